Context: an optimization exercise on an open-source flow, tuned for small area. The choices shown serve that exercise and are no tape-out recipe.
The RTL was checked by simulation tests, not by an equivalence proof against the original design.
Runs are listed by start time; runs that overlapped did not see each other's results, and the first one shown may already differ from the original design.
Some runs may be left out. An edit can pass the tests and still lose a function that they never use.
Power and IR drop assume default switching activity.

$ cat flow/design.v
module parking (clk, rst, car_entered, car_exited, is_uni_car_entered, is_uni_car_exited,
 uni_parked_car, parked_car, uni_vacated_space, vacated_space, uni_is_vacated_space, is_vacated_space, t
);
    input clk, rst, car_entered, car_exited, is_uni_car_entered, is_uni_car_exited;
    output [9:0] uni_parked_car, parked_car, uni_vacated_space, vacated_space;
    output uni_is_vacated_space, is_vacated_space;
    output [4:0] t;
    reg [4:0] hr;
    reg [8:0] p, up;
    assign t = hr;
    assign parked_car = {1'b0, p};
    assign uni_parked_car = {1'b0, up};
    reg [9:0] cap, ucap;
    always @* begin
        case (hr)
            5'd9, 5'd10, 5'd11, 5'd12, 5'd13: cap = 10'd200;
            5'd14: cap = 10'd250;
            5'd15: cap = 10'd300;
            5'd16: cap = 10'd350;
            default: cap = 10'd500;
        endcase
        ucap = 10'd700 - cap;
    end
    wire [9:0] pz = {1'b0, p}, upz = {1'b0, up};
    wire [10:0] b, ub;
    assign b[0] = 1'b0;
    assign ub[0] = 1'b0;
    genvar i;
    generate
        for (i = 0; i < 10; i = i + 1) begin : sub
            assign vacated_space[i] = cap[i] ^ pz[i] ^ b[i];
            assign b[i+1] = (~cap[i] & pz[i]) | (~(cap[i] ^ pz[i]) & b[i]);
            assign uni_vacated_space[i] = ucap[i] ^ upz[i] ^ ub[i];
            assign ub[i+1] = (~ucap[i] & upz[i]) | (~(ucap[i] ^ upz[i]) & ub[i]);
        end
    endgenerate
    wire [9:0] s = pz + upz;
    wire full = (s == 10'd700);
    wire u500 = (up == 9'd500);
    assign uni_is_vacated_space = ~u500 & ~full;
    wire lt_now = ~vacated_space[9] & (|vacated_space[8:0]);
    assign is_vacated_space = lt_now & ~full;
    reg lt_next;
    always @* begin
        case (hr)
            5'd8: lt_next = p < 9'd200;
            5'd13: lt_next = p < 9'd250;
            5'd14: lt_next = p < 9'd300;
            5'd15: lt_next = p < 9'd350;
            5'd16: lt_next = p != 9'd500;
            default: lt_next = lt_now;
        endcase
    end
    wire p_zero = (p == 9'd0);
    wire u_zero = (up == 9'd0);
    wire p_dec = car_exited & ~is_uni_car_exited & ~p_zero;
    wire u_dec = car_exited & is_uni_car_exited & ~u_zero;
    wire idle = ~p_dec & ~u_dec;
    wire p_inc = idle & car_entered & ~is_uni_car_entered & ~full & lt_next;
    wire u_inc = idle & car_entered & is_uni_car_entered & ~full & ~u500;
    wire [9:0] pa, pd, ua, ud;
    assign pa[0] = p_inc;
    assign pd[0] = p_dec;
    assign ua[0] = u_inc;
    assign ud[0] = u_dec;
    generate
        for (i = 0; i < 9; i = i + 1) begin : cnt
            assign pa[i+1] = pa[i] & p[i];
            assign pd[i+1] = pd[i] & ~p[i];
            assign ua[i+1] = ua[i] & up[i];
            assign ud[i+1] = ud[i] & ~up[i];
        end
    endgenerate
    wire [8:0] p_nx = p ^ (pa[8:0] | pd[8:0]);
    wire [8:0] u_nx = up ^ (ua[8:0] | ud[8:0]);
    wire c8 = &hr[2:0];
    wire [4:0] hr_nx = {c8 ? hr[3] : hr[4], c8 ? ~(hr[3] | hr[4]) : hr[3],
                        hr[2] ^ (hr[1] & hr[0]), hr[1] ^ hr[0], ~hr[0]};
    always @(posedge clk or posedge rst) begin
        if (rst) begin
            hr <= 5'd9;
            p <= 9'd0;
            up <= 9'd0;
        end else begin
            hr <= hr_nx;
            p <= p_nx;
            up <= u_nx;
        end
    end
endmodule
$ cat flow/constraint.sdc
create_clock -name core_clock -period 7.0 [get_ports {clk}]
set_input_delay 1.4000 -clock core_clock [delete_from_list [all_inputs] [get_ports {clk}]]
set_output_delay 1.4000 -clock core_clock [all_outputs]
set_load 0.01 [all_outputs]
$ cat flow/config.mk
export PLATFORM = sky130hd
export DESIGN_NAME = parking
export DESIGN_NICKNAME = parking
export VERILOG_FILES = /design/flow/design.v
export SDC_FILE = /design/flow/constraint.sdc
export NUM_CORES = 4
export LEC_CHECK = 0
export CAP_MARGIN = 20
export CORE_MARGIN = 2
export CORE_UTILIZATION = 40
export SLEW_MARGIN = 20
$ cat flow/run.sh
#!/bin/bash
# synth_recipe.tcl (not shown) runs the flow's synth.tcl, then flattens the netlist and writes it again
# the make line also repeats each setting of config.mk as NAME=value (left out here)
make -C /OpenROAD-flow-scripts/flow DESIGN_CONFIG=/design/flow/config.mk WORK_HOME=/design/flow/orfs CLKGATE_MAP_FILE= SYNTH_SCRIPT=/design/flow/synth_recipe.tcl finish
==> results of run 1 <==
cell families after synthesis:
family,Yosys count
muxes,2
DFF,23
buffers and inverters,46
and+or+nand+nor,90
AOI/OAI and AO/OA,57
adders and majority gates,34
other,1
xor gates and xnor gates,26
report_power, final:
group,switching (mW),internal (mW)
clock,0.0449,0.0398
sequential,0.134,0.184
combinational,0.475,0.523
cell type report:
class,instances,share of cell area [%]
inverter,34,3.989
timing repair buffer,56,17.36
clock buffer,3,1.291
multi-input combinational,211,56.08
clock inverter,1,0.1564
sequential,23,18.11
tap,77,3.011
worst max-delay path, cell delays in order (launching register included):
cell             delay, ps
dfstp_2                570
inv_1                   90
ha_2                   210
a21oi_1                190
and2_4                 190
inv_2                   70
ha_1                   290
inv_1                   50
fa_1                   400
fa_1                   390
fa_1                   380
fa_1                   390
fa_1                   380
fa_1                   380
fa_1                   390
xnor2_1                150
clkdlybuf4s50_1        550
Yosys cell counts, drive strengths merged, types with 3 or more instances:
| library cell | instances |
|---|---|
| nand3 | 7 |
| a21oi | 14 |
| o311ai | 3 |
| a31oi | 12 |
| xnor2 | 24 |
| a211oi | 3 |
| buf | 9 |
| o21ai | 6 |
| nor2b | 6 |
| nand4 | 3 |
| nor3 | 11 |
| ha | 17 |
| inv | 34 |
| fa | 17 |
| clkbuf | 3 |
| dfrtp | 21 |
| and3 | 4 |
| and2 | 3 |
| or4 | 4 |
| nand2 | 20 |
| nor2 | 12 |
| nor4 | 8 |
final timing paths:
check,end,slack (ps),cells past startpoint
setup / recovery,uni_vacated_space[9],260,16
hold / removal,hr[0],570,1
setup reg to reg,p[7],1380,24
hold reg to reg,hr[0],570,1
max in group asynchronous,hr[3],5140,3
min in group asynchronous,up[4],1360,2
state kept, by name, indices dropped and copies added (netlist names):
signal,flops
hr,5
p,9
up,9
routing by layer:
metal  global-route usage [%]  share of wire [%]  up-vias
met5                        0                  0        -
met4                    4.106                1.1        0
met2                    33.45                 49       58
met1                    25.61                 46     1052
li1                         -                  -     1078
met3                    3.264                4.1        6
what timing repair did:
item                       in CTS  in global routing
pin swaps                       1                  2
buffers inserted                0                  3
setup endpoints to repair       1                  3
hold buffers                    0                  0
resized for setup               2                  7
==> impl_metrics.env, run 1 <==
export IMPL_async_reset_ff_share_pct=100.0
export IMPL_synth_edff_count=0
export IMPL_routed_via_count=2194
export IMPL_grt_overflow_total=0
export IMPL_tightestPinTransition_ps=798.9
export IMPL_clockBufferDepth=2
export IMPL_design_area_um2=3199
export IMPL_power_density_nw_per_um2=437.6
export IMPL_slew_headroom_pct=46.25
export IMPL_chipHeight_um=83.71
export IMPL_ys_warnings_count=1
export IMPL_power_ir_vdd_worst_mv=0.2489
export IMPL_ys_top_cells_by_area="dfrtp_1 (21%), fa_1 (13%), ha_1 (8.4%)"
export IMPL_final_hold_viol_count=0
export IMPL_cts_buffers=3
export IMPL_post_synth_inst_count=279
export IMPL_dieWidth_um=83.71
export IMPL_initial_utilization_pct=40.72
export IMPL_hold_ws_ps=569.7
export IMPL_syn_to_final_growth_pct=25.90
export IMPL_htree_num_levels=1
export IMPL_layout_core_utilization_pct=51.26
export IMPL_multi_input_area_um2=1794
export IMPL_worst_ep_required_time_ps=5600
export IMPL_finClkSkew_ps=6.348
export IMPL_grt_start_max_net_pins=24
export IMPL_iter_0_drt_violations=74
export IMPL_worstSetupEndpointType="output port"
export IMPL_worstSetupStartpoint="hr[0]"
export IMPL_yosys_area_share_adder_pct=21.76
export IMPL_place_inst=397
export IMPL_worstSetupPathType="reg2out"
export IMPL_finalSetupViolations=0
export IMPL_power_total_mw=1.400
export IMPL_place_ws_ps=147.6
export IMPL_antenna_found_initial=0
export IMPL_hold_start="hr[0]"
export IMPL_placed_cell_area_um2=3082
export IMPL_combinational_family_with_the_most_area_after_synthesis="adder cells"
export IMPL_drt_pre_antenna_iters=4
export IMPL_drive_above_1_share_pct=10.67
export IMPL_timing_setup_tns_ps=0
export IMPL_routed_wl_um=6536
export IMPL_synthMuxAreaShare_pct=0.8863
export IMPL_timing_rr_start="hr[1]"
export IMPL_drc=0
export IMPL_synthXorXnorAreaFrac_pct=8.961
export IMPL_grt_setup_unrepaired="false"
export IMPL_wire_per_inst_um=16.14
export IMPL_syn_mean_instance_area_um2=9.108
export IMPL_clock_sinks=23
export IMPL_final_report_max_slew_violation_count=0
export IMPL_run_status="finished clean"
export IMPL_ys_seq_area_share_pct=22.75
export IMPL_gp_routability_congestion=0.9087
export IMPL_most_used_dff_post_synth="dfrtp_1"
export IMPL_timing_final_crit_period_ps=6740
export IMPL_cts_tree="yes"
export IMPL_drtAntennaViolNets=0
export IMPL_nature_of_the_critical_path_startpoint="register"
export IMPL_core_region_area_um2=6241
export IMPL_drv_max_cap_violation_count=0
export IMPL_grtUsageTotal_pct=19.39
export IMPL_critPathMaxFanout=6
export IMPL_ctsRootBufferMaster="clkbuf_8"
export IMPL_layoutNonFillerInstCount=405
export IMPL_place_port_buffers=50
export IMPL_insertion_delay_ps=270
export IMPL_hold_path_class="reg2reg"
export IMPL_finalCritPeriodShare_pct=96.28
export IMPL_fill_cells=593
export IMPL_synth_ff_latch_count=23
export IMPL_grt_pass1_wl_um=10880
export IMPL_mappedNetlistArea_um2=2541
export IMPL_netlist_top_cell_by_area="dfrtp_1"
export IMPL_most_common_layout_cells="clkdlybuf4s50_1 (49), inv_1 (33), xnor2_1 (24), dfrtp_1 (20), nand2_1 (19)"
export IMPL_first_global_vias=2195
export IMPL_finish_net_count=369
export IMPL_avgViaCountPerCell=5.417
export IMPL_floorplan_io_pins=53
export IMPL_max_freq_mhz=148.4
export IMPL_clkTransAtPathRegs_ps=90
export IMPL_hpwl_um=5101
export IMPL_floorplan_die_area_um2=7007
export IMPL_synth_cell_type_count=61
export IMPL_placement_rows=29
export IMPL_register_area_um2=579.3
export IMPL_most_frequent_standard_cell_in_the_layout_excluding_fill_and_tap_cells="clkdlybuf4s50_1"
export IMPL_synth_compound_area_share_pct=16.94
export IMPL_power_leakage_nw=1.345
export IMPL_worst_ep_arrival_time_ps=5340
export IMPL_final_critical_path_setup_slack_ps=260.2
export IMPL_synth_simple_gate_area_share_pct=20.58
export IMPL_antennaDiodeCount=0
export IMPL_synthDominantCellAreaShare_pct=20.68
==> run 2: changes to the inputs <==
--- a/flow/design.v
+++ b/flow/design.v
@@ -5,6 +5,7 @@
     output [9:0] uni_parked_car, parked_car, uni_vacated_space, vacated_space;
     output uni_is_vacated_space, is_vacated_space;
     output [4:0] t;
+    genvar i;
     reg [4:0] hr;
     reg [8:0] p, up;
     assign t = hr;
@@ -25,7 +26,6 @@
     wire [10:0] b, ub;
     assign b[0] = 1'b0;
     assign ub[0] = 1'b0;
-    genvar i;
     generate
         for (i = 0; i < 10; i = i + 1) begin : sub
             assign vacated_space[i] = cap[i] ^ pz[i] ^ b[i];
@@ -34,20 +34,35 @@
             assign ub[i+1] = (~ucap[i] & upz[i]) | (~(ucap[i] ^ upz[i]) & ub[i]);
         end
     endgenerate
-    wire [9:0] s = pz + upz;
-    wire full = (s == 10'd700);
+    localparam [9:0] K = 10'd324;
+    wire [9:0] cs_s = pz ^ upz ^ K;
+    wire [9:0] cs_c = (pz & upz) | ((pz | upz) & K);
+    wire [10:0] fc;
+    assign fc[0] = 1'b0;
+    generate
+        for (i = 0; i < 10; i = i + 1) begin : fcmp
+            if (i == 0) begin : b0
+                assign fc[1] = 1'b0;
+            end else begin : bi
+                assign fc[i+1] = (cs_s[i] & cs_c[i-1]) | ((cs_s[i] | cs_c[i-1]) & fc[i]);
+            end
+        end
+    endgenerate
+    wire full = fc[10] | cs_c[9];
     wire u500 = (up == 9'd500);
     assign uni_is_vacated_space = ~u500 & ~full;
     wire lt_now = ~vacated_space[9] & (|vacated_space[8:0]);
     assign is_vacated_space = lt_now & ~full;
+    wire [9:0] v = vacated_space;
+    wire v_gt_m50 = ~v[9] | (v >= 10'd975);      
+    wire v_gt_m150 = ~v[9] | (v >= 10'd875);     
+    wire v_gt_300 = ~v[9] & (v > 10'd300);
     reg lt_next;
     always @* begin
         case (hr)
-            5'd8: lt_next = p < 9'd200;
-            5'd13: lt_next = p < 9'd250;
-            5'd14: lt_next = p < 9'd300;
-            5'd15: lt_next = p < 9'd350;
-            5'd16: lt_next = p != 9'd500;
+            5'd8: lt_next = v_gt_300;
+            5'd13, 5'd14, 5'd15: lt_next = v_gt_m50;
+            5'd16: lt_next = v_gt_m150;
             default: lt_next = lt_now;
         endcase
     end
==> flow/flow/run.sh (new file) <==
#!/bin/bash
# Own layout flow: the standard synthesis, then its combinational logic
# re-mapped for area by ABC (flip-flops untouched), then the standard ORFS
# layout with minimum-size port buffers.
set -euo pipefail
W=$PWD
F=$W/flow
RES=$W/orfs/results/$FLOW_PLATFORM/parking/base
LIB=$FLOW_HOME/platforms/$FLOW_PLATFORM/lib/sky130_fd_sc_hd__tt_025C_1v80.lib
YOSYS=$FLOW_HOME/../tools/install/yosys/bin/yosys
[[ -x $YOSYS ]] || YOSYS=yosys

bash standard.sh synth > $W/1_synth_standard.log 2>&1
cp $RES/1_2_yosys.v $W/standard_synth.v

sed -e "s#@LIB@#$LIB#g" -e "s#@IN@#$W/standard_synth.v#g" -e "s#@TOP@#$FLOW_TOP#g" \
    -e "s#@ABC@#$F/reopt.abc#g" -e "s#@OUT@#$W/reopt.v#g" $F/reopt.ys > $W/reopt.ys
$YOSYS -s $W/reopt.ys > $W/1_reopt_yosys.log 2>&1

cp $W/reopt.v $RES/1_2_yosys.v
rm -f $RES/1_synth.odb $RES/1_synth.sdc
bash standard.sh "BUFFER_PORTS_ARGS=-buffer_cell sky130_fd_sc_hd__buf_1" finish > $W/2_layout.log 2>&1
==> flow/flow/reopt.abc (new file) <==
&get -n
&st
&deepsyn -J 100 -T 900
&dch -f
&nf -a
&put
topo
==> flow/flow/reopt.ys (new file) <==
# Re-maps the combinational logic of the standard synthesis netlist for area.
# The flip-flop cells (and their instance names) are kept as they are.
read_liberty -ignore_miss_func @LIB@
blackbox sky130_fd_sc_hd__df* sky130_fd_sc_hd__sdf* sky130_fd_sc_hd__edf* sky130_fd_sc_hd__dl* sky130_fd_sc_hd__sedf* sky130_fd_sc_hd__conb*
read_verilog @IN@
hierarchy -top @TOP@
flatten
opt_clean -purge
stat -liberty @LIB@
abc -liberty @LIB@ -dont_use *probe* -dont_use *lpflow* -script @ABC@
opt_clean -purge
setundef -zero
hilomap -singleton -hicell sky130_fd_sc_hd__conb_1 HI -locell sky130_fd_sc_hd__conb_1 LO
splitnets
opt_clean -purge
stat -liberty @LIB@
read_liberty -lib -ignore_miss_func @LIB@
check -assert
write_verilog -noattr -noexpr -nohex -nodec @OUT@
==> flow/standard.sh (new file) <==
#!/bin/bash
# synth_recipe.tcl (not shown) runs the flow's synth.tcl, then flattens the netlist and writes it again
# the make line also repeats each setting of config.mk as NAME=value (left out here)
make -C /OpenROAD-flow-scripts/flow DESIGN_CONFIG=/design/flow/config.mk WORK_HOME=/design/flow/orfs CLKGATE_MAP_FILE= SYNTH_SCRIPT=/design/flow/synth_recipe.tcl "${@:-finish}"
removed: flow/run.sh
==> run 2 against run 1 <==
Effect of this change:
- critical path depth fell by 1
- via count is 9.1% lower
- utilization down 3.1 points
- sequential power decreased by 6%
- register-to-register slack better by 720 ps
- worst setup slack better by 950 ps
- combinational power decreased by 45%
- cell count fell by 7.9%
- clock skew down 1.4 ps
- power fell by 33%
- global-route usage up 1.7 points
- synthesized cell count down 10%
- largest cell class unchanged
==> impl_metrics.env, run 2 <==
export IMPL_fill_cells=504
export IMPL_routed_via_count=1994
export IMPL_crit_path_frequent_cell="a21oi_1"
export IMPL_floorplan_die_area_um2=5464
export IMPL_register_area_um2=578.1
export IMPL_worst_ep_arrival_time_ps=4390
export IMPL_floorplan_io_pins=53
export IMPL_hpwl_um=4110
export IMPL_gp_routability_congestion=0.8892
export IMPL_crit_chain="nor3_1, mux2i_1, or3_1, a21oi_1, nor2b_1, nor3_1, o21ai_0, nand2_1, o211ai_1, nand3_1, a21oi_1, a21oi_1, maj3_1, o21ai_0, buf_1"
export IMPL_initial_utilization_pct=41.40
export IMPL_finalSetupViolations=0
export IMPL_mappedNetlistArea_um2=1956
export IMPL_htree_num_levels=1
export IMPL_clkTransAtPathRegs_ps=90
export IMPL_drive_above_1_share_pct=1.961
export IMPL_chipHeight_um=73.92
export IMPL_worst_ep_required_time_ps=5600
export IMPL_worstSetupEndpointType="output port"
export IMPL_power_density_nw_per_um2=410.2
export IMPL_nature_of_the_critical_path_startpoint="register"
export IMPL_insertion_delay_ps=270
export IMPL_iter_0_drt_violations=156
export IMPL_antenna_found_initial=0
export IMPL_multi_input_area_um2=1344
export IMPL_ctsRootBufferMaster="clkbuf_8"
export IMPL_final_report_max_slew_violation_count=0
export IMPL_design_area_um2=2277
export IMPL_most_common_layout_cells="buf_1 (50), nand2_1 (34), nor2_1 (27), dfrtp_1 (21), xnor2_1 (18)"
export IMPL_grt_pass1_wl_um=8873
export IMPL_tightestPinTransition_ps=838.4
export IMPL_finClkSkew_ps=4.900
export IMPL_grt_start_max_net_pins=24
export IMPL_critical_path_max_stage_delay_ps=530
export IMPL_drc=0
export IMPL_first_global_vias=1741
export IMPL_worstSetupPathType="reg2out"
export IMPL_cts_buffers=3
export IMPL_wire_per_inst_um=14.48
export IMPL_avgViaCountPerCell=5.346
export IMPL_placed_cell_area_um2=2231
export IMPL_final_hold_viol_count=0
export IMPL_cts_hold_repair_buffers=0
export IMPL_crit_slowest_cell="nor3_1"
export IMPL_slew_headroom_pct=43.76
export IMPL_timing_setup_tns_ps=0
export IMPL_grt_overflow_total=0
export IMPL_ys_warnings_count=1
export IMPL_run_status="finished clean"
export IMPL_timing_final_crit_period_ps=5789
export IMPL_cts_tree="yes"
export IMPL_hold_path_class="reg2reg"
export IMPL_drv_max_cap_violation_count=0
export IMPL_antennaDiodeCount=0
export IMPL_drt_pre_antenna_iters=4
export IMPL_finalCritPeriodShare_pct=82.70
export IMPL_placement_rows=25
export IMPL_grtUsageTotal_pct=21.08
export IMPL_most_frequent_standard_cell_in_the_layout_excluding_fill_and_tap_cells="buf_1"
export IMPL_power_ir_vdd_worst_mv=0.2277
export IMPL_syn_mean_instance_area_um2=7.791
export IMPL_routed_wl_um=5401
export IMPL_dieWidth_um=73.92
export IMPL_max_freq_mhz=172.7
export IMPL_core_region_area_um2=4723
export IMPL_critPathMaxFanout=8
export IMPL_place_port_buffers=50
export IMPL_finish_net_count=313
export IMPL_grt_setup_unrepaired="false"
export IMPL_syn_to_final_growth_pct=16.44
export IMPL_reg_largest_list="p (9), up (9), hr (5)"
export IMPL_drtAntennaViolNets=0
export IMPL_post_synth_inst_count=251
export IMPL_post_cts_resized_instances=0
export IMPL_clock_sinks=23
export IMPL_cts_post_setup_buffers_inserted=0
export IMPL_power_leakage_nw=0.8878
export IMPL_clockBufferDepth=2
==> run 2: stage by stage <==
stage / hold WS (ps) / worst slack [ps] / util [%] / instances / power (mW)
after floorplan: 476.2 / 1991 / - / 252 / 0.6584
after global placement: 470.9 / 1796 / 47.23 / 369 / 0.8456
after detailed placement: 477.5 / 1608 / 47.23 / 369 / 0.8449
after CTS: 499.9 / 1288 / 48.21 / 373 / 0.9357
after global routing: 521.6 / 760.8 / 48.21 / 373 / 1.021
final: 497.1 / 1211 / 48.21 / 373 / 0.9341
==> run 2: path summary, 6_finish.rpt <==
kind	start	endpoint	cells after the start	slack, ps
worst max register to register	hr[2]	p[7]	14	2100
worst min-delay path	hr[0]	hr[0]	1	500
worst max-delay path	hr[2]	uni_vacated_space[9]	15	1210
worst min register to register	hr[0]	hr[0]	1	500
min in group asynchronous	rst	p[1]	2	1150
max in group asynchronous	rst	up[3]	2	5450
==> run 2: layout make-up <==
type	instances	area share (%)
well taps	67	3.681
clock buffers	3	1.813
clock inverters	1	0.2198
inverters	10	1.648
flip-flops and latches	23	25.38
repair buffers	50	8.242
multi-input cells	219	59.01
==> run 2: layer usage <==
metal	GRT usage (%)	vias to the layer above	wire length, um
met5	0	-	0
met4	5.051	0	50
met3	2.743	4	300
met2	32.44	60	2416
met1	31.31	913	2634
li1	-	1017	-
==> run 2: report_power, final <==
part           switching [mW]  internal (mW)
logic                   0.326          0.221
clock network          0.0473         0.0399
registers               0.125          0.175
total                   0.498          0.436
==> run 2: critical path: cells and delay by family (launching register included) <==
family                   cells  cell delay (ps)
AND/OR/NAND/NOR              6             1560
AO/OA/AOI/OAI                6             1240
buffers and inverters        1              170
multiplexers                 1              290
flip-flops                   1              460
adder cells (fa/ha/maj)      1              400
==> run 3: changes to the inputs <==
--- a/flow/flow/run.sh
+++ b/flow/flow/run.sh
@@ -19,4 +19,5 @@
 
 cp $W/reopt.v $RES/1_2_yosys.v
 rm -f $RES/1_synth.odb $RES/1_synth.sdc
-bash standard.sh "BUFFER_PORTS_ARGS=-buffer_cell sky130_fd_sc_hd__buf_1" finish > $W/2_layout.log 2>&1
+bash standard.sh "BUFFER_PORTS_ARGS=-buffer_cell sky130_fd_sc_hd__buf_1" \
+    "CTS_ARGS=-sink_clustering_enable -sink_clustering_size 30 -sink_clustering_max_diameter 500 -buf_list sky130_fd_sc_hd__clkbuf_8 -root_buf sky130_fd_sc_hd__clkbuf_8 -dont_use_dummy_load -repair_clock_nets" finish > $W/2_layout.log 2>&1
==> run 3 against run 2 <==
Effect of this change:
- worst setup slack gained 0.84 ps
- via count is 0.55% higher
- worst hold slack about the same
- critical endpoint unchanged
- largest power group unchanged
==> impl_metrics.env, run 3 <==
export IMPL_grtUsageTotal_pct=21.02
export IMPL_cts_hold_repair_buffers=0
export IMPL_timing_setup_tns_ps=0
export IMPL_timing_rr_start="hr[2]"
export IMPL_cpLargestDelayFamily="simple AND/OR/NAND/NOR gates"
export IMPL_crit_end="uni_vacated_space[9]"
export IMPL_dieWidth_um=73.92
export IMPL_critical_path_max_stage_delay_ps=530
export IMPL_critPathMaxFanout=8
export IMPL_finalSetupViolations=0
export IMPL_drtAntennaViolNets=0
export IMPL_power_report_internal_total_mw=0.4348
export IMPL_clkTransAtPathRegs_ps=90
export IMPL_routed_wl_um=5356
export IMPL_wire_per_inst_um=14.40
export IMPL_mappedNetlistArea_um2=1956
export IMPL_most_common_layout_cells="buf_1 (50), nand2_1 (34), nor2_1 (27), dfrtp_1 (21), xnor2_1 (18)"
export IMPL_final_report_max_slew_violation_count=0
export IMPL_final_critical_path_setup_slack_ps=1212
export IMPL_critical_r2r_capture="p[7]"
export IMPL_power_total_mw=0.9267
export IMPL_placement_rows=25
export IMPL_worst_ep_required_time_ps=5600
export IMPL_most_frequent_standard_cell_in_the_layout_excluding_fill_and_tap_cells="buf_1"
export IMPL_worstSetupStartpoint="hr[2]"
export IMPL_finish_net_count=313
export IMPL_slew_headroom_pct=44.10
export IMPL_reg_largest_list="p (9), up (9), hr (5)"
export IMPL_clock_sinks=23
export IMPL_share_seq_of_total_power_pct=32.4
export IMPL_worst_ep_arrival_time_ps=4390
export IMPL_floorplan_die_area_um2=5464
export IMPL_floorplan_io_pins=53
export IMPL_worstSetupPathType="reg2out"
export IMPL_finClkSkew_ps=13.12
export IMPL_power_leakage_nw=0.8839
export IMPL_grt_overflow_total=0
export IMPL_crit_path_frequent_cell="a21oi_1"
export IMPL_timing_final_crit_period_ps=5788
export IMPL_grt_pass1_wl_um=8845
export IMPL_chipHeight_um=73.92
export IMPL_cts_buffers=3
export IMPL_power_density_nw_per_um2=407.9
export IMPL_ctsRootBufferMaster="clkbuf_8"
export IMPL_drc=0
export IMPL_tightestPinTransition_ps=833.4
export IMPL_cts_post_setup_buffers_inserted=0
export IMPL_max_freq_mhz=172.8
export IMPL_cts_tree="yes"
export IMPL_syn_mean_instance_area_um2=7.791
export IMPL_hpwl_um=4110
export IMPL_sw_frac_of_total_pct=53.08
export IMPL_drive_above_1_share_pct=1.639
export IMPL_avgViaCountPerCell=5.390
export IMPL_fill_cells=503
export IMPL_syn_to_final_growth_pct=16.19
export IMPL_crit_chain="nor3_1, mux2i_1, or3_1, a21oi_1, nor2b_1, nor3_1, o21ai_0, nand2_1, o211ai_1, nand3_1, a21oi_1, a21oi_1, maj3_1, o21ai_0, buf_1"
export IMPL_grt_start_max_net_pins=24
export IMPL_gp_routability_congestion=0.8892
export IMPL_hold_ws_ps=497.4
export IMPL_grt_setup_unrepaired="false"
export IMPL_drt_pre_antenna_iters=4
export IMPL_comb_power_share_pct=58.9
export IMPL_first_global_vias=1739
export IMPL_register_area_um2=578.1
export IMPL_insertion_delay_ps=270
export IMPL_crit_path_depth=15
export IMPL_clockBufferDepth=2
export IMPL_post_synth_inst_count=251
export IMPL_antennaDiodeCount=0
export IMPL_power_ir_vdd_worst_mv=0.2270
export IMPL_worstSetupEndpointType="output port"
export IMPL_run_status="finished clean"
export IMPL_routed_via_count=2005
export IMPL_iter_0_drt_violations=139
export IMPL_layoutNonFillerInstCount=372
export IMPL_reg2reg_depth=14
export IMPL_multi_input_area_um2=1344
export IMPL_post_cts_resized_instances=0
export IMPL_finalCritPeriodShare_pct=82.69
export IMPL_core_region_area_um2=4723
export IMPL_final_hold_viol_count=0
export IMPL_htree_num_levels=1
export IMPL_ys_warnings_count=1
export IMPL_place_inst=369
export IMPL_antenna_found_initial=0
export IMPL_setup_reg_to_reg_worst_slack_ps=2090
export IMPL_place_port_buffers=50
export IMPL_hold_path_class="reg2reg"
export IMPL_crit_slowest_cell="nor3_1"
export IMPL_power_frac_clock_pct=8.7
export IMPL_critical_path_n_buffers_inverters=1
export IMPL_drv_max_cap_violation_count=0
export IMPL_netSwitchingPower_mw=0.4919
export IMPL_nature_of_the_critical_path_startpoint="register"
export IMPL_place_ws_ps=1608
export IMPL_initial_utilization_pct=41.40
run 3: final cells by class:
cell class,instances,area share (%)
tap,67,3.689
clock buffer,3,1.817
inverter,10,1.652
sequential,23,25.44
timing repair buffer,50,8.260
multi-input combinational,219,59.14
run 3: how the worst min path moves through the flow:
stage	startpoint	end	cells after the start
2_1_floorplan	hr[0]	hr[0]	1
3_3_place_gp	hr[0]	hr[0]	1
3_5_place_dp	hr[0]	hr[0]	1
4_1_cts	hr[0]	hr[0]	1
5_1_grt	hr[0]	hr[0]	1
6_report	hr[0]	hr[0]	1
run 3: layer usage:
metal	wire, um	track usage, %	up-vias	part of all wire (%)
met2	2413	32.34	53	45
met4	51	5.051	0	0.95
met5	0	0	-	0
li1	-	-	1012	-
met1	2662	31.22	936	50
met3	229	2.743	4	4.3
run 3: through the flow:
step | util (%) | area (um2)
2_1_floorplan | - | 1959
4_1_cts | 48.11 | 2272
6_report | 48.11 | 2272
3_5_place_dp | 47.23 | 2231
5_1_grt | 48.11 | 2272
3_3_place_gp | 47.23 | 2231
run 3: worst reg2reg max path, delay by kind of cell (launching register included):
family                     cells  cell delay, ps
adders and majority gates      1             430
AOI/OAI and AO/OA              9            2660
and+or+nand+nor                2             830
xor gates and xnor gates       1             170
muxes                          1             290
DFF                            1             450
run 3: power groups by stage:
stage / Sequential (mW) / Clock, mW / Combinational (mW)
2_1_floorplan: 0.291 / 0 / 0.367
3_3_place_gp: 0.304 / 0 / 0.541
3_5_place_dp: 0.304 / 0 / 0.541
4_1_cts: 0.301 / 0.0848 / 0.545
5_1_grt: 0.316 / 0.0906 / 0.609
6_report: 0.300 / 0.0807 / 0.546
==> run 4: changes to the inputs <==
--- a/flow/design.v
+++ b/flow/design.v
@@ -49,7 +49,7 @@
         end
     endgenerate
     wire full = fc[10] | cs_c[9];
-    wire u500 = (up == 9'd500);
+    wire u500 = up[8] & up[7] & up[6] & up[5] & up[4] & up[2];
     assign uni_is_vacated_space = ~u500 & ~full;
     wire lt_now = ~vacated_space[9] & (|vacated_space[8:0]);
     assign is_vacated_space = lt_now & ~full;
==> flow/flow/run.sh (replaced) <==
#!/bin/bash
# Own layout flow: the standard synthesis, then its combinational logic
# re-mapped for area by ABC (flip-flops untouched), then the standard ORFS
# layout with minimum-size port buffers.
set -euo pipefail
W=$PWD
F=$W/flow
RES=$W/orfs/results/$FLOW_PLATFORM/parking/base
LIB=$FLOW_HOME/platforms/$FLOW_PLATFORM/lib/sky130_fd_sc_hd__tt_025C_1v80.lib
YOSYS=$FLOW_HOME/../tools/install/yosys/bin/yosys
[[ -x $YOSYS ]] || YOSYS=yosys

bash standard.sh synth > $W/1_synth_standard.log 2>&1
cp $RES/1_2_yosys.v $W/standard_synth.v

# ABC's deepsyn is run from a few random seeds in parallel; the smallest
# result is kept.
for S in 1 2 3 4 5 6 7 8; do
  sed "s/@SEED@/$S/" $F/reopt.abc > $W/reopt_$S.abc
  sed -e "s#@LIB@#$LIB#g" -e "s#@IN@#$W/standard_synth.v#g" -e "s#@TOP@#$FLOW_TOP#g" \
      -e "s#@ABC@#$W/reopt_$S.abc#g" -e "s#@OUT@#$W/reopt_$S.v#g" $F/reopt.ys > $W/reopt_$S.ys
  $YOSYS -s $W/reopt_$S.ys > $W/1_reopt_yosys_$S.log 2>&1 &
  (( S % 4 )) || wait
done
wait
best=; best_area=
for S in 1 2 3 4 5 6 7 8; do
  a=$(grep "Chip area" $W/1_reopt_yosys_$S.log | tail -1 | awk '{print $NF}')
  [[ -n $a && -s $W/reopt_$S.v ]] || continue
  if [[ -z $best ]] || awk -v a=$a -v b=$best_area 'BEGIN{exit !(a<b)}'; then best=$S; best_area=$a; fi
done
[[ -n $best ]]
echo "seed $best area $best_area" > $W/reopt_choice.txt
cp $W/reopt_$best.v $W/reopt.v

cp $W/reopt.v $RES/1_2_yosys.v
rm -f $RES/1_synth.odb $RES/1_synth.sdc
bash standard.sh "BUFFER_PORTS_ARGS=-buffer_cell sky130_fd_sc_hd__buf_1" finish > $W/2_layout.log 2>&1
==> flow/flow/reopt.abc (replaced) <==
&get -n
&st
&deepsyn -J 100 -T 300 -S @SEED@
&put
dch -f
amap -m -F 50 -A 100 -C 1000
topo
==> run 4 against run 3 <==
Effect of this change:
- synthesized cell count is 6.8% higher
- power grew 14%
- largest power group unchanged
- first-iteration DRC count is 9.4% higher
- highest routed layer unchanged
- worst hold slack gained 0.70 ps
- synthesized area fell by 7.4%
- clock skew decreased by 7.6 ps
- maximum frequency shrank 5.7%
==> impl_metrics.env, run 4 <==
export IMPL_slew_headroom_pct=39.88
export IMPL_final_report_max_slew_violation_count=0
export IMPL_post_synth_inst_count=268
export IMPL_gp_routability_congestion=0.9592
export IMPL_syn_to_final_growth_pct=17.07
export IMPL_critical_path_n_buffers_inverters=5
export IMPL_finClkSkew_ps=5.487
export IMPL_antennaDiodeCount=0
export IMPL_power_density_nw_per_um2=497.5
export IMPL_multi_input_area_um2=1079
export IMPL_cts_buffers=3
export IMPL_most_common_layout_cells="nor2_1 (52), buf_1 (50), clkinv_1 (42), a21oi_1 (38), o22ai_1 (22)"
export IMPL_crit_slowest_cell="dfstp_2"
export IMPL_chipHeight_um=71.28
export IMPL_syn_mean_instance_area_um2=6.756
export IMPL_drv_max_cap_violation_count=0
export IMPL_grt_pass1_wl_um=9149
export IMPL_crit_path_depth=25
export IMPL_timing_setup_tns_ps=0
export IMPL_fill_cells=437
export IMPL_drtAntennaViolNets=0
export IMPL_worst_ep_required_time_ps=5600
export IMPL_crit_end="is_vacated_space"
export IMPL_htree_num_levels=1
export IMPL_clockBufferDepth=2
export IMPL_wire_per_inst_um=14.63
export IMPL_grt_setup_unrepaired="false"
export IMPL_placement_rows=24
export IMPL_worst_ep_arrival_time_ps=4740
export IMPL_timing_final_crit_period_ps=6139
export IMPL_clkTransAtPathRegs_ps=80
export IMPL_drt_pre_antenna_iters=4
export IMPL_cts_hold_repair_buffers=0
export IMPL_critical_path_max_stage_delay_ps=560
export IMPL_setup_reg_to_reg_worst_slack_ps=1010
export IMPL_worstSetupPathType="reg2out"
export IMPL_dieWidth_um=71.28
export IMPL_worstSetupStartpoint="hr[3]"
export IMPL_final_hold_viol_count=0
export IMPL_nature_of_the_critical_path_startpoint="register"
export IMPL_reg2reg_depth=34
export IMPL_cpLargestDelayFamily="compound AO/OA/AOI/OAI gates"
export IMPL_drc=0
export IMPL_routed_via_count=2148
export IMPL_clock_sinks=23
export IMPL_cts_post_setup_buffers_inserted=0
export IMPL_hold_path_class="reg2reg"
export IMPL_post_cts_resized_instances=0
export IMPL_finalSetupViolations=0
export IMPL_first_global_vias=1959
export IMPL_hpwl_um=4300
export IMPL_crit_path_frequent_cell="nor2_1"
export IMPL_timing_rr_start="hr[3]"
export IMPL_final_critical_path_setup_slack_ps=861.1
export IMPL_grtUsageTotal_pct=22.45
export IMPL_core_region_area_um2=4354
export IMPL_floorplan_io_pins=53
export IMPL_avgViaCountPerCell=5.713
export IMPL_finalCritPeriodShare_pct=87.70
export IMPL_antenna_found_initial=0
export IMPL_grt_start_max_net_pins=24
export IMPL_grt_overflow_total=0
export IMPL_drive_above_1_share_pct=1.852
export IMPL_finish_net_count=331
export IMPL_most_frequent_standard_cell_in_the_layout_excluding_fill_and_tap_cells="nor2_1"
export IMPL_cts_tree="yes"
export IMPL_critPathMaxFanout=6
export IMPL_tightestPinTransition_ps=890.1
export IMPL_power_ir_vdd_worst_mv=0.1753
export IMPL_register_area_um2=578.1
export IMPL_max_freq_mhz=162.9
export IMPL_floorplan_die_area_um2=5080
export IMPL_insertion_delay_ps=270
export IMPL_worstSetupEndpointType="output port"
export IMPL_initial_utilization_pct=41.58
export IMPL_critical_r2r_capture="p[7]"
export IMPL_ys_warnings_count=1
export IMPL_place_port_buffers=50
export IMPL_power_leakage_nw=0.7529
export IMPL_mappedNetlistArea_um2=1810
export IMPL_routed_wl_um=5502
export IMPL_iter_0_drt_violations=152
export IMPL_reg_largest_list="p (9), up (9), hr (5)"
export IMPL_place_ws_ps=1240
export IMPL_ctsRootBufferMaster="clkbuf_8"
export IMPL_run_status="finished clean"
## run 4: how the worst min path moves through the flow
stage / start / to / cells after the start
4_1_cts: hr[4] / hr[3] / 1
2_1_floorplan: hr[0] / hr[0] / 1
6_report: hr[4] / hr[3] / 1
5_1_grt: hr[4] / hr[3] / 1
3_3_place_gp: hr[4] / hr[3] / 1
3_5_place_dp: hr[4] / hr[3] / 1
## run 4: through the flow
stage	cell area (um2)	utilization, %	power, mW	hold slack [ps]	cells
final	2120	48.68	1.054	498.1	376
after global routing	2120	48.68	1.162	537.4	376
after CTS	2120	48.68	1.054	499.0	376
after detailed placement	2074	47.64	0.9607	475.2	372
after global placement	2074	47.64	0.9573	482.2	372
after floorplan	1814	-	0.7454	482.8	269
## run 4: metal layers
layer | global-route usage [%] | up-vias | share of wire, %
met4 | 7.338 | 0 | 1.6
li1 | - | 1090 | -
met1 | 31.79 | 972 | 46
met5 | 0 | - | 0
met3 | 3.376 | 7 | 6.6
met2 | 35.29 | 79 | 46
## run 4: where the power goes
part	internal [mW]	switching, mW	total, mW
registers	0.181	0.0939	0.275
clock network	0.0408	0.0455	0.0863
logic	0.241	0.452	0.693
total	0.463	0.592	1.05
## run 4: worst register-to-register path, delay by kind of cell, from the launching register on
kind | cells | cell delay, ps
buf+inv | 5 | 610
simple gates | 15 | 2370
flops | 1 | 560
compound gates | 14 | 2370
## run 4: final cells by class
cell class | instances | share of cell area (%)
repair buffers | 51 | 9.209
clock buffers | 4 | 2.125
inverters | 42 | 7.438
well taps | 52 | 3.070
multi-input cells | 204 | 50.89
flip-flops and latches | 23 | 27.27
==> run 5: changes to the inputs <==
--- a/flow/design.v
+++ b/flow/design.v
@@ -51,19 +51,27 @@
     wire full = fc[10] | cs_c[9];
     wire u500 = up[8] & up[7] & up[6] & up[5] & up[4] & up[2];
     assign uni_is_vacated_space = ~u500 & ~full;
-    wire lt_now = ~vacated_space[9] & (|vacated_space[8:0]);
     assign is_vacated_space = lt_now & ~full;
-    wire [9:0] v = vacated_space;
-    wire v_gt_m50 = ~v[9] | (v >= 10'd975);      
-    wire v_gt_m150 = ~v[9] | (v >= 10'd875);     
-    wire v_gt_300 = ~v[9] & (v > 10'd300);
-    reg lt_next;
+    wire lt200 = ~p[8] & ~(p[7] & p[6] & (p[5] | p[4] | p[3]));
+    wire lt250 = ~p[8] & ~(p[7] & p[6] & p[5] & p[4] & p[3] & (p[2] | p[1]));
+    wire lt300 = ~p[8] | (~p[7] & ~p[6] & ~(p[5] & (p[4] | (p[3] & p[2]))));
+    wire lt350 = ~p[8] | (~p[7] & ~(p[6] & (p[5] | (p[4] & p[3] & p[2] & p[1]))));
+    wire lt500 = ~(p[8] & p[7] & p[6] & p[5] & p[4] & p[2]);
+    reg lt_now, lt_next;
     always @* begin
         case (hr)
-            5'd8: lt_next = v_gt_300;
-            5'd13, 5'd14, 5'd15: lt_next = v_gt_m50;
-            5'd16: lt_next = v_gt_m150;
-            default: lt_next = lt_now;
+            5'd9, 5'd10, 5'd11, 5'd12, 5'd13: lt_now = lt200;
+            5'd14: lt_now = lt250;
+            5'd15: lt_now = lt300;
+            5'd16: lt_now = lt350;
+            default: lt_now = lt500;
+        endcase
+        case (hr)
+            5'd8, 5'd9, 5'd10, 5'd11, 5'd12: lt_next = lt200;
+            5'd13: lt_next = lt250;
+            5'd14: lt_next = lt300;
+            5'd15: lt_next = lt350;
+            default: lt_next = lt500;
         endcase
     end
     wire p_zero = (p == 9'd0);
==> run 5 against run 4 <==
Effect of this change:
- non-clock buffer count shrank 1
- worst setup slack better by 120 ps
- clock-buffer cell count unchanged
- critical endpoint is now vacated_space[8]
- worst hold slack worse by 7.2 ps
- sequential power down 7%
- sequential share of layout area rose by 0.31 points
- synthesized area decreased by 0.90%
- still clean
- combinational power fell by 32%
- maximum frequency up 1.9%
- synthesized cell count grew 0.37%
==> impl_metrics.env, run 5 <==
export IMPL_ctsRootBufferMaster="clkbuf_8"
export IMPL_post_cts_resized_instances=0
export IMPL_grt_setup_unrepaired="false"
export IMPL_antennaDiodeCount=0
export IMPL_final_hold_viol_count=0
export IMPL_cts_post_setup_buffers_inserted=0
export IMPL_chipHeight_um=70.98
export IMPL_worst_ep_arrival_time_ps=4620
export IMPL_timing_setup_tns_ps=0
export IMPL_critPathMaxFanout=7
export IMPL_iter_0_drt_violations=168
export IMPL_nature_of_the_critical_path_startpoint="register"
export IMPL_place_port_buffers=50
export IMPL_cts_hold_repair_buffers=0
export IMPL_drc=0
export IMPL_worst_ep_required_time_ps=5600
export IMPL_clock_sinks=23
export IMPL_timing_final_crit_period_ps=6022
export IMPL_floorplan_io_pins=53
export IMPL_clockBufferDepth=2
export IMPL_insertion_delay_ps=270
export IMPL_fill_cells=508
export IMPL_post_synth_inst_count=269
export IMPL_cts_buffers=3
export IMPL_first_global_vias=1900
export IMPL_avgViaCountPerCell=5.691
export IMPL_routed_wl_um=5576
export IMPL_run_status="finished clean"
export IMPL_drv_max_cap_violation_count=0
export IMPL_syn_to_final_growth_pct=16.81
export IMPL_finClkSkew_ps=6.216
export IMPL_drt_pre_antenna_iters=4
export IMPL_grt_overflow_total=0
export IMPL_power_ir_vdd_worst_mv=0.1694
export IMPL_clkTransAtPathRegs_ps=90
export IMPL_drive_above_1_share_pct=1.543
export IMPL_gp_routability_congestion=0.9062
export IMPL_wire_per_inst_um=14.83
export IMPL_finalCritPeriodShare_pct=86.02
export IMPL_slew_headroom_pct=42.25
export IMPL_routed_via_count=2140
export IMPL_final_report_max_slew_violation_count=0
export IMPL_htree_num_levels=1
export IMPL_max_freq_mhz=166.1
export IMPL_dieWidth_um=70.98
export IMPL_drtAntennaViolNets=0
export IMPL_ys_warnings_count=1
export IMPL_reg_largest_list="p (9), up (9), hr (5)"
export IMPL_mappedNetlistArea_um2=1794
export IMPL_most_common_layout_cells="buf_1 (50), nor2_1 (47), clkinv_1 (36), a21oi_1 (29), o21ai_0 (28)"
export IMPL_cts_tree="yes"
export IMPL_most_frequent_standard_cell_in_the_layout_excluding_fill_and_tap_cells="buf_1"
export IMPL_grtUsageTotal_pct=22.54
export IMPL_initial_utilization_pct=41.49
export IMPL_finalSetupViolations=0
export IMPL_power_leakage_nw=0.7693
export IMPL_grt_start_max_net_pins=24
export IMPL_grt_pass1_wl_um=9101
export IMPL_placement_rows=24
export IMPL_core_region_area_um2=4324
export IMPL_multi_input_area_um2=1085
export IMPL_power_total_mw=0.8190
export IMPL_worstSetupPathType="reg2out"
export IMPL_worstSetupEndpointType="output port"
export IMPL_tightestPinTransition_ps=860.9
export IMPL_antenna_found_initial=0
export IMPL_hpwl_um=4395
export IMPL_register_area_um2=578.1
export IMPL_placed_cell_area_um2=2051
export IMPL_power_density_nw_per_um2=390.8
export IMPL_layout_core_utilization_pct=48.47
export IMPL_hold_path_class="reg2reg"
export IMPL_design_area_um2=2096
export IMPL_floorplan_die_area_um2=5037
export IMPL_finish_net_count=331
export IMPL_syn_mean_instance_area_um2=6.670
-- run 5: path summary, 6_finish.rpt --
kind | slack [ps] | depth (start not counted) | from | end
min in group asynchronous | 1160 | 2 | rst | up[4]
max in group asynchronous | 5430 | 2 | rst | p[2]
worst min register to register | 490 | 1 | hr[0] | hr[0]
worst min-delay path | 490 | 1 | hr[0] | hr[0]
worst max-delay path | 980 | 20 | hr[0] | vacated_space[8]
worst max register to register | 3400 | 18 | p[5] | p[6]
-- run 5: final cells by class --
cell class,instances,share of cell area [%]
clock buffer,4,2.149
inverter,36,6.448
timing repair buffer,50,8.955
tap,52,3.104
sequential,23,27.58
multi-input combinational,211,51.76
-- run 5: critical path: stages (launching register included) --
cell	delay (ps)
dfstp_2	570
clkinv_1	100
nor2_1	180
nand2_1	140
nor3_1	580
nor2_1	170
clkinv_1	140
nor2_1	130
o21ai_0	360
o22ai_1	190
o22ai_1	270
o22ai_1	170
nor2_1	170
a21oi_1	90
nor2_1	160
a21oi_1	90
o21ai_0	320
o22a_1	210
nand2_1	60
o21ai_0	90
buf_1	170
-- run 5: report_power, final --
part           leakage, nW  total [mW]  internal, mW  switching, mW
logic                0.467       0.473         0.167          0.307
registers            0.279       0.257         0.171         0.0860
clock network       0.0228      0.0884        0.0408         0.0477
-- run 5: per-stage QoR --
stage / hold WS [ps] / std cells / setup WS, ps
final: 491.0 / 376 / 978.4
after CTS: 493.5 / 376 / 984.5
after floorplan: 477.0 / 270 / 2081
after global placement: 472.3 / 372 / 1282
after global routing: 513.9 / 376 / 443.0
after detailed placement: 471.6 / 372 / 1304
-- run 5: layer usage --
layer	vias up	share of wire, %	wire [um]	track usage [%]
li1	1097	-	-	-
met1	970	46	2560	30.61
met2	61	47	2644	37.49
met3	12	4.7	262	2.849
met4	0	1.9	108	6.918
met5	-	0	0	0
==> run 6: changes to the inputs <==
--- a/flow/design.v
+++ b/flow/design.v
@@ -11,17 +11,20 @@
     assign t = hr;
     assign parked_car = {1'b0, p};
     assign uni_parked_car = {1'b0, up};
-    reg [9:0] cap, ucap;
-    always @* begin
-        case (hr)
-            5'd9, 5'd10, 5'd11, 5'd12, 5'd13: cap = 10'd200;
-            5'd14: cap = 10'd250;
-            5'd15: cap = 10'd300;
-            5'd16: cap = 10'd350;
-            default: cap = 10'd500;
-        endcase
-        ucap = 10'd700 - cap;
-    end
+    wire r200 = hr[3] & ((~hr[2] & (hr[1] | hr[0])) | (hr[2] & ~hr[1]));
+    wire r250 = hr[3] & hr[2] & hr[1] & ~hr[0];
+    wire r300 = hr[3] & hr[2] & hr[1] & hr[0];
+    wire r350 = hr[4] & ~hr[2] & ~hr[1] & ~hr[0];
+    wire r500 = ~(r200 | r250 | r300 | r350);
+    wire n200 = hr[3] & ~(hr[2] & (hr[1] | hr[0]));
+    wire n250 = hr[3] & hr[2] & ~hr[1] & hr[0];
+    wire n300 = r250;
+    wire n350 = r300;
+    wire n500 = ~(n200 | n250 | n300 | n350);
+    wire [9:0] cap = {1'b0, ~(r200 | r250), ~(r300 | r350), ~r300, ~(r200 | r350),
+                      ~(r200 | r300), ~r500, ~(r200 | r250), r250 | r350, 1'b0};
+    wire [9:0] ucap = {1'b0, ~r500, ~r350, ~r300, r200, ~(r250 | r500),
+                       r350 | r500, r200 | r350, r250 | r350, 1'b0};
     wire [9:0] pz = {1'b0, p}, upz = {1'b0, up};
     wire [10:0] b, ub;
     assign b[0] = 1'b0;
@@ -57,23 +60,8 @@
     wire lt300 = ~p[8] | (~p[7] & ~p[6] & ~(p[5] & (p[4] | (p[3] & p[2]))));
     wire lt350 = ~p[8] | (~p[7] & ~(p[6] & (p[5] | (p[4] & p[3] & p[2] & p[1]))));
     wire lt500 = ~(p[8] & p[7] & p[6] & p[5] & p[4] & p[2]);
-    reg lt_now, lt_next;
-    always @* begin
-        case (hr)
-            5'd9, 5'd10, 5'd11, 5'd12, 5'd13: lt_now = lt200;
-            5'd14: lt_now = lt250;
-            5'd15: lt_now = lt300;
-            5'd16: lt_now = lt350;
-            default: lt_now = lt500;
-        endcase
-        case (hr)
-            5'd8, 5'd9, 5'd10, 5'd11, 5'd12: lt_next = lt200;
-            5'd13: lt_next = lt250;
-            5'd14: lt_next = lt300;
-            5'd15: lt_next = lt350;
-            default: lt_next = lt500;
-        endcase
-    end
+    wire lt_now = (r200 & lt200) | (r250 & lt250) | (r300 & lt300) | (r350 & lt350) | (r500 & lt500);
+    wire lt_next = (n200 & lt200) | (n250 & lt250) | (n300 & lt300) | (n350 & lt350) | (n500 & lt500);
     wire p_zero = (p == 9'd0);
     wire u_zero = (up == 9'd0);
     wire p_dec = car_exited & ~is_uni_car_exited & ~p_zero;
--- a/flow/flow/run.sh
+++ b/flow/flow/run.sh
@@ -15,7 +15,7 @@
 
 # ABC's deepsyn is run from a few random seeds in parallel; the smallest
 # result is kept.
-for S in 1 2 3 4 5 6 7 8; do
+for S in 1 2 3 4 5 6 7 8 9 10 11 12; do
   sed "s/@SEED@/$S/" $F/reopt.abc > $W/reopt_$S.abc
   sed -e "s#@LIB@#$LIB#g" -e "s#@IN@#$W/standard_synth.v#g" -e "s#@TOP@#$FLOW_TOP#g" \
       -e "s#@ABC@#$W/reopt_$S.abc#g" -e "s#@OUT@#$W/reopt_$S.v#g" $F/reopt.ys > $W/reopt_$S.ys
@@ -24,7 +24,7 @@
 done
 wait
 best=; best_area=
-for S in 1 2 3 4 5 6 7 8; do
+for S in 1 2 3 4 5 6 7 8 9 10 11 12; do
   a=$(grep "Chip area" $W/1_reopt_yosys_$S.log | tail -1 | awk '{print $NF}')
   [[ -n $a && -s $W/reopt_$S.v ]] || continue
   if [[ -z $best ]] || awk -v a=$a -v b=$best_area 'BEGIN{exit !(a<b)}'; then best=$S; best_area=$a; fi
==> run 6 against run 5 <==
Effect of this change:
- still clean on timing, DRC and antenna
- clock power shrank 2.4%
- sequential share of layout area grew 0.13 points
- worst hold slack gained 21 ps
- design area shrank 0.48%
- combinational power grew 13%
- cell count is the same
- maximum frequency grew 4.4%
==> impl_metrics.env, run 6 <==
export IMPL_run_status="finished clean"
export IMPL_routed_wl_um=5437
export IMPL_fill_cells=478
export IMPL_antennaDiodeCount=0
export IMPL_crit_slowest_cell="dfstp_2"
export IMPL_post_cts_resized_instances=0
export IMPL_placement_rows=24
export IMPL_critical_path_max_stage_delay_ps=580
export IMPL_insertion_delay_ps=270
export IMPL_finish_net_count=331
export IMPL_grt_pass1_wl_um=8956
export IMPL_finalSetupViolations=0
export IMPL_grt_overflow_total=0
export IMPL_power_leakage_nw=0.7765
export IMPL_finClkSkew_ps=7.839
export IMPL_clockBufferDepth=2
export IMPL_max_freq_mhz=173.4
export IMPL_gp_routability_congestion=0.8497
export IMPL_final_hold_viol_count=0
export IMPL_routed_via_count=2110
export IMPL_iter_0_drt_violations=130
export IMPL_power_total_mw=0.8882
export IMPL_hold_ws_ps=512.1
export IMPL_timing_setup_tns_ps=0
export IMPL_first_global_vias=1887
export IMPL_clkTransAtPathRegs_ps=80
export IMPL_syn_to_final_growth_pct=17.48
export IMPL_drive_above_1_share_pct=2.160
export IMPL_initial_utilization_pct=41.06
export IMPL_hpwl_um=4242
export IMPL_drc=0
export IMPL_nature_of_the_critical_path_startpoint="register"
export IMPL_finalCritPeriodShare_pct=82.37
export IMPL_floorplan_io_pins=53
export IMPL_grtUsageTotal_pct=22.11
export IMPL_floorplan_die_area_um2=4988
export IMPL_most_common_layout_cells="nor2_1 (50), buf_1 (50), clkinv_1 (41), o22ai_1 (30), a21oi_1 (29)"
export IMPL_crit_chain="clkinv_1, nor3_1, clkinv_1, nor2_1, nor2_1, clkinv_1, nor2_1, clkinv_1, o22ai_1, o22ai_1, nor2_1, a21oi_1, o22ai_1, o22ai_1, nor3_1, a31oi_1, o22ai_1, a21oi_1, nand2_1, o21ai_0, buf_1"
export IMPL_drtAntennaViolNets=0
export IMPL_critPathMaxFanout=7
export IMPL_mappedNetlistArea_um2=1775
export IMPL_hold_path_class="reg2reg"
export IMPL_drt_pre_antenna_iters=4
export IMPL_worstSetupPathType="reg2out"
export IMPL_syn_mean_instance_area_um2=6.625
export IMPL_drv_max_cap_violation_count=0
export IMPL_power_density_nw_per_um2=425.8
export IMPL_wire_per_inst_um=14.46
export IMPL_place_port_buffers=50
export IMPL_power_ir_vdd_worst_mv=0.1909
export IMPL_worst_ep_required_time_ps=5600
export IMPL_worstSetupEndpointType="output port"
export IMPL_ctsRootBufferMaster="clkbuf_8"
export IMPL_reg2reg_depth=17
export IMPL_grt_start_max_net_pins=24
export IMPL_antenna_found_initial=0
export IMPL_cts_hold_repair_buffers=0
export IMPL_final_report_max_slew_violation_count=0
export IMPL_chipHeight_um=70.63
export IMPL_dieWidth_um=70.63
export IMPL_cts_tree="yes"
export IMPL_slew_headroom_pct=43.34
export IMPL_cts_buffers=3
export IMPL_core_region_area_um2=4324
export IMPL_crit_path_frequent_cell="o22ai_1"
export IMPL_hold_depth=1
export IMPL_worst_ep_arrival_time_ps=4370
export IMPL_multi_input_area_um2=1047
export IMPL_timing_final_crit_period_ps=5766
export IMPL_clock_sinks=23
export IMPL_avgViaCountPerCell=5.612
export IMPL_tightestPinTransition_ps=844.7
export IMPL_post_synth_inst_count=268
export IMPL_register_area_um2=578.1
export IMPL_reg_largest_list="p (9), up (9), hr (5)"
export IMPL_htree_num_levels=1
export IMPL_grt_setup_unrepaired="false"
export IMPL_ys_warnings_count=1
export IMPL_cts_post_setup_buffers_inserted=0
-- run 6: routing by layer --
layer	wire length (um)	GRT usage, %	up-vias
li1	-	-	1095
met1	2533	32.65	909
met2	2346	33.44	94
met3	419	2.707	12
met4	137	7.966	0
met5	0	0	-
-- run 6: critical path, delay by kind of cell, from the launching register on --
kind | cells | cell delay, ps
AND/OR/NAND/NOR | 7 | 1190
AO/OA/AOI/OAI | 9 | 1620
flip-flops | 1 | 580
buffers and inverters | 5 | 710
-- run 6: per-stage QoR --
step                      util, %  setup slack [ps]  cells  instance area, um2
after global routing        48.24             785.7    376                2086
after detailed placement    47.16              1572    372                2039
after floorplan                 -              2205    269                1779
after global placement      47.16              1757    372                2039
final                       48.24              1234    376                2086
after CTS                   48.24              1270    376                2086
-- run 6: path summary, 6_finish.rpt --
path	from	endpoint	slack, ps
max in group asynchronous	rst	hr[4]	5450
max reg2reg	up[0]	up[7]	3440
min	hr[0]	hr[0]	510
min reg2reg	hr[0]	hr[0]	510
min in group asynchronous	rst	p[0]	1150
max	hr[0]	vacated_space[8]	1230
-- run 6: final cells by class --
| class | instances | area share, % |
|---|---|---|
| Inverter | 41 | 7.379 |
| Clock inverter | 1 | 0.2400 |
| Tap cell | 52 | 3.119 |
| Sequential cell | 23 | 27.71 |
| Clock buffer | 3 | 1.980 |
| Multi-Input combinational cell | 205 | 50.21 |
| Timing Repair Buffer | 51 | 9.358 |
-- run 6: power by group --
part	internal [mW]	leakage, nW	switching [mW]
Combinational	0.184	0.474	0.351
Clock	0.0398	0.0255	0.0465
Sequential	0.177	0.276	0.0895
Total	0.401	0.776	0.487
==> run 7: changes to the inputs <==
--- a/flow/flow/run.sh
+++ b/flow/flow/run.sh
@@ -35,4 +35,6 @@
 
 cp $W/reopt.v $RES/1_2_yosys.v
 rm -f $RES/1_synth.odb $RES/1_synth.sdc
-bash standard.sh "BUFFER_PORTS_ARGS=-buffer_cell sky130_fd_sc_hd__buf_1" finish > $W/2_layout.log 2>&1
+bash standard.sh "BUFFER_PORTS_ARGS=-buffer_cell sky130_fd_sc_hd__buf_1" \
+    "CTS_ARGS=-sink_clustering_enable -repair_clock_nets -root_buf sky130_fd_sc_hd__clkbuf_16 -buf_list sky130_fd_sc_hd__clkbuf_16" \
+    finish > $W/2_layout.log 2>&1
==> run 7 against run 6 <==
Effect of this change:
- maximum frequency shrank 0.34%
- via count shrank 1.0%
- clock power grew 48%
- design area grew 1.6%
- utilization grew 0.78 points
- power grew 5.0%
- die area is the same
- worst hold slack lost 5.4 ps
- highest routed layer unchanged
- first-iteration DRC count grew 0.77%
- critical path type unchanged
- clock-buffer cell count is the same
- cell count is the same
- synthesized cell count is the same
==> impl_metrics.env, run 7 <==
export IMPL_run_status="finished clean"
export IMPL_final_critical_path_setup_slack_ps=1214
export IMPL_hold_depth=1
export IMPL_cpLargestDelayFamily="compound AO/OA/AOI/OAI gates"
export IMPL_layout_core_utilization_pct=49.02
export IMPL_timing_final_crit_period_ps=5786
export IMPL_critical_r2r_capture="p[6]"
export IMPL_ys_warnings_count=1
export IMPL_cts_hold_repair_buffers=0
export IMPL_max_freq_mhz=172.8
export IMPL_worstSetupEndpointType="output port"
export IMPL_grt_pass1_wl_um=8949
export IMPL_finish_net_count=331
export IMPL_clock_sinks=23
export IMPL_avgViaCountPerCell=5.556
export IMPL_final_hold_viol_count=0
export IMPL_worst_ep_arrival_time_ps=4390
export IMPL_insertion_delay_ps=260
export IMPL_crit_path_frequent_cell="o22ai_1"
export IMPL_hpwl_um=4242
export IMPL_place_ws_ps=1572
export IMPL_routed_wl_um=5429
export IMPL_worst_ep_required_time_ps=5600
export IMPL_register_area_um2=578.1
export IMPL_hold_path_class="reg2reg"
export IMPL_first_global_vias=1887
export IMPL_clkTransAtPathRegs_ps=60
export IMPL_initial_utilization_pct=41.06
export IMPL_critical_path_n_buffers_inverters=5
export IMPL_tightestPinTransition_ps=860.5
export IMPL_most_common_layout_cells="nor2_1 (50), buf_1 (50), clkinv_1 (41), o22ai_1 (30), a21oi_1 (29)"
export IMPL_syn_mean_instance_area_um2=6.625
export IMPL_post_synth_inst_count=268
export IMPL_layoutNonFillerInstCount=376
export IMPL_finClkSkew_ps=6.321
export IMPL_finalCritPeriodShare_pct=82.66
export IMPL_cts_buffers=3
export IMPL_post_cts_resized_instances=0
export IMPL_drc=0
export IMPL_antenna_found_initial=0
export IMPL_timing_setup_tns_ps=0
export IMPL_place_port_buffers=50
export IMPL_crit_slowest_cell="dfstp_2"
export IMPL_floorplan_io_pins=53
export IMPL_crit_chain="clkinv_1, nor3_1, clkinv_1, nor2_1, nor2_1, clkinv_1, nor2_1, clkinv_1, o22ai_1, o22ai_1, nor2_1, a21oi_1, o22ai_1, o22ai_1, nor3_1, a31oi_1, o22ai_1, a21oi_1, nand2_1, o21ai_0, buf_1"
export IMPL_timing_rr_start="up[0]"
export IMPL_power_ir_vdd_worst_mv=0.1909
export IMPL_fill_cells=474
export IMPL_nature_of_the_critical_path_startpoint="register"
export IMPL_grt_start_max_net_pins=24
export IMPL_routed_via_count=2089
export IMPL_place_inst=372
export IMPL_worstSetupPathType="reg2out"
export IMPL_slew_headroom_pct=42.28
export IMPL_hold_path_end="hr[0]"
export IMPL_power_leakage_nw=0.7919
export IMPL_dieWidth_um=70.63
export IMPL_multi_input_area_um2=1047
export IMPL_clockBufferDepth=2
export IMPL_critPathMaxFanout=7
export IMPL_antennaDiodeCount=0
export IMPL_reg2reg_depth=15
export IMPL_setup_reg_to_reg_worst_slack_ps=3470
export IMPL_core_region_area_um2=4324
export IMPL_ctsRootBufferMaster="clkbuf_16"
export IMPL_htree_num_levels=1
export IMPL_iter_0_drt_violations=131
export IMPL_reg_largest_list="p (9), up (9), hr (5)"
export IMPL_finalSetupViolations=0
export IMPL_chipHeight_um=70.63
export IMPL_grtUsageTotal_pct=22.17
export IMPL_gp_routability_congestion=0.8497
export IMPL_floorplan_die_area_um2=4988
export IMPL_drt_pre_antenna_iters=4
export IMPL_drive_above_1_share_pct=2.160
export IMPL_wire_per_inst_um=14.44
export IMPL_grt_setup_unrepaired="false"
export IMPL_grt_overflow_total=0
export IMPL_placement_rows=24
export IMPL_final_report_max_slew_violation_count=0
export IMPL_cts_tree="yes"
export IMPL_drv_max_cap_violation_count=0
export IMPL_power_total_mw=0.9325
export IMPL_critical_path_max_stage_delay_ps=570
export IMPL_hold_start="hr[0]"
export IMPL_mappedNetlistArea_um2=1775
export IMPL_syn_to_final_growth_pct=19.38
export IMPL_power_density_nw_per_um2=439.9
export IMPL_cts_post_setup_buffers_inserted=0
export IMPL_drtAntennaViolNets=0
## run 7: cell type report
type                    count  area share (%)
clock buffers               3           3.542
well taps                  52           3.070
clock inverters             1          0.2361
inverters                  41           7.261
repair buffers             51           9.209
flip-flops and latches     23           27.27
multi-input cells         205           49.41
## run 7: how the worst max path moves through the flow
stage | from | endpoint | slack [ps] | cells after the start
after global routing | hr[0] | vacated_space[8] | 810 | 21
after detailed placement | hr[0] | vacated_space[8] | 1570 | 21
after floorplan | hr[0] | vacated_space[8] | 2210 | 20
after global placement | hr[0] | vacated_space[8] | 1760 | 21
after CTS | hr[0] | vacated_space[8] | 1290 | 21
final | hr[0] | vacated_space[8] | 1210 | 21
## run 7: where the power goes
part           total [mW]  switching (mW)  leakage (nW)  internal, mW
clock network       0.128          0.0508        0.0409        0.0770
logic               0.536           0.352         0.474         0.184
registers           0.268          0.0906         0.276         0.177
## run 7: routing by layer
metal	vias up	GRT usage (%)	wire length, um
li1	1095	-	-
met2	66	33.96	2404
met1	918	32.47	2653
met4	0	7.966	107
met5	-	0	0
met3	10	2.564	264
## run 7: metrics by stage
| stage | instance area (um2) | hold slack [ps] |
|---|---|---|
| 2_1_floorplan | 1779 | 487.8 |
| 3_3_place_gp | 2039 | 477.2 |
| 3_5_place_dp | 2039 | 489.5 |
| 4_1_cts | 2120 | 504.4 |
| 5_1_grt | 2120 | 517.8 |
| 6_report | 2120 | 506.7 |
==> run 8: changes to the inputs <==
==> flow/flow/run.sh (replaced) <==
#!/bin/bash
# Own layout flow: the standard synthesis, then its combinational logic
# re-mapped for area by ABC (flip-flops untouched), then the standard ORFS
# layout with minimum-size port buffers.
set -euo pipefail
W=$PWD
F=$W/flow
RES=$W/orfs/results/$FLOW_PLATFORM/parking/base
LIB=$FLOW_HOME/platforms/$FLOW_PLATFORM/lib/sky130_fd_sc_hd__tt_025C_1v80.lib
YOSYS=$FLOW_HOME/../tools/install/yosys/bin/yosys
[[ -x $YOSYS ]] || YOSYS=yosys

bash standard.sh synth > $W/1_synth_standard.log 2>&1
cp $RES/1_2_yosys.v $W/standard_synth.v

# ABC's deepsyn is run from several random seeds, with two choice
# computations (reopt.abc, reopt_r.abc), four at a time; the smallest result
# is kept.
RUNS=
for S in $(seq 1 16); do RUNS="$RUNS $S:reopt $S:reopt_r"; done
n=0
for R in $RUNS; do
  S=${R%%:*}; A=${R#*:}; K=${A}_$S
  sed "s/@SEED@/$S/" $F/$A.abc > $W/$K.abc
  sed -e "s#@LIB@#$LIB#g" -e "s#@IN@#$W/standard_synth.v#g" -e "s#@TOP@#$FLOW_TOP#g" \
      -e "s#@ABC@#$W/$K.abc#g" -e "s#@OUT@#$W/$K.v#g" $F/reopt.ys > $W/$K.ys
  $YOSYS -s $W/$K.ys > $W/1_yosys_$K.log 2>&1 &
  n=$((n + 1))
  (( n % 4 )) || wait
done
wait
best=; best_area=
for R in $RUNS; do
  S=${R%%:*}; A=${R#*:}; K=${A}_$S
  a=$(grep "Chip area" $W/1_yosys_$K.log | tail -1 | awk '{print $NF}')
  [[ -n $a && -s $W/$K.v ]] || continue
  if [[ -z $best ]] || awk -v a=$a -v b=$best_area 'BEGIN{exit !(a<b)}'; then best=$K; best_area=$a; fi
done
[[ -n $best ]]
echo "$best area $best_area" > $W/reopt_choice.txt
cp $W/$best.v $W/reopt.v

cp $W/reopt.v $RES/1_2_yosys.v
rm -f $RES/1_synth.odb $RES/1_synth.sdc
bash standard.sh "BUFFER_PORTS_ARGS=-buffer_cell sky130_fd_sc_hd__buf_1" finish > $W/2_layout.log 2>&1
==> flow/flow/reopt_r.abc (new file) <==
&get -n
&st
&deepsyn -J 100 -T 300 -S @SEED@
&put
dch -f -r
amap -m -F 50 -A 100 -C 1000
topo
==> run 8 against run 7 <==
Effect of this change:
- non-clock buffer count unchanged
- clock-buffer cell count unchanged
- clock power decreased by 33%
- die area unchanged
- sequential power about the same
- first-iteration DRC count decreased by 0.76%
- global-route usage decreased by 0.060 points
- worst setup slack improved by 20 ps
- critical path type unchanged
- combinational power about the same
==> impl_metrics.env, run 8 <==
export IMPL_sw_frac_of_total_pct=54.82
export IMPL_fill_cells=478
export IMPL_netSwitchingPower_mw=0.4869
export IMPL_wire_per_inst_um=14.46
export IMPL_tightestPinTransition_ps=844.7
export IMPL_core_region_area_um2=4324
export IMPL_place_port_buffers=50
export IMPL_routed_via_count=2110
export IMPL_critical_path_n_buffers_inverters=5
export IMPL_power_density_nw_per_um2=425.8
export IMPL_power_report_internal_total_mw=0.4013
export IMPL_mappedNetlistArea_um2=1775
export IMPL_run_status="finished clean"
export IMPL_critical_path_max_stage_delay_ps=580
export IMPL_cts_post_setup_buffers_inserted=0
export IMPL_final_report_max_slew_violation_count=0
export IMPL_grt_start_max_net_pins=24
export IMPL_multi_input_area_um2=1047
export IMPL_grt_setup_unrepaired="false"
export IMPL_share_seq_of_total_power_pct=30.0
export IMPL_power_leakage_nw=0.7765
export IMPL_cpLargestDelayFamily="compound AO/OA/AOI/OAI gates"
export IMPL_insertion_delay_ps=270
export IMPL_drv_max_cap_violation_count=0
export IMPL_initial_utilization_pct=41.06
export IMPL_critPathMaxFanout=7
export IMPL_timing_setup_tns_ps=0
export IMPL_reg_largest_list="p (9), up (9), hr (5)"
export IMPL_drtAntennaViolNets=0
export IMPL_finClkSkew_ps=7.839
export IMPL_syn_mean_instance_area_um2=6.625
export IMPL_final_critical_path_setup_slack_ps=1234
export IMPL_clkTransAtPathRegs_ps=80
export IMPL_crit_path_frequent_cell="o22ai_1"
export IMPL_routed_wl_um=5437
export IMPL_ys_warnings_count=1
export IMPL_clock_sinks=23
export IMPL_htree_num_levels=1
export IMPL_comb_power_share_pct=60.3
export IMPL_crit_chain="clkinv_1, nor3_1, clkinv_1, nor2_1, nor2_1, clkinv_1, nor2_1, clkinv_1, o22ai_1, o22ai_1, nor2_1, a21oi_1, o22ai_1, o22ai_1, nor3_1, a31oi_1, o22ai_1, a21oi_1, nand2_1, o21ai_0, buf_1"
export IMPL_antenna_found_initial=0
export IMPL_worst_ep_arrival_time_ps=4370
export IMPL_place_inst=372
export IMPL_ctsRootBufferMaster="clkbuf_8"
export IMPL_nature_of_the_critical_path_startpoint="register"
export IMPL_grt_pass1_wl_um=8956
export IMPL_post_synth_inst_count=268
export IMPL_final_hold_viol_count=0
export IMPL_gp_routability_congestion=0.8497
export IMPL_cts_buffers=3
export IMPL_place_ws_ps=1572
export IMPL_drt_pre_antenna_iters=4
export IMPL_drive_above_1_share_pct=2.160
export IMPL_power_ir_vdd_worst_mv=0.1909
export IMPL_chipHeight_um=70.63
export IMPL_slew_headroom_pct=43.34
export IMPL_grtUsageTotal_pct=22.11
export IMPL_drc=0
export IMPL_syn_to_final_growth_pct=17.48
export IMPL_placement_rows=24
export IMPL_floorplan_io_pins=53
export IMPL_worst_ep_required_time_ps=5600
export IMPL_wirelength_met1_um=2533
export IMPL_layout_core_utilization_pct=48.24
export IMPL_finish_net_count=331
export IMPL_grt_overflow_total=0
export IMPL_design_area_um2=2086
export IMPL_met2WireLength_um=2346
export IMPL_hold_ws_ps=512.1
export IMPL_antennaDiodeCount=0
export IMPL_finalCritPeriodShare_pct=82.37
export IMPL_power_frac_clock_pct=9.7
export IMPL_dieWidth_um=70.63
export IMPL_cts_hold_repair_buffers=0
export IMPL_hpwl_um=4242
export IMPL_clockBufferDepth=2
export IMPL_iter_0_drt_violations=130
export IMPL_first_global_vias=1887
export IMPL_worstSetupPathType="reg2out"
export IMPL_floorplan_die_area_um2=4988
export IMPL_detailroute_wirelength_met3_um=419
export IMPL_max_freq_mhz=173.4
export IMPL_cts_tree="yes"
export IMPL_placed_cell_area_um2=2039
export IMPL_timing_final_crit_period_ps=5766
export IMPL_layoutNonFillerInstCount=376
export IMPL_worstSetupEndpointType="output port"
export IMPL_register_area_um2=578.1
export IMPL_post_cts_resized_instances=0
export IMPL_crit_slowest_cell="dfstp_2"
export IMPL_top_layer="met4"
export IMPL_finalSetupViolations=0
export IMPL_power_total_mw=0.8882
export IMPL_avgViaCountPerCell=5.612
export IMPL_most_common_layout_cells="nor2_1 (50), buf_1 (50), clkinv_1 (41), o22ai_1 (30), a21oi_1 (29)"
export IMPL_hold_path_class="reg2reg"
[run 8: final cells by class]
type	count	area share, %
Multi-Input combinational cell	205	50.21
Sequential cell	23	27.71
Timing Repair Buffer	51	9.358
Inverter	41	7.379
Tap cell	52	3.119
Clock buffer	3	1.980
Clock inverter	1	0.2400
[run 8: per-layer routing]
metal  global-route usage, %  vias up
met4                   7.966        0
li1                        -     1095
met5                       0        -
met2                   33.44       94
met1                   32.65      909
met3                   2.707       12
[run 8: worst register-to-register path, delay by kind of cell, from the launching register on]
kind / cells / cell delay, ps
buffers and inverters: 2 / 380
and+or+nand+nor: 6 / 910
DFF: 1 / 500
AOI/OAI and AO/OA: 9 / 1690
[run 8: final timing paths]
kind / depth (start not counted) / startpoint / end / slack, ps
max: 21 / hr[0] / vacated_space[8] / 1230
max in group asynchronous: 2 / rst / hr[4] / 5450
min: 1 / hr[0] / hr[0] / 510
min reg2reg: 1 / hr[0] / hr[0] / 510
max reg2reg: 17 / up[0] / up[7] / 3440
min in group asynchronous: 2 / rst / p[0] / 1150
[run 8: power by group through the flow]
stage | registers, mW | clock network, mW | logic, mW
after floorplan | 0.270 | 0 | 0.354
after global placement | 0.272 | 0 | 0.528
after detailed placement | 0.270 | 0 | 0.529
after CTS | 0.268 | 0.0872 | 0.534
after global routing | 0.280 | 0.0945 | 0.599
final | 0.267 | 0.0863 | 0.535

static timing again, ports no longer ideal:
The flow's constraints put no driver on any port. The routed layouts listed below were extracted and timed again, unchanged, in two steps. Step 1 assumes that a clkbuf_16 drives the clock port and a buf_2 every other input. Step 2, shift: input delay + t, output delay - t, t = (earliest + latest rising clock arrival at the registers) / 2. This alone moves slack from input paths to output paths. Slacks: ideal ports / drivers / drivers and shift; pairs: ideal ports / drivers.
run | shift t [ns] | setup slack, ns | clock arrival spread, ns
run 1 | 0.294 | 0.260 / 0.231 / 0.525 | 0.006 / 0.006
run 2 | 0.297 | 1.211 / 1.184 / 1.481 | 0.005 / 0.005
run 3 | 0.289 | 1.212 / 1.185 / 1.474 | 0.013 / 0.013
run 4 | 0.297 | 0.861 / 0.834 / 1.012 | 0.005 / 0.005
run 5 | 0.295 | 0.978 / 0.951 / 1.247 | 0.006 / 0.007
run 6 | 0.295 | 1.234 / 1.208 / 1.503 | 0.008 / 0.008
run 7 | 0.291 | 1.214 / 1.183 / 1.475 | 0.006 / 0.007
run 8 | 0.295 | 1.234 / 1.208 / 1.503 | 0.008 / 0.008
After both steps setup and hold are still met in every run listed.
